Source: an optimization exercise on an open RTL-to-GDS flow (aim: small area and a short achievable clock period). Production flows keep margins and buffers that such runs may drop.
At most, simulation tests tie the RTL to the original design; equivalence was not proved.
The runs stand in the order in which they began. Some may have run side by side, so a run need not build on the results above it, and the first need not be the original design.
Some runs may be left out. An edit can pass the tests and still lose a function that they never use.
No functional check of the RTL was part of runs 2 to 4.
No activity file was given, so power comes from the tool's default toggle rates.

===== flow/config.mk =====
export PLATFORM = sky130hd
export DESIGN_NAME = single_cycle_cpu_interrupt
export DESIGN_NICKNAME = single_cycle_cpu_interrupt
export VERILOG_FILES = /design/flow/design.v
export SDC_FILE = /design/flow/constraint.sdc
export NUM_CORES = 4
export LEC_CHECK = 0
export CAP_MARGIN = 20
export CORE_MARGIN = 2
export CORE_UTILIZATION = 35
export SETUP_SLACK_MARGIN = 0.3
export SLEW_MARGIN = 20

===== flow/run.sh =====
#!/bin/bash
# synth_recipe.tcl (not shown) runs the flow's synth.tcl, then flattens the netlist and writes it again
# the make line also repeats each setting of config.mk as NAME=value (left out here)
make -C /OpenROAD-flow-scripts/flow DESIGN_CONFIG=/design/flow/config.mk WORK_HOME=/design/flow/orfs CLKGATE_MAP_FILE= SYNTH_SCRIPT=/design/flow/synth_recipe.tcl finish

===== flow/constraint.sdc =====
create_clock -name core_clock -period 12.5 [get_ports {clock}]
set_input_delay 2.5000 -clock core_clock [delete_from_list [all_inputs] [get_ports {clock}]]
set_output_delay 2.5000 -clock core_clock [all_outputs]
set_load 0.01 [all_outputs]

===== flow/design.v =====
`timescale 1ns / 1ps
module single_cycle_cpu_interrupt (clock, resetn, inst, d_f_mem, pc, m_addr, d_t_mem, wmem, rmem,intr0, intr1);
    input  clock, resetn;   
    input  [31:0] inst;     
    input  [31:0] d_f_mem;  
    output [31:0] pc;       
    output [31:0] m_addr;   
    output [31:0] d_t_mem;  
    output wmem;
    output rmem;
    input  intr0;           
    input  intr1;           
    wire [05:00] opcode = inst[31:26];
    wire [04:00] rs     = inst[25:21];
    wire [04:00] rt     = inst[20:16];
    wire [04:00] rd     = inst[15:11];
    wire [04:00] sa     = inst[10:06];
    wire [05:00] func   = inst[05:00];
    wire [15:00] imm    = inst[15:00];
    wire [25:00] addr   = inst[25:00];
    wire         sign   = inst[15];
    wire i_add  = (opcode == 6'h00) & (func == 6'h20);
    wire i_sub  = (opcode == 6'h00) & (func == 6'h22);
    wire i_and  = (opcode == 6'h00) & (func == 6'h24);
    wire i_or   = (opcode == 6'h00) & (func == 6'h25);
    wire i_xor  = (opcode == 6'h00) & (func == 6'h26);
    wire i_slt  = (opcode == 6'h00) & (func == 6'h2a);
    wire i_sll  = (opcode == 6'h00) & (func == 6'h00);
    wire i_srl  = (opcode == 6'h00) & (func == 6'h02);
    wire i_sra  = (opcode == 6'h00) & (func == 6'h03);
    wire i_sllv = (opcode == 6'h00) & (func == 6'h04);
    wire i_srlv = (opcode == 6'h00) & (func == 6'h06);
    wire i_srav = (opcode == 6'h00) & (func == 6'h07);    
    wire i_jr   = (opcode == 6'h00) & (func == 6'h08);    
    wire i_addi = (opcode == 6'h08);
    wire i_andi = (opcode == 6'h0c);
    wire i_ori  = (opcode == 6'h0d);
    wire i_xori = (opcode == 6'h0e);
    wire i_slti = (opcode == 6'h0a);
    wire i_lw   = (opcode == 6'h23);
    wire i_sw   = (opcode == 6'h2b);
    wire i_beq  = (opcode == 6'h04);
    wire i_bne  = (opcode == 6'h05);
    wire i_lui  = (opcode == 6'h0f);
    wire i_j    = (opcode == 6'h02);
    wire i_jal  = (opcode == 6'h03);
    wire i_eret = (opcode == 6'h10) & inst[25] & (func == 6'h18);  
    reg wreg, wmem, rmem;
    reg [31:0] ALU_out;
    reg [4:0]  dest_rn;
    reg [31:0] next_pc;
    reg [31:0] pc, epc;
    reg ie;
    always @ (posedge clock or negedge resetn) begin
        if (!resetn) begin 
            pc  <= 32'h00;
            epc <= 32'h00;
            ie  <= 1'b1;                  
        end else if (i_eret) begin
            pc  <= epc;                   
            ie  <= 1'b1;                  
        end else if (intr0 && ie) begin
            epc <= next_pc;               
            pc  <= 32'h08;                
            ie  <= 1'b0;                  
        end else if (intr1 && ie) begin
            epc <= next_pc;               
            pc  <= 32'h10;                
            ie  <= 1'b0;                  
        end else pc  <= next_pc;
    end
    wire [31:0] data_2_rf = i_lw ? d_f_mem : ALU_out;
    reg  [31:0] regfile [1:31];
    wire [31:0] a = (rs==0) ? 0 : regfile[rs];
    wire [31:0] b = (rt==0) ? 0 : regfile[rt];
    always @ (posedge clock) begin
        if (wreg && (dest_rn != 0)) begin
            regfile[dest_rn] <= data_2_rf;
        end
    end
    wire [31:0] pc_plus_4 = pc + 4;
    assign d_t_mem =   b;
    assign m_addr  =   ALU_out;
    always @(*) begin
        ALU_out = 0;
        dest_rn = rd;
        wreg    = 0;
        wmem    = 0;
        rmem    = 0;
        next_pc = pc_plus_4;
        case (1'b1)
            i_add: begin  
                ALU_out = a + b;
                wreg    = 1; end
            i_sub: begin  
                ALU_out = a - b;
                wreg    = 1; end
            i_and: begin  
                ALU_out = a & b;
                wreg    = 1; end
            i_or: begin  
                ALU_out = a | b;
                wreg    = 1; end
            i_xor: begin  
                ALU_out = a ^ b;
                wreg    = 1; end
            i_slt: begin  
                ALU_out = a < b;
                wreg    = 1; end            
            i_sll: begin  
                ALU_out = b << sa;
                wreg    = 1; end
            i_srl: begin  
                ALU_out = b >> sa;
                wreg    = 1; end
            i_sra: begin  
                ALU_out = $signed(b) >>> sa;
                wreg    = 1; end
            i_sllv: begin  
                ALU_out = b << a;
                wreg    = 1; end
            i_srlv: begin  
                ALU_out = b >> a;
                wreg    = 1; end
            i_srav: begin  
                ALU_out = $signed(b) >>> a;
                wreg    = 1; end
            i_jr: begin  
                next_pc = a; end
            i_addi: begin  
                ALU_out = a + {{16{sign}},imm};
                dest_rn = rt;
                wreg    = 1; end         
            i_andi: begin  
                ALU_out = a & {16'h0,imm};
                dest_rn = rt;
                wreg    = 1; end
            i_ori: begin  
                ALU_out = a | {16'h0,imm};
                dest_rn = rt;
                wreg    = 1; end
            i_xori: begin  
                ALU_out = a ^ {16'h0,imm};
                dest_rn = rt;
                wreg    = 1; end
            i_slti: begin  
                ALU_out = a < {16'h0,imm};
                dest_rn = rt;
                wreg    = 1; end                
            i_lw: begin  
                ALU_out = a + {{16{sign}},imm};
                dest_rn = rt;
                rmem    = 1;
                wreg    = 1; end
            i_sw: begin  
                ALU_out = a + {{16{sign}},imm};
                wmem    = 1; end
            i_beq: begin  
                if (a == b) 
                  next_pc = pc_plus_4 + {{14{sign}},imm,2'b00}; end
            i_bne: begin  
                if (a != b) 
                  next_pc = pc_plus_4 + {{14{sign}},imm,2'b00}; end
            i_lui: begin  
                ALU_out = {imm,16'h0};
                dest_rn = rt;
                wreg    = 1; end
            i_j: begin  
                next_pc = {pc_plus_4[31:28],addr,2'b00}; end
            i_jal: begin  
                ALU_out = pc_plus_4;
                wreg    = 1;
                dest_rn = 5'd31;
                next_pc = {pc_plus_4[31:28],addr,2'b00}; end
            default: ;
        endcase
    end
endmodule

==> results of run 1 <==
## cell families (layout without fill, tap and decap cells)
| family | after synthesis | after routing | share of synthesized area |
|---|---|---|---|
| AO/OA/AOI/OAI | 1660 | 1660 | 0.162 |
| XOR/XNOR | 96 | 96 | 0.0121 |
| adder cells (fa/ha/maj) | 211 | 211 | 0.0384 |
| buffers and inverters | 618 | 1014 | 0.0430 |
| flip-flops | 1057 | 1057 | 0.451 |
| multiplexers | 950 | 950 | 0.203 |
| other | 0 | 12 | 0 |
| AND/OR/NAND/NOR | 1360 | 1360 | 0.0903 |
## flip-flops by register name (all words and copies together), names as in the netlist
name / cells
regfile: 992
pc: 32
epc: 32
ie: 1
## Yosys cell counts (23+ instances only)
cell      number  share of area
a211oi_1     119          0.013
a21o_1        50         0.0054
a21oi_1      349          0.025
a221o_1       42         0.0060
a221oi_1      43         0.0054
a22o_1        38         0.0048
a22oi_1      121          0.013
a31oi_1       73         0.0066
and2_1        32         0.0029
and3_1        23         0.0021
buf_1         41         0.0022
buf_2        101         0.0073
buf_4         44         0.0047
clkbuf_1     241          0.013
dfrtp_1       64          0.023
edfxtp_1     992           0.43
ha_1         207          0.037
inv_1        136         0.0073
mux2_2       114          0.018
mux2i_1      478          0.069
mux4_2       346           0.11
nand2_1      421          0.023
nand2b_1      34         0.0031
nand3_1      118         0.0085
nand4_1       25         0.0022
nor2_1       448          0.024
nor3_1        85         0.0061
nor4_1        29         0.0026
o211ai_1      61         0.0066
o21a_1        27         0.0029
o21ai_0      290          0.021
o221ai_1      40         0.0050
o22ai_1      121          0.011
o31ai_1       32         0.0035
or3_1         32         0.0029
xnor2_1       65         0.0082
xor2_1        31         0.0039
## cell type report
cell class              instances  area share
repair buffers                645      0.0672
multi-input cells            4277       0.445
clock inverters                81      0.0118
flip-flops and latches       1057       0.390
clock buffers                 135      0.0370
well taps                    2640      0.0410
diodes                         12    0.000373
inverters                     153     0.00714
## final timing paths
check,startpoint,end,cells after the start
worst max-delay path,inst[18],m_addr[31],27
worst max register to register,regfile[31][2],regfile[2][31],24
worst min register to register,epc[24],pc[24],2
min in group asynchronous,resetn,epc[19],2
max in group asynchronous,resetn,epc[27],2
worst min-delay path,epc[24],pc[24],2
## timing repair
action                                  CTS  global route
buffers inserted                          0             2
endpoints found under the setup margin    0            10
hold endpoints to repair                  0             0
resized for setup                         0            12
## per-layer routing
layer | vias to the layer above | track usage | routed length [um]
met4 | 14 | 0.220 | 27500
met2 | 4102 | 0.515 | 156000
met5 | - | 0 | 93
met1 | 30500 | 0.426 | 132000
li1 | 24200 | - | -
met3 | 889 | 0.0650 | 34000
## worst register-to-register path, delay by kind of cell (launching register included)
| family | cells | cell delay (ns) |
|---|---|---|
| adders and majority gates | 1 | 0.35 |
| muxes | 2 | 1.17 |
| and+or+nand+nor | 1 | 0.32 |
| buffers and inverters | 7 | 1.38 |
| DFF | 1 | 0.37 |
| AOI/OAI and AO/OA | 13 | 3.37 |
## where the power goes
group	internal, mW	leakage [nW]	switching (mW)
clock network	2.04	1.89	1.48
logic	1.18	17.3	2.32
registers	4.05	10.1	0.0598
total	7.28	29.3	3.86
## through the flow
step,power [mW],instance area [sq um],worst slack [ns],cells
final,11.1,80500,0.439,9000
after detailed placement,7.57,76400,0.415,8770
after CTS,11.1,80400,0.357,8986
after global placement,7.58,76400,0.311,8770
after floorplan,6.09,69600,1.72,5952
after global routing,11.5,80500,0.292,8989
==> metrics.yaml, run 1 <==
status: "finished clean"
synth_edf_count: 992
cp_data_arrival_time_ns: 9.56
drt_iter0_drc: 8670
synth_cells: 5952
power.density_nw_per_um2: 138
final_cell_mix: "edfxtp_1, mux2i_1, buf_4, nand2_1, nor2_1"
crit_fanout: 20
place_congestion: 1.06
dieHeight_um: 450
clk-insertion-delay-late_ns: 0.78
nNetsFinal: 6527
htreeDepth: 3
ir_worst_vdd_uv: 125
dr.pass1.iters: 9
rsz0062_at_grt: "no"
holdWs_ns: 0.474
critPathBufInv: 10
max_slew_margin: 0.167
cts.path.max_buffers: 3
syn_area_per_cell_sq_um: 11.7
fin_util: 0.408
clock-sinks: 1057
die_w_um: 450
gr-total-overflow: 0
core-area_sq_um: 197000
clk_pin_slew_ns: 0.06
synth.distinct_cells: 119
ys_ff_latch: 1057
grt_max_degree: 76
rrSetupSlack_ns: 5.16
wl_um: 349000
grt_pass1_vias: 56600
final_layout_size_suffix_gt1_frac: 0.207
tightest_slew_ns: 1.25
slowest_stage: "clkdlybuf4s50_1"
synthArstFlopShare: 0.0615
hpwl_um: 250000
hold_path.class: "reg2reg"
critPathTopFamily: "compound AO/OA/AOI/OAI gates"
final_common_cell: "edfxtp_1"
ys.flop_type: "edfxtp_1"
drv_slew: 0
numCtsBuffers: 114
yosysWarnings: 1
endpoint_kind: "primary output"
area_growth_pct: 15.6
nFillCells: 18900
p_leak_nw: 29.3
setup_viol: 0
netlist_area_sq_um: 69600
timing.final.crit_share: 0.965
avgViaCountPerCell: 6.63
rows: 163
antenna_found_initial: 26
multiInputGateArea_sq_um: 35800
drv_cap: 0
die_area_sq_um: 202000
clock_skew_ns: 0.0670
cts_hold_buf: 0
vias: 59700
cts_root_buffer: "clkbuf_16"
place.port_buffers: 165
min_period_ns: 12.06
ioPinCount: 166
routedWlPerCell_um: 38.8
ant_nets: 0
crit_type: "in2out"
cts_tree: "yes"
ff_latch_area_sq_um: 31400
synth-seq-area-share: 0.451
crit_top_cell: "buf_4"
grt_pass1_wl_um: 473000
grt_use_total: 0.333
fmax_ghz: 0.0829
hold_viol_final: 0
slowest_delay_ns: 0.62
worstPathRequired_ns: 10.00
tns_ns: 0
drc: 0
start_util: 0.353
critPathLaunchType: "primary input"
==> run 2, diff against run 1 <==
==> flow/design.v (replaced) <==
`timescale 1ns / 1ps
module single_cycle_cpu_interrupt (clock, resetn, inst, d_f_mem, pc, m_addr, d_t_mem, wmem, rmem, intr0, intr1);
    input  clock, resetn;
    input  [31:0] inst;
    input  [31:0] d_f_mem;
    output [31:0] pc;
    output [31:0] m_addr;
    output [31:0] d_t_mem;
    output wmem;
    output rmem;
    input  intr0;
    input  intr1;
    wire [5:0]  op  = inst[31:26];
    wire [4:0]  rs  = inst[25:21];
    wire [4:0]  rt  = inst[20:16];
    wire [4:0]  rd  = inst[15:11];
    wire [4:0]  sa  = inst[10:6];
    wire [5:0]  fn  = inst[5:0];
    wire [15:0] imm = inst[15:0];
    wire rtype  = (op == 6'h00);
    wire i_add  = rtype & (fn == 6'h20);
    wire i_sub  = rtype & (fn == 6'h22);
    wire i_and  = rtype & (fn == 6'h24);
    wire i_or   = rtype & (fn == 6'h25);
    wire i_xor  = rtype & (fn == 6'h26);
    wire i_slt  = rtype & (fn == 6'h2a);
    wire i_shf  = rtype & (fn[5:3] == 3'b000) & (fn[1:0] != 2'b01);   
    wire i_jr   = rtype & (fn == 6'h08);
    wire i_addi = (op == 6'h08);
    wire i_andi = (op == 6'h0c);
    wire i_ori  = (op == 6'h0d);
    wire i_xori = (op == 6'h0e);
    wire i_slti = (op == 6'h0a);
    wire i_lw   = (op == 6'h23);
    wire i_sw   = (op == 6'h2b);
    wire i_beq  = (op == 6'h04);
    wire i_bne  = (op == 6'h05);
    wire i_lui  = (op == 6'h0f);
    wire i_j    = (op == 6'h02);
    wire i_jal  = (op == 6'h03);
    wire i_eret = (op == 6'h10) & inst[25] & (fn == 6'h18);
    wire wreg = i_add | i_sub | i_and | i_or | i_xor | i_slt | i_shf |
                i_addi | i_andi | i_ori | i_xori | i_slti | i_lw | i_lui | i_jal;
    wire [4:0] dest = i_jal ? 5'd31 : (rtype ? rd : rt);
    wire [31:0] wd;
    wire [31:1] we;
    wire [31:0] q [1:31];
    genvar g, i;
    generate
        for (g = 1; g < 32; g = g + 1) begin : R
            assign we[g] = wreg & (dest == g);
            wire [31:0] d;
            reg  [31:0] r;
            always @(posedge clock) r <= d;
            assign q[g] = r;
            for (i = 0; i < 32; i = i + 1) begin : B
                rf_hold h (.we(we[g]), .wen(~we[g]), .d(wd[i]), .q(r[i]), .y(d[i]));
            end
        end
    endgenerate
    wire [32:0] sela, selb;
    generate
        for (g = 1; g < 32; g = g + 1) begin : S
            assign sela[g] = (rs == g);
            assign selb[g] = (rt == g);
        end
    endgenerate
    assign sela[0] = 1'b0; assign sela[32] = 1'b0;
    assign selb[0] = 1'b0; assign selb[32] = 1'b0;
    wire [31:0] a, b;
    generate
        for (i = 0; i < 32; i = i + 1) begin : P
            wire [10:0] na, nb;
            for (g = 0; g < 11; g = g + 1) begin : G
                rf_sel3 ua (.s0(sela[3*g]), .s1(sela[3*g+1]), .s2(sela[3*g+2]),
                            .d0(3*g   == 0 ? 1'b0 : q[3*g   == 0 ? 1 : 3*g  ][i]),
                            .d1(q[3*g+1][i]),
                            .d2(3*g+2 > 31 ? 1'b0 : q[3*g+2 > 31 ? 31 : 3*g+2][i]),
                            .y(na[g]));
                rf_sel3 ub (.s0(selb[3*g]), .s1(selb[3*g+1]), .s2(selb[3*g+2]),
                            .d0(3*g   == 0 ? 1'b0 : q[3*g   == 0 ? 1 : 3*g  ][i]),
                            .d1(q[3*g+1][i]),
                            .d2(3*g+2 > 31 ? 1'b0 : q[3*g+2 > 31 ? 31 : 3*g+2][i]),
                            .y(nb[g]));
            end
            assign a[i] = ~&na;
            assign b[i] = ~&nb;
        end
    endgenerate
    wire        sext   = i_addi | i_lw | i_sw;
    wire [31:0] immx   = {{16{sext & imm[15]}}, imm};
    wire        use_b  = rtype | i_beq | i_bne;
    wire [31:0] opb    = use_b ? b : immx;
    wire        subx   = rtype ? (fn[1] | fn[3]) : i_slti;   
    wire [32:0] sum    = {1'b0, a} + {1'b0, opb ^ {32{subx}}} + {32'h0, subx};
    wire        lt     = ~sum[32];                           
    wire [31:0] x_and = a & opb;
    wire [31:0] x_or  = a | opb;
    wire [31:0] x_xor = a ^ opb;
    wire        eq    = ~|x_xor;
    wire        left  = ~fn[1];
    wire        fill  = fn[0] & b[31];
    wire [4:0]  shamt = fn[2] ? a[4:0] : sa;
    wire        big   = fn[2] & (|a[31:5]);
    reg  [31:0] bx, sr, shres;
    integer k;
    always @(*) begin
        for (k = 0; k < 32; k = k + 1) bx[k] = left ? b[31-k] : b[k];
        sr = $signed({fill, bx}) >>> shamt;
        if (big) sr = {32{fill}};
        for (k = 0; k < 32; k = k + 1) shres[k] = left ? sr[31-k] : sr[k];
    end
    reg  [31:0] pc, epc;
    reg         ie;
    wire [31:0] pc4   = pc + 32'd4;
    wire [31:0] brt   = pc4 + {{14{imm[15]}}, imm, 2'b00};
    wire [31:0] jt    = {pc4[31:28], inst[25:0], 2'b00};
    wire        taken = (i_beq & eq) | (i_bne & ~eq);
    wire [31:0] next_pc = i_jr ? a : (i_j | i_jal) ? jt : taken ? brt : pc4;
    wire sel_add = i_add | i_sub | i_addi;
    wire sel_lt  = i_slt | i_slti;
    wire sel_and = i_and | i_andi;
    wire sel_or  = i_or  | i_ori;
    wire sel_xor = i_xor | i_xori;
    assign wd = ({32{sel_add}} & sum[31:0]) |
                ({32{sel_lt }} & {31'h0, lt}) |
                ({32{sel_and}} & x_and) |
                ({32{sel_or }} & x_or) |
                ({32{sel_xor}} & x_xor) |
                ({32{i_shf  }} & shres) |
                ({32{i_lui  }} & {imm, 16'h0}) |
                ({32{i_jal  }} & pc4) |
                ({32{i_lw   }} & d_f_mem);
    assign m_addr  = sum[31:0];
    assign d_t_mem = b;
    assign wmem    = i_sw;
    assign rmem    = i_lw;
    always @(posedge clock or negedge resetn) begin
        if (!resetn) begin
            pc  <= 32'h0;
            epc <= 32'h0;
            ie  <= 1'b1;
        end else if (i_eret) begin
            pc  <= epc;
            ie  <= 1'b1;
        end else if (ie && (intr0 || intr1)) begin
            epc <= next_pc;
            pc  <= intr0 ? 32'h08 : 32'h10;
            ie  <= 1'b0;
        end else begin
            pc  <= next_pc;
        end
    end
endmodule
module rf_hold (we, wen, d, q, y);
    input we, wen, d, q;
    output y;
    assign y = (we & d) | (wen & q);
endmodule
module rf_sel3 (s0, s1, s2, d0, d1, d2, y);
    input s0, s1, s2, d0, d1, d2;
    output y;
    assign y = ~((s0 & d0) | (s1 & d1) | (s2 & d2));
endmodule
--- a/flow/config.mk
+++ b/flow/config.mk
@@ -9,4 +9,6 @@
 export CORE_MARGIN = 2
-export CORE_UTILIZATION = 35
-export SETUP_SLACK_MARGIN = 0.3
+export CORE_UTILIZATION = 50
+export SETUP_SLACK_MARGIN = 4
 export SLEW_MARGIN = 20
+export SYNTH_HIERARCHICAL = 1
+export SYNTH_MINIMUM_KEEP_SIZE = 0
==> run 2 against run 1 <==
  * Area after synthesis decreased by 27%
  * Combinational power shrank 41%
  * Global-route usage increased by 19 points
  * Power is 18% lower
  * Final cell count is 19% lower
  * Highest routed layer unchanged
  * Critical path type unchanged
  * Synthesized cell count decreased by 18%
  * Setup slack improved by 2.0 ns
  * Cell area fell by 18%
  * Sequential power decreased by 13%
  * Wire length shrank 17%
  * Non-clock buffer count is 112 higher
  * Largest power group unchanged
  * Sequential share of layout area fell by 6.4 points
==> metrics.yaml, run 2 <==
status: "finished clean"  # unchanged
power.density_nw_per_um2: 138  # about the same
area_growth_pct: 29.6  # was 15.6%
rows: 116  # was 163
hpwl_um: 191000  # was 250000 um
tightest_slew_ns: 1.28  # was 1.25 ns
synth-seq-area-share: 0.423  # was 0.451
synth_cells: 4853  # was 5952
synthTopCellsByArea: "dfxtp_1, a22o_1, a222oi_1"  # was edfxtp_1, mux4_2, mux2i_1
htreeDepth: 3  # unchanged
vias: 58200  # was 59700
grt_max_degree: 66  # was 76
core-area_sq_um: 100000  # was 197000 sq um
crit_type: "in2out"  # unchanged
cts_tree: "yes"  # unchanged
antenna_found_initial: 29  # was 26
synth_top_area_cell: "dfxtp_1"  # was edfxtp_1
clk-insertion-delay-late_ns: 0.76  # was 0.78 ns
endpoint_kind: "primary output"  # unchanged
clock-sinks: 1057  # unchanged
cts_hold_buf: 0  # unchanged
hold_viol_final: 0  # unchanged
grt_use_total: 0.528  # was 0.333
min_period_ns: 10.05  # was 12.06 ns
yosysWarnings: 7  # was 1
fmax_ghz: 0.0995  # was 0.0829 GHz
cts.path.max_buffers: 3  # unchanged
nNetsFinal: 6057  # was 6527
holdWs_ns: 0.480  # was 0.474 ns
dieHeight_um: 323  # was 450 um
synth_edf_count: 0  # was 992
worstPathRequired_ns: 10.00  # about the same
cp_data_arrival_time_ns: 7.55  # was 9.56 ns
ys.flop_type: "dfxtp_1"  # was edfxtp_1
place_congestion: 1.10  # was 1.06
die_area_sq_um: 104000  # was 202000 sq um
synthDominantCellAreaShare: 0.391  # was 0.428
ir_worst_vdd_uv: 127  # was 125 uV
netlist_area_sq_um: 50900  # was 69600 sq um
crit_fanout: 19  # was 20
synth_most_common_cell: "a22o_1"  # was edfxtp_1
rsz0062_at_grt: "yes"  # was no
max_flop_register: "R.r"  # was regfile
synth.distinct_cells: 87  # was 119
tns_ns: 0  # unchanged
clk_pin_slew_ns: 0.06  # about the same
max_slew_margin: 0.146  # was 0.167
drv_cap: 0  # unchanged
wl_um: 289000  # was 349000 um
final_common_cell: "a22o_1"  # was edfxtp_1
drt_iter0_drc: 15000  # was 8670
setup_viol: 0  # unchanged
grt_pass1_vias: 52400  # was 56600
largest_registers: "R.r (992), epc (32), pc (32)"  # was regfile (992), epc (32), pc (32)
drc: 0  # unchanged
place.port_buffers: 165  # unchanged
nFillCells: 8083  # was 18900
start_util: 0.506  # was 0.353
syn_area_per_cell_sq_um: 10.5  # was 11.7 sq um
critPathLaunchType: "primary input"  # unchanged
gr-total-overflow: 0  # unchanged
routedWlPerCell_um: 39.5  # was 38.8 um
drv_slew: 0  # unchanged
synthArstFlopShare: 0.0615  # unchanged
ioPinCount: 166  # unchanged
avgViaCountPerCell: 7.94  # was 6.63
synth_common_cells: "a22o_1, dfxtp_1, a222oi_1"  # was edfxtp_1, mux2i_1, nor2_1
hold_path.class: "reg2reg"  # unchanged
die_w_um: 323  # was 450 um
grt_pass1_wl_um: 397000  # was 473000 um
ys_ff_latch: 1057  # unchanged
timing.final.crit_share: 0.804  # was 0.965
p_leak_nw: 26.2  # was 29.3 nW
ant_nets: 0  # unchanged
cts_root_buffer: "clkbuf_16"  # unchanged
final_cell_mix: "a22o_1, dfxtp_1, a222oi_1, buf_4, conb_1"  # was edfxtp_1, mux2i_1, buf_4, nand2_1, nor2_1
numCtsBuffers: 108  # was 114
largest_reg_flops: 992  # unchanged
dr.pass1.iters: 15  # was 9
clock_skew_ns: 0.0495  # was 0.0670 ns
final_layout_size_suffix_gt1_frac: 0.204  # was 0.207
## run 2: critical path, stage by stage
cell and delay (ns):
buf_6 0.18, nand3b_1 0.19, buf_12 0.17, nor2_4 0.13
buf_6 0.21, a222oi_1 0.38, nand4_1 0.52, nor2_4 0.54
nand4_1 0.26, buf_6 0.23, ha_2 0.21, a21o_1 0.22
a21o_1 0.18, a21oi_2 0.17, o211ai_1 0.22, or2_4 0.35
a31oi_4 0.25, buf_12 0.14, o21bai_4 0.06, a21oi_2 0.13
xnor2_1 0.12, buf_2 0.15
## run 2: through the flow
stage / power [mW] / worst slack (ns) / utilization / instance area [sq um] / std cells
after floorplan: 4.62 / 3.17 / - / 52500 / 5108
after global placement: 5.38 / 0.233 / 0.577 / 58000 / 6806
after detailed placement: 5.39 / 0.400 / 0.577 / 58000 / 6808
after CTS: 8.87 / 2.83 / 0.647 / 64900 / 7242
after global routing: 9.26 / 2.45 / 0.656 / 65900 / 7314
final: 9.09 / 2.45 / 0.656 / 65900 / 7328
## run 2: final timing paths
kind / slack [ns] / cells past startpoint / start / end
max: 2.45 / 22 / inst[25] / m_addr[27]
min: 0.48 / 2 / epc[6] / pc[6]
max reg2reg: 6.04 / 18 / R[24].r[3] / epc[26]
max in group asynchronous: 9.91 / 2 / resetn / pc[17]
min in group asynchronous: 1.96 / 2 / resetn / pc[3]
min reg2reg: 0.48 / 2 / epc[6] / pc[6]
## run 2: cells by family (layout without fill, tap and decap cells)
group,Yosys count,count (layout),share of synthesized area
simple gates,877,885,0.0858
other cells,1,276,0.0000737
buf+inv,275,1110,0.0211
fa+ha+maj,127,127,0.0315
xor+xnor,116,116,0.0200
compound gates,2302,2302,0.391
flops,1057,1057,0.423
mux,98,98,0.0282
## run 2: final cells by class
class | count | area [sq um] | area share
multi-input combinational | 3784 | 31500 | 0.478
sequential | 1057 | 21500 | 0.326
timing repair buffer | 757 | 6850 | 0.104
clock buffer | 151 | 3140 | 0.0476
tap | 1357 | 1700 | 0.0258
clock inverter | 48 | 591 | 0.00896
inverter | 154 | 578 | 0.00877
antenna | 20 | 50.0 | 0.000759
## run 2: power breakdown
group	switching (mW)	total (mW)	internal, mW
registers	0.113	3.58	3.47
clock network	1.49	3.43	1.94
logic	1.27	2.07	0.807
## run 2: modules after synthesis (local to each module, per instance)
module | times used | cells | flops+latches | area (sq um)
single_cycle_cpu_interrupt | 1 | 3157 | 1057 | 35100
rf_sel3 | 704 | 1 | 0 | 10.0
rf_hold | 992 | 1 | 0 | 8.76
## run 2: timing repair
item / in CTS / in global routing
gates resized for setup: 442 / 85
cloned: 8 / 5
pin swaps: 220 / 129
buffers inserted: 227 / 60
endpoints found under the setup margin: 1107 / 262
## run 2: layer usage
metal	share of wire	routed length [um]	GRT usage	up-vias
li1	-	-	-	23000
met5	0.0014	413	0.0227	-
met1	0.34	98400	0.638	27800
met4	0.099	28600	0.386	32
met3	0.18	51100	0.251	1535
met2	0.38	111000	0.725	5778
==> run 3, diff against run 2 <==
--- a/flow/config.mk
+++ b/flow/config.mk
@@ -10,3 +10,3 @@
 export CORE_UTILIZATION = 50
-export SETUP_SLACK_MARGIN = 4
+export SETUP_SLACK_MARGIN = 5
 export SLEW_MARGIN = 20
==> run 3 against run 2 <==
  * The run now fails in global routing
  * Synthesized cell count is the same
  * Area after synthesis unchanged
==> metrics.yaml, run 3 <==
synth_top_family_by_area: "compound AO/OA/AOI/OAI gates"  # unchanged
grt_use_total: 0.562
dieHeight_um: 323  # unchanged
synth_fa_ha_area_frac: 0.0315  # unchanged
synthArstFlopShare: 0.0615  # unchanged
synth_cells: 4853  # unchanged
stop_stage: "global routing"
place.port_buffers: 165  # unchanged
ys_ff_latch: 1057  # unchanged
synth.distinct_cells: 87  # unchanged
clock-sinks: 1057  # unchanged
synth_top_area_cell: "dfxtp_1"  # unchanged
rows: 116  # unchanged
pre_cts_ws_ns: 0.349  # was 0.400 ns
start_util: 0.506  # unchanged
synthDominantCellAreaShare: 0.391  # unchanged
synthTopCellsByArea: "dfxtp_1, a22o_1, a222oi_1"  # unchanged
synthMuxAreaShare: 0.0282  # unchanged
synth_most_common_cell: "a22o_1"  # unchanged
place_congestion: 1.09  # was 1.10
numCtsBuffers: 108  # unchanged
ys.flop_type: "dfxtp_1"  # unchanged
yosys.area_share.simple: 0.0858  # unchanged
cts_root_buffer: "clkbuf_16"  # unchanged
synth_edf_count: 0  # unchanged
synth_xor_xnor_area_share: 0.0200  # unchanged
synth-seq-area-share: 0.423  # unchanged
grt_max_degree: 66
syn_area_per_cell_sq_um: 10.5  # unchanged
ioPinCount: 166  # unchanged
hpwl_um: 190000  # was 191000 um
synth_compound_area_frac: 0.391  # unchanged
yosysWarnings: 7  # unchanged
status: "did not finish"  # was finished clean
synth_common_cells: "a22o_1, dfxtp_1, a222oi_1"  # unchanged
gr-total-overflow: 1
netlist_area_sq_um: 50900  # unchanged
error_line: "[ERROR GRT-0232] Routing congestion too high. Check the congestion heatmap in the GUI."
htreeDepth: 3  # unchanged
die_w_um: 323  # unchanged
cts.path.max_buffers: 3  # unchanged
run 3: cell counts after synthesis:
No cell type changed its count.
run 3: logic make-up after synthesis:
family | after synthesis
compound gates | 2302
xor+xnor | 116
mux | 98
simple gates | 877
flops | 1057
other cells | 1
fa+ha+maj | 127
buf+inv | 275
run 3: Yosys stat by module, one instance, submodules excluded:
module                      cell area [sq um]  cells
rf_hold                                  8.76      1
single_cycle_cpu_interrupt              35100   3157
rf_sel3                                  10.0      1
run 3: timing repair:
item                                    4_1_cts
setup buffers                               299
hold buffers                                  0
pin swaps                                   288
cloned                                       20
gates resized for setup                     672
endpoints found under the setup margin     1116
run 3: per-stage QoR:
step / area (sq um) / instances / util / hold WS [ns] / power, mW
detailed placement: 58200 / 6825 / 0.580 / 0.460 / 5.41
floorplan: 52700 / 5108 / - / 0.443 / 4.63
CTS: 66600 / 7347 / 0.663 / 0.474 / 9.09
global placement: 58200 / 6824 / 0.580 / 0.457 / 5.40
run 3: worst min-delay path by stage:
stage                  from     end  slack [ns]  cells after the start
CTS                 epc[18]  pc[18]        0.47                      2
detailed placement  epc[18]  pc[18]        0.46                      2
global placement    epc[15]  pc[15]        0.46                      2
floorplan           epc[30]  pc[30]        0.44                      2
run 3: metal layers:
layer  global-route usage  overflow
met5               0.0366         0
met4                0.461         0
met3                0.320         0
met2                0.742         0
met1                0.649         1
run 3: power by group through the flow:
| stage | Combinational [mW] | Sequential [mW] | Clock, mW |
|---|---|---|---|
| after detailed placement | 1.77 | 3.64 | 0 |
| after floorplan | 0.998 | 3.63 | 0 |
| after CTS | 1.96 | 3.57 | 3.55 |
| after global placement | 1.76 | 3.64 | 0 |
==> run 4, diff against run 3 <==
--- a/flow/design.v
+++ b/flow/design.v
@@ -60,3 +60,3 @@
     endgenerate
-    wire [32:0] sela, selb;
+    wire [31:1] sela, selb;
     generate
@@ -67,4 +67,2 @@
     endgenerate
-    assign sela[0] = 1'b0; assign sela[32] = 1'b0;
-    assign selb[0] = 1'b0; assign selb[32] = 1'b0;
     wire [31:0] a, b;
@@ -72,20 +70,16 @@
         for (i = 0; i < 32; i = i + 1) begin : P
-            wire [10:0] na, nb;
-            for (g = 0; g < 11; g = g + 1) begin : G
-                rf_sel3 ua (.s0(sela[3*g]), .s1(sela[3*g+1]), .s2(sela[3*g+2]),
-                            .d0(3*g   == 0 ? 1'b0 : q[3*g   == 0 ? 1 : 3*g  ][i]),
-                            .d1(q[3*g+1][i]),
-                            .d2(3*g+2 > 31 ? 1'b0 : q[3*g+2 > 31 ? 31 : 3*g+2][i]),
+            wire [9:0] na, nb;
+            for (g = 0; g < 10; g = g + 1) begin : G
+                rf_sel3 ua (.s0(sela[3*g+1]), .s1(sela[3*g+2]), .s2(sela[3*g+3]),
+                            .d0(q[3*g+1][i]), .d1(q[3*g+2][i]), .d2(q[3*g+3][i]),
                             .y(na[g]));
-                rf_sel3 ub (.s0(selb[3*g]), .s1(selb[3*g+1]), .s2(selb[3*g+2]),
-                            .d0(3*g   == 0 ? 1'b0 : q[3*g   == 0 ? 1 : 3*g  ][i]),
-                            .d1(q[3*g+1][i]),
-                            .d2(3*g+2 > 31 ? 1'b0 : q[3*g+2 > 31 ? 31 : 3*g+2][i]),
+                rf_sel3 ub (.s0(selb[3*g+1]), .s1(selb[3*g+2]), .s2(selb[3*g+3]),
+                            .d0(q[3*g+1][i]), .d1(q[3*g+2][i]), .d2(q[3*g+3][i]),
                             .y(nb[g]));
             end
-            assign a[i] = ~&na;
-            assign b[i] = ~&nb;
-        end
-    endgenerate
-    wire        sext   = i_addi | i_lw | i_sw;
+            assign a[i] = ~&{na, ~(sela[31] & q[31][i])};
+            assign b[i] = ~&{nb, ~(selb[31] & q[31][i])};
+        end
+    endgenerate
+    wire        sext   = i_addi;
     wire [31:0] immx   = {{16{sext & imm[15]}}, imm};
@@ -93,9 +87,30 @@
     wire [31:0] opb    = use_b ? b : immx;
-    wire        subx   = rtype ? (fn[1] | fn[3]) : i_slti;   
-    wire [32:0] sum    = {1'b0, a} + {1'b0, opb ^ {32{subx}}} + {32'h0, subx};
-    wire        lt     = ~sum[32];                           
-    wire [31:0] x_and = a & opb;
-    wire [31:0] x_or  = a | opb;
-    wire [31:0] x_xor = a ^ opb;
-    wire        eq    = ~|x_xor;
+    wire        subx   = rtype ? (fn[1] & ~fn[2]) : i_slti;   
+    wire [31:0] bb     = opb ^ {32{subx}};
+    wire [31:0] p      = a ^ bb;
+    wire [31:0] gg     = a & bb;
+    wire [31:0] gk [0:5];
+    wire [31:0] pk [0:5];
+    assign gk[0] = {gg[31:1], gg[0] | (p[0] & subx)};
+    assign pk[0] = p;
+    genvar l;
+    generate
+        for (l = 0; l < 5; l = l + 1) begin : KS
+            for (i = 0; i < 32; i = i + 1) begin : N
+                if (i >= (1 << l)) begin : C
+                    assign gk[l+1][i] = gk[l][i] | (pk[l][i] & gk[l][i - (1 << l)]);
+                    assign pk[l+1][i] = pk[l][i] & pk[l][i - (1 << l)];
+                end else begin : W
+                    assign gk[l+1][i] = gk[l][i];
+                    assign pk[l+1][i] = pk[l][i];
+                end
+            end
+        end
+    endgenerate
+    wire [31:0] sum = p ^ {gk[5][30:0], subx};
+    wire        lt  = ~gk[5][31];                        
+    wire [31:0] x_and = gg;
+    wire [31:0] x_or  = gg | p;
+    wire [31:0] x_xor = p;
+    wire        eq    = ~|p;
     wire        left  = ~fn[1];
@@ -114,4 +129,49 @@
     reg         ie;
-    wire [31:0] pc4   = pc + 32'd4;
-    wire [31:0] brt   = pc4 + {{14{imm[15]}}, imm, 2'b00};
+    wire [29:0] pu = pc[31:2];
+    wire [7:0]  gall;                                    
+    wire [7:0]  gin;                                     
+    wire [29:0] pinc;
+    generate
+        for (i = 0; i < 8; i = i + 1) begin : IG
+            if (i < 7) begin : F
+                assign gall[i] = &pu[4*i+3:4*i];
+            end else begin : L
+                assign gall[i] = &pu[29:28];
+            end
+            if (i == 0) begin : Z
+                assign gin[i] = 1'b1;
+            end else begin : NZ
+                assign gin[i] = &gall[i-1:0];
+            end
+        end
+        for (i = 0; i < 30; i = i + 1) begin : IB
+            if (i % 4 == 0) begin : Z
+                assign pinc[i] = pu[i] ^ gin[i/4];
+            end else begin : NZ
+                assign pinc[i] = pu[i] ^ (gin[i/4] & (&pu[i-1:4*(i/4)]));
+            end
+        end
+    endgenerate
+    wire [31:0] pc4 = {pinc, pc[1:0]};
+    wire [29:0] bo  = {{14{imm[15]}}, imm};
+    wire [29:0] bp  = pu ^ bo;                           
+    wire [29:0] bg  = pu & bo;
+    wire [29:0] bg0 = {bg[29:1], bg[0] | bp[0]};
+    reg  [29:0] cg, cp, bc;
+    integer m, n, st;
+    always @(*) begin
+        cg = bg0; cp = bp;
+        for (st = 1; st < 32; st = st * 2)
+            for (n = 2 * st - 1; n < 30; n = n + 2 * st) begin
+                cg[n] = cg[n] | (cp[n] & cg[n - st]);
+                cp[n] = cp[n] & cp[n - st];
+            end
+        for (st = 8; st >= 1; st = st / 2)
+            for (n = 3 * st - 1; n < 30; n = n + 2 * st) begin
+                cg[n] = cg[n] | (cp[n] & cg[n - st]);
+                cp[n] = cp[n] & cp[n - st];
+            end
+        bc = {cg[28:0], 1'b1};                           
+    end
+    wire [31:0] brt   = {bp ^ bc, pc[1:0]};
     wire [31:0] jt    = {pc4[31:28], inst[25:0], 2'b00};
@@ -133,3 +193,22 @@
                 ({32{i_lw   }} & d_f_mem);
-    assign m_addr  = sum[31:0];
+    wire [31:0] mim = {{16{imm[15]}}, imm};
+    wire [31:0] mp  = a ^ mim;
+    wire [31:0] mgk [0:5];
+    wire [31:0] mpk [0:5];
+    assign mgk[0] = a & mim;
+    assign mpk[0] = mp;
+    generate
+        for (l = 0; l < 5; l = l + 1) begin : MKS
+            for (i = 0; i < 32; i = i + 1) begin : N
+                if (i >= (1 << l)) begin : C
+                    assign mgk[l+1][i] = mgk[l][i] | (mpk[l][i] & mgk[l][i - (1 << l)]);
+                    assign mpk[l+1][i] = mpk[l][i] & mpk[l][i - (1 << l)];
+                end else begin : W
+                    assign mgk[l+1][i] = mgk[l][i];
+                    assign mpk[l+1][i] = mpk[l][i];
+                end
+            end
+        end
+    endgenerate
+    assign m_addr  = mp ^ {mgk[5][30:0], 1'b0};
     assign d_t_mem = b;
--- a/flow/config.mk
+++ b/flow/config.mk
@@ -9,4 +9,5 @@
 export CORE_MARGIN = 2
-export CORE_UTILIZATION = 50
-export SETUP_SLACK_MARGIN = 5
+export CORE_UTILIZATION = 45
+export CTS_BUF_LIST = sky130_fd_sc_hd__clkbuf_8
+export SETUP_SLACK_MARGIN = 4
 export SLEW_MARGIN = 20
==> run 4 against run 3 <==
  * The run now finishes clean
  * Synthesized cell count is 1.1% higher
  * Area after synthesis is 1.0% higher
==> metrics.yaml, run 4 <==
status: "finished clean"  # was did not finish
drt_iter0_drc: 13700
gr-total-overflow: 0
synthArstFlopShare: 0.0615  # unchanged
critPathLaunchType: "primary input"
finalInstanceArea_sq_um: 63400
drc: 0
die_area_sq_um: 117000
power.density_nw_per_um2: 128
endpoint_kind: "primary output"
clock-sinks: 1057  # unchanged
fmax_ghz: 0.101
drv_cap: 0
grt_pass1_vias: 50600
grt_max_degree: 66
avgViaCountPerCell: 7.85
cp_data_arrival_time_ns: 7.44
setup_ws_ns: 2.56
min_period_ns: 9.94
vias: 56300
final_layout_size_suffix_gt1_frac: 0.190
antenna_found_initial: 28
tightest_slew_ns: 1.25
worstPathRequired_ns: 10.00
synth_common_cells: "a22o_1, dfxtp_1, a222oi_1"  # unchanged
dr.pass1.iters: 17
synth_cells: 4906  # was 4853
setup_viol: 0
ant_nets: 0
final_cell_mix: "a22o_1, dfxtp_1, a222oi_1, buf_4, nand2_1"
timing.final.crit_share: 0.796
drv_slew: 0
clk-insertion-delay-late_ns: 0.91
place_congestion: 1.05  # was 1.09
tns_ns: 0
p_total_mw: 8.09
largest_reg_flops: 992
wl_um: 279000
ir_worst_vdd_uv: 111
rows: 123  # was 116
cts_hold_buf: 0  # unchanged
area_growth_pct: 23.4
htreeDepth: 4  # was 3
synth.distinct_cells: 100  # was 87
synth_top_area_cell: "dfxtp_1"  # unchanged
rsz0062_at_grt: "yes"
cts_tree: "yes"
synth-seq-area-share: 0.418  # was 0.423
crit_type: "in2out"
routedWlPerCell_um: 38.8
dieHeight_um: 342  # was 323 um
start_util: 0.455  # was 0.506
crit_fanout: 7
grt_use_total: 0.453
cts_root_buffer: "clkbuf_8"  # was clkbuf_16
pre_cts_ws_ns: 0.674  # was 0.349 ns
hold_viol_final: 0
nNetsFinal: 5754
numCtsBuffers: 176  # was 108
hpwl_um: 184000  # was 190000 um
cts.path.max_buffers: 3  # unchanged
synth_most_common_cell: "a22o_1"  # unchanged
syn_area_per_cell_sq_um: 10.5  # about the same
ys.flop_type: "dfxtp_1"  # unchanged
hold_path.class: "reg2reg"
p_leak_nw: 25.0
netlist_area_sq_um: 51400  # was 50900 sq um
largest_registers: "R.r (992), epc (32), pc (32)"
max_flop_register: "R.r"
grt_pass1_wl_um: 386000
final_common_cell: "a22o_1"
place.port_buffers: 165  # unchanged
clk_pin_slew_ns: 0.06
yosysWarnings: 7  # unchanged
placed_area_sq_um: 56600  # was 58200 sq um
synth_edf_count: 0  # unchanged
core-area_sq_um: 113000
synthDominantCellAreaShare: 0.387  # was 0.391
max_slew_margin: 0.165
ioPinCount: 166  # unchanged
die_w_um: 342  # was 323 um
clock_skew_ns: 0.0601
ys_ff_latch: 1057  # unchanged
synthTopCellsByArea: "dfxtp_1, a22o_1, a222oi_1"  # unchanged
[run 4: cell count changes after synthesis, sizes merged, moves of 13 or more]
cell / delta
nand2: +71
nand4: -13
nor3: -49
a21o: +13
nand3: -38
clkbuf: +13
a22oi: +13
o21ai: +28
a2111o: +30
fa: +15
a222oi: -81
[run 4: logic make-up after synthesis]
logic type / synth area share
XOR/XNOR: 0.0184
flip-flops: 0.418
adder cells (fa/ha/maj): 0.0385
buffers and inverters: 0.0226
multiplexers: 0.0296
AND/OR/NAND/NOR: 0.0838
AO/OA/AOI/OAI: 0.389
[run 4: layout make-up]
type	instances	area, sq um
clock inverters	99	692
inverters	156	594
fillers	9841	49400
repair buffers	582	5270
well taps	1500	1880
multi-input cells	3565	30500
diodes	6	15.0
clock buffers	210	2890
flip-flops and latches	1057	21500
[run 4: modules after synthesis (local to each module, per instance)]
module	cell area (sq um)	cells	flops+latches	copies in the design
rf_sel3	10.0	1	0	640
rf_hold	8.76	1	0	992
single_cycle_cpu_interrupt	36300	3274	1057	1
[run 4: critical path, cell delays in order]
cell       delay [ns]
buf_12           0.13
or2b_4           0.28
buf_6            0.16
nor2_4           0.08
buf_16           0.15
a222oi_1         0.62
nand4_1          0.74
nor2_4           0.39
nand3_4          0.16
ha_4             0.36
o211ai_1         0.11
a21oi_2          0.20
a41oi_2          0.22
a311oi_4         0.44
o2111ai_2        0.18
a31oi_2          0.19
a21o_1           0.15
a21oi_2          0.07
xnor2_2          0.15
buf_2            0.15
[run 4: metal layers]
| layer | up-vias | routed length (um) | global-route usage | share of wire |
|---|---|---|---|---|
| li1 | 22500 | - | - | - |
| met1 | 27400 | 104000 | 0.590 | 0.37 |
| met2 | 5167 | 106000 | 0.603 | 0.38 |
| met3 | 1192 | 48300 | 0.227 | 0.17 |
| met4 | 38 | 19700 | 0.238 | 0.071 |
| met5 | - | 492 | 0.0167 | 0.0018 |
[run 4: power by group]
| group | total (mW) | internal, mW | switching [mW] |
|---|---|---|---|
| Combinational | 1.30 | 0.484 | 0.815 |
| Sequential | 3.61 | 3.46 | 0.148 |
| Clock | 3.18 | 1.67 | 1.51 |
[run 4: worst paths after layout]
path	start	endpoint	slack [ns]	cells after the start
setup reg to reg	R[25].r[22]	R[5].r[25]	5.84	18
max in group asynchronous	resetn	epc[30]	10.12	2
hold / removal	epc[22]	pc[22]	0.48	2
hold reg to reg	epc[22]	pc[22]	0.48	2
setup / recovery	inst[25]	m_addr[30]	2.56	20
min in group asynchronous	resetn	pc[5]	1.80	2
[run 4: stage by stage]
stage	hold slack, ns	cells	util
3_5_place_dp	0.462	6635	0.501
6_report	0.478	7175	0.562
3_3_place_gp	0.455	6635	0.501
5_1_grt	0.503	7171	0.562
4_1_cts	0.481	7099	0.552
2_1_floorplan	0.448	4906	-
[run 4: repair_timing]
| item | CTS | global route |
|---|---|---|
| gates cloned | 10 | 4 |
| pin swaps | 163 | 109 |
| setup buffers | 145 | 62 |
| resized for setup | 339 | 137 |
| endpoints found under the setup margin | 1005 | 490 |
==> run 5, diff against run 4 <==
--- a/flow/design.v
+++ b/flow/design.v
@@ -67,3 +67,3 @@
     endgenerate
-    wire [31:0] a, b;
+    wire [31:0] a, b, am;
     generate
@@ -71,2 +71,4 @@
             wire [9:0] na, nb;
+            wire [2:0] xa, xb;
+            wire       an, bn, amn;
             for (g = 0; g < 10; g = g + 1) begin : G
@@ -79,4 +81,14 @@
             end
-            assign a[i] = ~&{na, ~(sela[31] & q[31][i])};
-            assign b[i] = ~&{nb, ~(selb[31] & q[31][i])};
+            rf_nand4 a0 (.a(na[0]), .b(na[1]), .c(na[2]), .d(na[3]), .y(xa[0]));
+            rf_nand4 a1 (.a(na[4]), .b(na[5]), .c(na[6]), .d(na[7]), .y(xa[1]));
+            rf_nand3 a2 (.a(na[8]), .b(na[9]), .c(~(sela[31] & q[31][i])), .y(xa[2]));
+            rf_nor3  a3 (.a(xa[0]), .b(xa[1]), .c(xa[2]), .y(an));
+            rf_nor3  a4 (.a(xa[0]), .b(xa[1]), .c(xa[2]), .y(amn));
+            rf_nand4 b0 (.a(nb[0]), .b(nb[1]), .c(nb[2]), .d(nb[3]), .y(xb[0]));
+            rf_nand4 b1 (.a(nb[4]), .b(nb[5]), .c(nb[6]), .d(nb[7]), .y(xb[1]));
+            rf_nand3 b2 (.a(nb[8]), .b(nb[9]), .c(~(selb[31] & q[31][i])), .y(xb[2]));
+            rf_nor3  b3 (.a(xb[0]), .b(xb[1]), .c(xb[2]), .y(bn));
+            assign a[i]  = ~an;
+            assign am[i] = ~amn;
+            assign b[i]  = ~bn;
         end
@@ -100,4 +112,4 @@
                 if (i >= (1 << l)) begin : C
-                    assign gk[l+1][i] = gk[l][i] | (pk[l][i] & gk[l][i - (1 << l)]);
-                    assign pk[l+1][i] = pk[l][i] & pk[l][i - (1 << l)];
+                    ks_node n (.gi(gk[l][i]), .pi(pk[l][i]), .gj(gk[l][i - (1 << l)]),
+                               .pj(pk[l][i - (1 << l)]), .go(gk[l+1][i]), .po(pk[l+1][i]));
                 end else begin : W
@@ -194,6 +206,6 @@
     wire [31:0] mim = {{16{imm[15]}}, imm};
-    wire [31:0] mp  = a ^ mim;
+    wire [31:0] mp  = am ^ mim;
     wire [31:0] mgk [0:5];
     wire [31:0] mpk [0:5];
-    assign mgk[0] = a & mim;
+    assign mgk[0] = am & mim;
     assign mpk[0] = mp;
@@ -203,4 +215,4 @@
                 if (i >= (1 << l)) begin : C
-                    assign mgk[l+1][i] = mgk[l][i] | (mpk[l][i] & mgk[l][i - (1 << l)]);
-                    assign mpk[l+1][i] = mpk[l][i] & mpk[l][i - (1 << l)];
+                    ks_node n (.gi(mgk[l][i]), .pi(mpk[l][i]), .gj(mgk[l][i - (1 << l)]),
+                               .pj(mpk[l][i - (1 << l)]), .go(mgk[l+1][i]), .po(mpk[l+1][i]));
                 end else begin : W
@@ -243 +255,22 @@
 endmodule
+module rf_nand4 (a, b, c, d, y);
+    input a, b, c, d;
+    output y;
+    assign y = ~(a & b & c & d);
+endmodule
+module rf_nand3 (a, b, c, y);
+    input a, b, c;
+    output y;
+    assign y = ~(a & b & c);
+endmodule
+module rf_nor3 (a, b, c, y);
+    input a, b, c;
+    output y;
+    assign y = ~(a | b | c);
+endmodule
+module ks_node (gi, pi, gj, pj, go, po);
+    input gi, pi, gj, pj;
+    output go, po;
+    assign go = gi | (pi & gj);
+    assign po = pi & pj;
+endmodule
==> run 5 against run 4 <==
  * Power fell by 0.60%
  * Global-route usage up 2.1 points
  * Clock skew is 0.013 ns higher
  * Setup slack better by 0.96 ns
  * Wire length up 8.8%
  * Core utilization up 0.46 points
  * Die area up 3.4%
  * First-iteration DRC count down 1.7%
==> metrics.yaml, run 5 <==
ioPinCount: 166  # unchanged
tightest_slew_ns: 1.20  # was 1.25 ns
vias: 58800  # was 56300
htreeDepth: 4  # unchanged
p_total_mw: 8.04  # was 8.09 mW
hold_viol_final: 0  # unchanged
yosysWarnings: 7  # unchanged
die_area_sq_um: 121000  # was 117000 sq um
placed_area_sq_um: 58600  # was 56600 sq um
cts_tree: "yes"  # unchanged
dieHeight_um: 348  # was 342 um
dp_cells: 6949  # was 6635
rows: 126  # was 123
endpoint_kind: "primary output"  # unchanged
area_growth_pct: 25.3  # was 23.4%
cp_cell_sequence: "buf_12 -> or2_4 -> buf_12 -> nor2_4 -> buf_6 -> a222oi_1 -> nand4_1 -> buf_6 -> nor3_4 -> inv_2 -> ha_4 -> and2_4 -> and2_4 -> and2_1 -> a21o_1 -> a21o_1 -> xnor2_2 -> xnor2_2 -> buf_2"  # was buf_12 -> or2b_4 -> buf_6 -> nor2_4 -> buf_16 -> a222oi_1 -> nand4_1 -> nor2_4 -> nand3_4 -> ha_4 -> o211ai_1 -> a21oi_2 -> a41oi_2 -> a311oi_4 -> o2111ai_2 -> a31oi_2 -> a21o_1 -> a21oi_2 -> xnor2_2 -> buf_2
core-area_sq_um: 118000  # was 113000 sq um
nNetsFinal: 6139  # was 5754
finalInstanceArea_sq_um: 66600  # was 63400 sq um
numCtsBuffers: 178  # was 176
ant_nets: 0  # unchanged
drv_slew: 0  # unchanged
max_slew_margin: 0.201  # was 0.165
dr.pass1.iters: 14  # was 17
clock_skew_ns: 0.0730  # was 0.0601 ns
cts_hold_buf: 0  # unchanged
cp_data_arrival_time_ns: 6.49  # was 7.44 ns
cts.path.max_buffers: 3  # unchanged
worstPathRequired_ns: 10.00  # about the same
netlist_area_sq_um: 53100  # was 51400 sq um
routedWlPerCell_um: 39.8  # was 38.8 um
antenna_found_initial: 6  # was 28
hold_path.class: "reg2reg"  # unchanged
status: "finished clean"  # unchanged
fin_util: 0.566  # was 0.562
cts_root_buffer: "clkbuf_8"  # unchanged
fin_cells: 7613  # was 7175
critPathBufInv: 6  # was 4
final_cell_mix: "a22o_1, dfxtp_1, a222oi_1, buf_4, a21o_1"  # was a22o_1, dfxtp_1, a222oi_1, buf_4, nand2_1
place_congestion: 1.07  # was 1.05
grt_use_total: 0.474  # was 0.453
max_flop_register: "R.r"  # unchanged
min_period_ns: 8.99  # was 9.94 ns
drv_cap: 0  # unchanged
final_common_cell: "a22o_1"  # unchanged
grt_max_degree: 66  # unchanged
multiInputGateArea_sq_um: 32500  # was 30500 sq um
rsz0062_at_grt: "yes"  # unchanged
critPathTopFamily: "simple AND/OR/NAND/NOR gates"  # was compound AO/OA/AOI/OAI gates
gr-total-overflow: 0  # unchanged
die_w_um: 348  # was 342 um
drt_iter0_drc: 13400  # was 13700
clock-sinks: 1057  # unchanged
largest_reg_flops: 992  # unchanged
final_layout_size_suffix_gt1_frac: 0.204  # was 0.190
drc: 0  # unchanged
clk_pin_slew_ns: 0.06  # about the same
hpwl_um: 194000  # was 184000 um
ff_latch_area_sq_um: 21500  # unchanged
slowest_stage: "a222oi_1"  # was nand4_1
tns_ns: 0  # unchanged
grt_pass1_wl_um: 415000  # was 386000 um
synth_cells: 5151  # was 4906
clk-insertion-delay-late_ns: 0.98  # was 0.91 ns
syn_area_per_cell_sq_um: 10.3  # was 10.5 sq um
power.density_nw_per_um2: 121  # was 128 nW/um^2
fmax_ghz: 0.111  # was 0.101 GHz
start_util: 0.452  # was 0.455
slowest_delay_ns: 0.70  # was 0.74 ns
p_leak_nw: 28.8  # was 25.0 nW
critPathLaunchType: "primary input"  # unchanged
timing.final.crit_share: 0.719  # was 0.796
setup_viol: 0  # unchanged
largest_registers: "R.r (992), epc (32), pc (32)"  # unchanged
ir_worst_vdd_uv: 114  # was 111 uV
grt_pass1_vias: 53600  # was 50600
avgViaCountPerCell: 7.72  # was 7.85
nFillCells: 10400  # was 9841
wl_um: 303000  # was 279000 um
place.port_buffers: 165  # unchanged
crit_type: "in2out"  # unchanged
crit_fanout: 8  # was 7
-- run 5: timing repair --
| item | CTS | global route |
|---|---|---|
| setup buffers | 231 | 62 |
| gates resized for setup | 306 | 108 |
| hold endpoints to repair | 0 | 0 |
| endpoints found under the setup margin | 1116 | 773 |
| pin swaps | 225 | 88 |
| gates cloned | 29 | 8 |
-- run 5: final timing paths --
path                       startpoint          to  slack [ns]  cells after the start
min reg2reg                   epc[31]     epc[31]        0.48                      2
min                           epc[31]     epc[31]        0.48                      2
max                          inst[24]  m_addr[31]        3.51                     19
max reg2reg                R[1].r[11]  R[30].r[7]        5.70                     15
max in group asynchronous      resetn      pc[25]       10.11                      2
min in group asynchronous      resetn       pc[4]        1.77                      2
-- run 5: per-stage QoR --
step | setup WS [ns] | hold slack (ns)
global route | 3.62 | 0.497
detailed placement | 1.73 | 0.470
global placement | 1.76 | 0.464
finish | 3.51 | 0.482
floorplan | 4.00 | 0.450
CTS | 3.84 | 0.486
-- run 5: area by class of cell --
type,count,area share
inverter,173,0.00975
timing repair buffer,681,0.0934
antenna,6,0.000225
clock inverter,100,0.0106
multi-input combinational,3834,0.488
sequential,1057,0.323
clock buffer,226,0.0467
tap,1536,0.0289
-- run 5: report_power, final --
group	leakage (nW)	total (mW)	switching [mW]	internal (mW)
logic	17.8	1.13	0.692	0.442
clock network	2.17	3.35	1.58	1.77
registers	8.84	3.56	0.110	3.45
-- run 5: per-layer routing --
| layer | track usage | part of all wire | vias to the layer above |
|---|---|---|---|
| li1 | - | - | 23500 |
| met1 | 0.613 | 0.37 | 28500 |
| met2 | 0.638 | 0.38 | 5383 |
| met3 | 0.195 | 0.16 | 1350 |
| met4 | 0.318 | 0.087 | 8 |
| met5 | 0.00640 | 0.00048 | - |
-- run 5: worst register-to-register path: stages (launching register included) --
cell and delay [ns]:
dfxtp_1 0.32, a222oi_1 0.68, nand4_1 0.21, buf_6 0.21
buf_4 0.14, nor3_2 0.87, nand4_1 0.20, nor4_1 0.95
a41o_1 0.62, nand2_1 0.27, nand2_1 0.19, o21ai_0 0.37
a221oi_1 0.93, o21ai_2 0.10, buf_4 0.33, a22o_1 0.29
==> run 6, diff against run 5 <==
--- a/flow/design.v
+++ b/flow/design.v
@@ -196,11 +196,16 @@
     wire sel_xor = i_xor | i_xori;
-    assign wd = ({32{sel_add}} & sum[31:0]) |
-                ({32{sel_lt }} & {31'h0, lt}) |
-                ({32{sel_and}} & x_and) |
-                ({32{sel_or }} & x_or) |
-                ({32{sel_xor}} & x_xor) |
-                ({32{i_shf  }} & shres) |
-                ({32{i_lui  }} & {imm, 16'h0}) |
-                ({32{i_jal  }} & pc4) |
-                ({32{i_lw   }} & d_f_mem);
+    wire [31:0] wd_early = ({32{sel_and}} & x_and) |
+                           ({32{sel_or }} & x_or) |
+                           ({32{sel_xor}} & x_xor) |
+                           ({32{i_shf  }} & shres) |
+                           ({32{i_lui  }} & {imm, 16'h0}) |
+                           ({32{i_jal  }} & pc4) |
+                           ({32{i_lw   }} & d_f_mem) |
+                           {31'h0, sel_add & sum[0]};
+    rf_ao21 w0 (.a(sel_lt), .b(lt), .c(wd_early[0]), .y(wd[0]));
+    generate
+        for (i = 1; i < 32; i = i + 1) begin : WD
+            rf_ao21 w (.a(sel_add), .b(sum[i]), .c(wd_early[i]), .y(wd[i]));
+        end
+    endgenerate
     wire [31:0] mim = {{16{imm[15]}}, imm};
@@ -276 +281,6 @@
 endmodule
+module rf_ao21 (a, b, c, y);
+    input a, b, c;
+    output y;
+    assign y = (a & b) | c;
+endmodule
==> run 6 against run 5 <==
  * Setup slack better by 0.084 ns
  * Count of clock-buffer cells in the layout down 15
  * Critical path depth down 1
  * Largest cell class unchanged
==> metrics.yaml, run 6 <==
worstPathRequired_ns: 10.00  # about the same
ir_worst_vdd_uv: 97.9  # was 114 uV
slowest_stage: "a222oi_1"  # unchanged
hold_viol_final: 0  # unchanged
tns_ns: 0  # unchanged
drt_iter0_drc: 13300  # was 13400
yosysWarnings: 7  # unchanged
final_cell_mix: "a22o_1, dfxtp_1, a222oi_1, buf_4, a21o_1"  # unchanged
grt_pass1_wl_um: 417000  # was 415000 um
place_congestion: 1.05  # was 1.07
dp_cells: 6914  # was 6949
avgViaCountPerCell: 7.69  # was 7.72
status: "finished clean"  # unchanged
cts_tree: "yes"  # unchanged
clk_pin_slew_ns: 0.06  # about the same
ant_nets: 0  # unchanged
crit_type: "in2out"  # unchanged
setup_ws_ns: 3.60  # was 3.51 ns
pre_cts_ws_ns: 1.55  # was 1.73 ns
synth_cells: 5115  # was 5151
cts_root_buffer: "clkbuf_8"  # unchanged
setup_viol: 0  # unchanged
drc: 0  # unchanged
hpwl_um: 194000  # about the same
fin_cells: 7535  # was 7613
dieHeight_um: 348  # about the same
p_leak_nw: 28.8  # about the same
start_util: 0.452  # about the same
fmax_ghz: 0.112  # was 0.111 GHz
numCtsBuffers: 175  # was 178
critPathLaunchType: "primary input"  # unchanged
syn_area_per_cell_sq_um: 10.4  # was 10.3 sq um
cp_data_arrival_time_ns: 6.40  # was 6.49 ns
clock-sinks: 1057  # unchanged
clock_skew_ns: 0.0695  # was 0.0730 ns
drv_cap: 0  # unchanged
hold_path.class: "reg2reg"  # unchanged
cp_cell_sequence: "buf_12 -> nand2b_4 -> nor2_4 -> buf_4 -> a222oi_1 -> nand4_1 -> buf_6 -> nor3_4 -> inv_2 -> ha_4 -> and2_4 -> a21o_1 -> a21o_1 -> a21o_1 -> a21o_1 -> xnor2_2 -> xnor2_2 -> buf_2"  # was buf_12 -> or2_4 -> buf_12 -> nor2_4 -> buf_6 -> a222oi_1 -> nand4_1 -> buf_6 -> nor3_4 -> inv_2 -> ha_4 -> and2_4 -> and2_4 -> and2_1 -> a21o_1 -> a21o_1 -> xnor2_2 -> xnor2_2 -> buf_2
area_growth_pct: 24.7  # was 25.3%
endpoint_kind: "primary output"  # unchanged
grt_pass1_vias: 53500  # was 53600
cts_hold_buf: 0  # unchanged
fin_util: 0.564  # was 0.566
slowest_delay_ns: 0.47  # was 0.70 ns
final_common_cell: "a22o_1"  # unchanged
min_from: "epc[3]"  # was epc[31]
min_to: "epc[3]"  # was epc[31]
htreeDepth: 4  # unchanged
rsz0062_at_grt: "yes"  # unchanged
nFillCells: 10300  # was 10400
vias: 57900  # was 58800
max_slew_margin: 0.152  # was 0.201
worstRegToRegCells: 14  # was 15
core-area_sq_um: 118000  # unchanged
timing.final.crit_share: 0.712  # was 0.719
cts.path.max_buffers: 3  # unchanged
largest_registers: "R.r (992), epc (32), pc (32)"  # unchanged
antenna_found_initial: 18  # was 6
rrSetupSlack_ns: 6.21  # was 5.70 ns
place.port_buffers: 165  # unchanged
die_area_sq_um: 121000  # about the same
crit_top_cell: "a21o_1"
rows: 126  # unchanged
worst_r2r_endpoint: "R[10].r[7]"  # was R[30].r[7]
largest_reg_flops: 992  # unchanged
die_w_um: 348  # about the same
grt_use_total: 0.477  # was 0.474
tightest_slew_ns: 1.26  # was 1.20 ns
wl_um: 302000  # was 303000 um
final_layout_size_suffix_gt1_frac: 0.204  # about the same
nNetsFinal: 6080  # was 6139
grt_max_degree: 66  # unchanged
dr.pass1.iters: 25  # was 14
drv_slew: 0  # unchanged
worstSetupStartpoint: "inst[24]"  # unchanged
routedWlPerCell_um: 40.1  # was 39.8 um
max_flop_register: "R.r"  # unchanged
whs_path_depth: 1  # was 2
min_period_ns: 8.90  # was 8.99 ns
power.density_nw_per_um2: 119  # was 121 nW/um^2
clk-insertion-delay-late_ns: 0.94  # was 0.98 ns
r2r_start: "R[22].r[31]"  # was R[1].r[11]
ioPinCount: 166  # unchanged
netlist_area_sq_um: 53200  # was 53100 sq um
gr-total-overflow: 0  # unchanged
crit_fanout: 16  # was 8
==> run 6: through the flow <==
stage / instance area [sq um] / power (mW) / hold slack, ns
6_report: 66400 / 7.90 / 0.474
5_1_grt: 66400 / 8.07 / 0.494
4_1_cts: 65700 / 7.81 / 0.476
3_5_place_dp: 58600 / 4.70 / 0.464
3_3_place_gp: 58500 / 4.69 / 0.454
2_1_floorplan: 53300 / 4.16 / 0.444
==> run 6: worst max-delay path, delay by kind of cell <==
| kind | cells | cell delay [ns] |
|---|---|---|
| AO/OA/AOI/OAI | 5 | 1.37 |
| XOR/XNOR | 2 | 0.35 |
| adder cells (fa/ha/maj) | 1 | 0.24 |
| buffers and inverters | 5 | 0.82 |
| AND/OR/NAND/NOR | 5 | 1.08 |
==> run 6: where the power goes <==
| group | leakage, nW | switching (mW) | internal (mW) |
|---|---|---|---|
| Sequential | 8.84 | 0.113 | 3.45 |
| Clock | 2.02 | 1.53 | 1.60 |
| Combinational | 18.0 | 0.749 | 0.446 |
==> run 6: what timing repair did <==
item,in CTS,in global routing
pin swaps,204,103
endpoints found under the setup margin,1116,159
setup buffers,246,37
gates resized for setup,354,89
cloned,27,1
endpoints found under the hold margin,0,0
==> run 6: routing by layer <==
layer,up-vias,part of all wire,track usage
li1,23300,-,-
met1,27900,0.35,0.593
met2,5371,0.39,0.670
met3,1383,0.15,0.180
met4,30,0.096,0.353
met5,-,0.0011,0.00240
==> run 6: worst max path at each step <==
stage | end | slack, ns | depth (start not counted)
3_5_place_dp | m_addr[25] | 1.55 | 15
3_3_place_gp | m_addr[31] | 1.58 | 16
6_report | m_addr[31] | 3.60 | 18
5_1_grt | m_addr[31] | 3.64 | 20
4_1_cts | m_addr[31] | 3.79 | 19
2_1_floorplan | m_addr[31] | 4.00 | 15
==> run 6: cell type report <==
type / instances / area (sq um) / area share
multi-input cells: 3799 / 32600 / 0.492
clock inverters: 95 / 597 / 0.00899
clock buffers: 211 / 2900 / 0.0438
well taps: 1536 / 1920 / 0.0290
diodes: 4 / 10.0 / 0.000151
inverters: 174 / 653 / 0.00984
repair buffers: 659 / 6170 / 0.0930
flip-flops and latches: 1057 / 21500 / 0.324
==> run 7, diff against run 6 <==
--- a/flow/design.v
+++ b/flow/design.v
@@ -112,7 +112,12 @@
                 if (i >= (1 << l)) begin : C
-                    ks_node n (.gi(gk[l][i]), .pi(pk[l][i]), .gj(gk[l][i - (1 << l)]),
-                               .pj(pk[l][i - (1 << l)]), .go(gk[l+1][i]), .po(pk[l+1][i]));
+                    if (l % 2 == 0) begin : E
+                        ks_an n (.gi(gk[l][i]), .pi(pk[l][i]), .gj(gk[l][i - (1 << l)]),
+                                 .pj(pk[l][i - (1 << l)]), .go(gk[l+1][i]), .po(pk[l+1][i]));
+                    end else begin : O
+                        ks_oa n (.gi(gk[l][i]), .pi(pk[l][i]), .gj(gk[l][i - (1 << l)]),
+                                 .pj(pk[l][i - (1 << l)]), .go(gk[l+1][i]), .po(pk[l+1][i]));
+                    end
                 end else begin : W
-                    assign gk[l+1][i] = gk[l][i];
-                    assign pk[l+1][i] = pk[l][i];
+                    assign gk[l+1][i] = ~gk[l][i];
+                    assign pk[l+1][i] = ~pk[l][i];
                 end
@@ -121,4 +126,4 @@
     endgenerate
-    wire [31:0] sum = p ^ {gk[5][30:0], subx};
-    wire        lt  = ~gk[5][31];                        
+    wire [31:0] sum = p ^ {~gk[5][30:0], subx};
+    wire        lt  = gk[5][31];                         
     wire [31:0] x_and = gg;
@@ -131,3 +136,3 @@
     wire        big   = fn[2] & (|a[31:5]);
-    reg  [31:0] bx, sr, shres;
+    reg  [31:0] bx, sr, srr;
     integer k;
@@ -136,5 +141,7 @@
         sr = $signed({fill, bx}) >>> shamt;
-        if (big) sr = {32{fill}};
-        for (k = 0; k < 32; k = k + 1) shres[k] = left ? sr[31-k] : sr[k];
+        for (k = 0; k < 32; k = k + 1) srr[k] = sr[31-k];
     end
+    wire sel_shr  = i_shf & ~left & ~big;
+    wire sel_shl  = i_shf & left & ~big;
+    wire sel_fill = i_shf & big & fill;
     reg  [31:0] pc, epc;
@@ -199,3 +206,5 @@
                            ({32{sel_xor}} & x_xor) |
-                           ({32{i_shf  }} & shres) |
+                           ({32{sel_shr}} & sr) |
+                           ({32{sel_shl}} & srr) |
+                           {32{sel_fill}} |
                            ({32{i_lui  }} & {imm, 16'h0}) |
@@ -220,7 +229,12 @@
                 if (i >= (1 << l)) begin : C
-                    ks_node n (.gi(mgk[l][i]), .pi(mpk[l][i]), .gj(mgk[l][i - (1 << l)]),
-                               .pj(mpk[l][i - (1 << l)]), .go(mgk[l+1][i]), .po(mpk[l+1][i]));
+                    if (l % 2 == 0) begin : E
+                        ks_an n (.gi(mgk[l][i]), .pi(mpk[l][i]), .gj(mgk[l][i - (1 << l)]),
+                                 .pj(mpk[l][i - (1 << l)]), .go(mgk[l+1][i]), .po(mpk[l+1][i]));
+                    end else begin : O
+                        ks_oa n (.gi(mgk[l][i]), .pi(mpk[l][i]), .gj(mgk[l][i - (1 << l)]),
+                                 .pj(mpk[l][i - (1 << l)]), .go(mgk[l+1][i]), .po(mpk[l+1][i]));
+                    end
                 end else begin : W
-                    assign mgk[l+1][i] = mgk[l][i];
-                    assign mpk[l+1][i] = mpk[l][i];
+                    assign mgk[l+1][i] = ~mgk[l][i];
+                    assign mpk[l+1][i] = ~mpk[l][i];
                 end
@@ -229,3 +243,3 @@
     endgenerate
-    assign m_addr  = mp ^ {mgk[5][30:0], 1'b0};
+    assign m_addr  = mp ^ {~mgk[5][30:0], 1'b0};
     assign d_t_mem = b;
@@ -275,7 +289,13 @@
 endmodule
-module ks_node (gi, pi, gj, pj, go, po);
+module ks_an (gi, pi, gj, pj, go, po);
     input gi, pi, gj, pj;
     output go, po;
-    assign go = gi | (pi & gj);
-    assign po = pi & pj;
+    assign go = ~(gi | (pi & gj));
+    assign po = ~(pi & pj);
+endmodule
+module ks_oa (gi, pi, gj, pj, go, po);
+    input gi, pi, gj, pj;
+    output go, po;
+    assign go = ~(gi & (pi | gj));
+    assign po = ~(pi | pj);
 endmodule
==> run 7 against run 6 <==
  * Area after synthesis fell by 0.34%
  * Clock skew is 0.00054 ns higher
  * Global-route usage fell by 0.98 points
  * Register-to-register slack lost 0.26 ns
  * Power rose by 0.74%
  * Clock power up 4%
  * Highest routed layer unchanged
==> metrics.yaml, run 7 <==
synth_cells: 5101  # was 5115
hold_viol_final: 0  # unchanged
min_period_ns: 8.89  # was 8.90 ns
setup_viol: 0  # unchanged
r2r_start: "R[13].r[31]"  # was R[22].r[31]
cts_hold_buf: 0  # unchanged
drt_iter0_drc: 13400  # was 13300
clock-sinks: 1057  # unchanged
max_flop_register: "R.r"  # unchanged
die_area_sq_um: 121000  # about the same
timing.final.crit_share: 0.711  # was 0.712
critPathTopFamily: "compound AO/OA/AOI/OAI gates"  # unchanged
final_common_cell: "a22o_1"  # unchanged
numCtsBuffers: 175  # unchanged
whs_path_depth: 2  # was 1
hpwl_um: 190000  # was 194000 um
largest_registers: "R.r (992), epc (32), pc (32)"  # unchanged
critPathBufInv: 7  # was 5
slowest_delay_ns: 0.92  # was 0.47 ns
start_util: 0.455  # was 0.452
place.port_buffers: 165  # unchanged
htreeDepth: 4  # unchanged
grt_use_total: 0.467  # was 0.477
fin_util: 0.571  # was 0.564
die_w_um: 347  # was 348 um
area_growth_pct: 25.4  # was 24.7%
clk-insertion-delay-late_ns: 0.96  # was 0.94 ns
clock_skew_ns: 0.0700  # was 0.0695 ns
min_from: "epc[31]"  # was epc[3]
dr.pass1.iters: 15  # was 25
wl_um: 300000  # was 302000 um
crit_type: "in2reg"  # was in2out
yosysWarnings: 7  # unchanged
rsz0062_at_grt: "yes"  # unchanged
critPathLaunchType: "primary input"  # unchanged
cp_data_arrival_time_ns: 9.70  # was 6.40 ns
tightest_slew_ns: 1.23  # was 1.26 ns
cp_cell_sequence: "clkdlybuf4s50_1 -> buf_12 -> nor2b_2 -> nand2_4 -> nor2_4 -> buf_4 -> a222oi_1 -> nand4_1 -> nor3_2 -> buf_6 -> buf_4 -> nand2b_1 -> nor4b_4 -> buf_4 -> a221oi_1 -> o211ai_1 -> a221oi_1 -> o211ai_1 -> a21o_1 -> buf_4 -> a22o_1"  # was buf_12 -> nand2b_4 -> nor2_4 -> buf_4 -> a222oi_1 -> nand4_1 -> buf_6 -> nor3_4 -> inv_2 -> ha_4 -> and2_4 -> a21o_1 -> a21o_1 -> a21o_1 -> a21o_1 -> xnor2_2 -> xnor2_2 -> buf_2
dieHeight_um: 347  # was 348 um
dp_cells: 6891  # was 6914
clk_pin_slew_ns: 0.06  # about the same
power_frac_seq: 0.447  # was 0.451
drv_cap: 0  # unchanged
p_leak_nw: 26.1  # was 28.8 nW
final_cell_mix: "a22o_1, dfxtp_1, a222oi_1, buf_4, nand2_1"  # was a22o_1, dfxtp_1, a222oi_1, buf_4, a21o_1
ir_worst_vdd_uv: 114  # was 97.9 uV
holdWs_ns: 0.485  # was 0.474 ns
avgViaCountPerCell: 7.75  # was 7.69
max_slew_margin: 0.176  # was 0.152
ioPinCount: 166  # unchanged
cts_root_buffer: "clkbuf_8"  # unchanged
core-area_sq_um: 117000  # was 118000 sq um
gr-total-overflow: 0  # unchanged
slowest_stage: "a221oi_1"  # was a222oi_1
status: "finished clean"  # unchanged
cts_tree: "yes"  # unchanged
syn_area_per_cell_sq_um: 10.4  # about the same
drv_slew: 0  # unchanged
cts.path.max_buffers: 3  # unchanged
grt_pass1_wl_um: 409000  # was 417000 um
power.density_nw_per_um2: 120  # was 119 nW/um^2
crit_fanout: 31  # was 16
nNetsFinal: 6069  # was 6080
routedWlPerCell_um: 39.8  # was 40.1 um
grt_max_degree: 66  # unchanged
p_int_mw: 5.59  # was 5.50 mW
fmax_ghz: 0.113  # was 0.112 GHz
antenna_found_initial: 17  # was 18
p_switching_mw: 2.36  # was 2.40 mW
worstPathRequired_ns: 13.31  # was 10.00 ns
grt_pass1_vias: 53000  # was 53500
rrSetupSlack_ns: 5.95  # was 6.21 ns
largest_reg_flops: 992  # unchanged
fin_cells: 7532  # was 7535
rows: 125  # was 126
p_total_mw: 7.95  # was 7.90 mW
final_layout_size_suffix_gt1_frac: 0.246  # was 0.204
comb_power_share: 0.142  # was 0.151
netlist_area_sq_um: 53000  # was 53200 sq um
worstRegToRegCells: 15  # was 14
p_sw_frac: 0.297  # was 0.304
power_frac_clock: 0.410  # was 0.398
endpoint_kind: "flip-flop"  # was primary output
ant_nets: 0  # unchanged
worst_r2r_endpoint: "R[11].r[21]"  # was R[10].r[7]
vias: 58400  # was 57900
hold_path.class: "reg2reg"  # unchanged
place_congestion: 1.05  # about the same
crit_top_cell: "buf_4"  # was a21o_1
tns_ns: 0  # unchanged
min_to: "epc[31]"  # was epc[3]
drc: 0  # unchanged
## run 7: per-layer routing
layer | routed length [um] | vias up | track usage
li1 | - | 23300 | -
met1 | 110000 | 28500 | 0.600
met2 | 119000 | 5349 | 0.654
met3 | 48900 | 1220 | 0.191
met4 | 22500 | 24 | 0.273
met5 | 263 | - | 0.00400
## run 7: per-stage QoR
step | setup WS (ns) | instance area, sq um
after detailed placement | 1.53 | 58300
final | 3.61 | 66500
after floorplan | 4.06 | 53000
after global routing | 3.86 | 66400
after global placement | 1.39 | 58300
after CTS | 3.80 | 65300
## run 7: area by class of cell
class / instances / area (sq um)
multi-input combinational: 3763 / 32400
clock buffer: 222 / 3060
clock inverter: 93 / 639
antenna: 15 / 37.5
tap: 1524 / 1910
fill: 10200 / 50000
timing repair buffer: 673 / 6240
inverter: 185 / 694
sequential: 1057 / 21500
## run 7: worst max-delay path by stage
stage,from,endpoint,slack [ns],cells after the start
global route,inst[23],m_addr[31],3.86,19
finish,inst[16],R[11].r[21],3.61,21
floorplan,inst[23],m_addr[31],4.06,15
global placement,inst[23],m_addr[31],1.39,16
CTS,inst[23],m_addr[31],3.80,19
detailed placement,inst[23],m_addr[31],1.53,16
## run 7: repair_timing
item	CTS	global route
endpoints found under the hold margin	0	0
gates resized for setup	311	185
gates cloned	19	8
buffers inserted	239	43
setup endpoints to repair	1116	111
pin swaps	167	117
## run 7: power by group through the flow
stage,Sequential [mW],Clock (mW),Combinational (mW)
after floorplan,3.61,0,0.555
after global placement,3.63,0,0.991
after detailed placement,3.63,0,0.997
after CTS,3.56,3.25,1.06
after global routing,3.57,3.40,1.18
final,3.56,3.27,1.13
## run 7: tightest hold or removal path: stages (launching register included)
cell	delay, ns
dfrtp_1	0.34
nand2_1	0.04
o21ai_0	0.06
==> run 8, diff against run 7 <==
--- a/flow/config.mk
+++ b/flow/config.mk
@@ -10,3 +10,5 @@
 export CORE_UTILIZATION = 45
-export CTS_BUF_LIST = sky130_fd_sc_hd__clkbuf_8
+export CTS_BUF_LIST = sky130_fd_sc_hd__clkbuf_16
+export CTS_CLUSTER_DIAMETER = 70
+export CTS_CLUSTER_SIZE = 24
 export SETUP_SLACK_MARGIN = 4
==> run 8 against run 7 <==
  * Sequential power about the same
  * Critical path depth decreased by 9
  * Sequential share of layout area increased by 0.67 points
  * First-iteration DRC count decreased by 1.8%
  * Non-clock buffer count decreased by 6
  * Cell area decreased by 2.0%
  * Largest cell class unchanged
  * Highest routed layer unchanged
==> metrics.yaml, run 8 <==
fmax_ghz: 0.115  # was 0.113 GHz
cts_tree: "yes"  # unchanged
hold_path.class: "reg2reg"  # unchanged
slowest_delay_ns: 0.63  # was 0.92 ns
ir_worst_vdd_uv: 119  # was 114 uV
holdWs_ns: 0.490  # was 0.485 ns
grt_max_degree: 66  # unchanged
finalInstanceArea_sq_um: 65100  # was 66500 sq um
syn_area_per_cell_sq_um: 10.4  # unchanged
area_growth_pct: 22.8  # was 25.4%
clk_pin_slew_ns: 0.08  # was 0.06 ns
worstPathRequired_ns: 10.00  # was 13.31 ns
dp_cells: 6891  # unchanged
pre_cts_ws_ns: 1.53  # unchanged
nNetsFinal: 5963  # was 6069
crit_type: "in2out"  # was in2reg
endpoint_kind: "primary output"  # was flip-flop
grt_pass1_vias: 51900  # was 53000
critPathLaunchType: "primary input"  # unchanged
ioPinCount: 166  # unchanged
start_util: 0.455  # unchanged
p_leak_nw: 25.1  # was 26.1 nW
crit_fanout: 32  # was 31
die_area_sq_um: 121000  # unchanged
core-area_sq_um: 117000  # unchanged
p_total_mw: 7.30  # was 7.95 mW
grt_use_total: 0.464  # was 0.467
final_common_cell: "a22o_1"  # unchanged
final_cell_mix: "a22o_1, dfxtp_1, a222oi_1, buf_4, nand2_1"  # unchanged
ant_nets: 0  # unchanged
place_congestion: 1.05  # unchanged
max_flop_register: "R.r"  # unchanged
cts.path.max_buffers: 3  # unchanged
fin_util: 0.559  # was 0.571
max_slew_margin: 0.204  # was 0.176
cp_cell_sequence: "clkdlybuf4s50_1 -> buf_8 -> nand3b_1 -> buf_4 -> nor2_4 -> buf_4 -> a222oi_1 -> nand4_1 -> nor3_2 -> buf_6 -> inv_1 -> clkdlybuf4s50_1"  # was clkdlybuf4s50_1 -> buf_12 -> nor2b_2 -> nand2_4 -> nor2_4 -> buf_4 -> a222oi_1 -> nand4_1 -> nor3_2 -> buf_6 -> buf_4 -> nand2b_1 -> nor4b_4 -> buf_4 -> a221oi_1 -> o211ai_1 -> a221oi_1 -> o211ai_1 -> a21o_1 -> buf_4 -> a22o_1
cp_data_arrival_time_ns: 6.19  # was 9.70 ns
synth_cells: 5101  # unchanged
gr-total-overflow: 0  # unchanged
clk-insertion-delay-late_ns: 0.70  # was 0.96 ns
cts_root_buffer: "clkbuf_16"  # was clkbuf_8
numCtsBuffers: 72  # was 175
clock-sinks: 1057  # unchanged
drt_iter0_drc: 13200  # was 13400
netlist_area_sq_um: 53000  # unchanged
die_w_um: 347  # unchanged
drv_slew: 0  # unchanged
clock_skew_ns: 0.0415  # was 0.0700 ns
dieHeight_um: 347  # unchanged
final_layout_size_suffix_gt1_frac: 0.232  # was 0.246
rows: 125  # unchanged
setup_ws_ns: 3.81  # was 3.61 ns
hpwl_um: 190000  # unchanged
placed_area_sq_um: 58300  # unchanged
place.port_buffers: 165  # unchanged
hold_viol_final: 0  # unchanged
min_period_ns: 8.69  # was 8.89 ns
slowest_stage: "nand4_1"  # was a221oi_1
status: "finished clean"  # unchanged
routedWlPerCell_um: 40.4  # was 39.8 um
nFillCells: 10200  # about the same
dr.pass1.iters: 15  # unchanged
yosysWarnings: 7  # unchanged
avgViaCountPerCell: 7.85  # was 7.75
grt_pass1_wl_um: 405000  # was 409000 um
timing.final.crit_share: 0.695  # was 0.711
largest_reg_flops: 992  # unchanged
largest_registers: "R.r (992), epc (32), pc (32)"  # unchanged
fin_cells: 7328  # was 7532
tightest_slew_ns: 1.19  # was 1.23 ns
setup_viol: 0  # unchanged
tns_ns: 0  # unchanged
drv_cap: 0  # unchanged
antenna_found_initial: 14  # was 17
rsz0062_at_grt: "yes"  # unchanged
htreeDepth: 3  # was 4
vias: 57500  # was 58400
power.density_nw_per_um2: 112  # was 120 nW/um^2
drc: 0  # unchanged
wl_um: 296000  # was 300000 um
[run 8: cell types whose count changed in the layout (fill, tap and decap cells not counted), sizes merged]
cell	change
dlygate4sd2	-1
clkdlybuf4s15	-2
diode	-12
clkbuf	-149
buf	-3
clkdlybuf4s50	-1
dlymetal6s2s	+2
inv	-35
bufinv	-3
clkinv	-3
nor2	+3
[run 8: routing by layer]
metal / vias up / wire (um) / track usage
met5: - / 223 / 0.00360
met4: 26 / 23000 / 0.261
met1: 28100 / 108000 / 0.604
met2: 5176 / 117000 / 0.652
li1: 23100 / - / -
met3: 1167 / 47500 / 0.177
[run 8: path summary, 6_finish.rpt]
path	start	depth (start not counted)	slack [ns]	end
min reg2reg	epc[2]	2	0.49	pc[2]
min	epc[2]	2	0.49	pc[2]
min in group asynchronous	resetn	2	2.02	pc[19]
max	inst[16]	12	3.81	d_t_mem[17]
max in group asynchronous	resetn	2	9.91	epc[2]
max reg2reg	R[4].r[5]	17	6.25	R[13].r[21]
[run 8: report_power, final]
part	leakage, nW	internal [mW]	switching, mW
clock	1.21	1.18	1.43
combinational	15.1	0.443	0.686
sequential	8.84	3.44	0.112
total	25.1	5.07	2.23
[run 8: critical path: cells and delay by family]
kind | cells | cell delay, ns
AOI/OAI and AO/OA | 1 | 0.62
buffers and inverters | 7 | 1.90
and+or+nand+nor | 4 | 1.13
[run 8: area by class of cell]
cell class | count | area (sq um) | area share
multi-input cells | 3766 | 32400 | 0.497
flip-flops and latches | 1057 | 21500 | 0.330
repair buffers | 667 | 6210 | 0.0953
well taps | 1524 | 1910 | 0.0293
clock buffers | 74 | 1850 | 0.0284
inverters | 185 | 701 | 0.0108
clock inverters | 52 | 601 | 0.00922
diodes | 3 | 7.51 | 0.000115
[run 8: what timing repair did]
action,CTS,global route
pin swaps,170,129
setup buffers,218,64
setup endpoints to repair,1116,526
cloned,20,3
resized for setup,303,195
hold buffers,0,0
endpoints found under the hold margin,0,0
==> run 9, diff against run 8 <==
==> flow/design.v: back to that of run 6 <==
==> run 9 against run 8 <==
  * Via count increased by 0.52%
  * Sequential cell count is the same
  * First-iteration DRC count is 0.71% higher
  * Combinational power grew 6%
  * Core utilization is 0.13 points higher
  * Non-clock buffer count increased by 11
  * Cell area rose by 1.2%
  * Sequential share of layout area is 0.38 points lower
  * Die area increased by 0.34%
  * Setup slack got worse by 0.19 ns
  * Area after synthesis grew 0.34%
  * Critical path type unchanged
  * Largest cell class unchanged
==> metrics.yaml, run 9 <==
final_cell_mix: "a22o_1, dfxtp_1, a222oi_1, buf_4, a21o_1"  # was a22o_1, dfxtp_1, a222oi_1, buf_4, nand2_1
dr.pass1.iters: 20  # was 15
hpwl_um: 194000  # was 190000 um
comb_power_share: 0.161  # was 0.155
drv_cap: 0  # unchanged
worstSetupPathDepth: 15  # was 12
power.density_nw_per_um2: 113  # was 112 nW/um^2
status: "finished clean"  # unchanged
syn_area_per_cell_sq_um: 10.4  # about the same
drt_iter0_drc: 13200  # about the same
max_slew_margin: 0.149  # was 0.204
final_common_cell: "a22o_1"  # unchanged
p_int_mw: 5.12  # was 5.07 mW
synth_cells: 5115  # was 5101
gr-total-overflow: 0  # unchanged
clock-sinks: 1057  # unchanged
die_w_um: 348  # was 347 um
cts_hold_buf: 0  # unchanged
p_switching_mw: 2.35  # was 2.23 mW
final_layout_size_suffix_gt1_frac: 0.193  # was 0.232
antenna_found_initial: 11  # was 14
setup_viol: 0  # unchanged
power_frac_clock: 0.362  # was 0.359
finalInstanceArea_sq_um: 65900  # was 65100 sq um
fmax_ghz: 0.113  # was 0.115 GHz
cts_tree: "yes"  # unchanged
place_congestion: 1.05  # about the same
numCtsBuffers: 73  # was 72
rows: 126  # was 125
netlist_area_sq_um: 53200  # was 53000 sq um
vias: 57800  # was 57500
place.port_buffers: 165  # unchanged
dieHeight_um: 348  # was 347 um
cts_root_buffer: "clkbuf_16"  # unchanged
nFillCells: 10300  # was 10200
grt_pass1_vias: 52400  # was 51900
largest_reg_flops: 992  # unchanged
hold_viol_final: 0  # unchanged
rsz0062_at_grt: "yes"  # unchanged
holdWs_ns: 0.477  # was 0.490 ns
worstPathRequired_ns: 10.00  # about the same
tns_ns: 0  # unchanged
p_total_mw: 7.46  # was 7.30 mW
cts.path.max_buffers: 3  # unchanged
placed_area_sq_um: 58600  # was 58300 sq um
cp_cell_sequence: "buf_16 -> or3b_4 -> buf_12 -> nor2_4 -> buf_12 -> a222oi_1 -> nand4_1 -> buf_6 -> nor3_4 -> inv_2 -> ha_4 -> and2_4 -> a21o_1 -> xor2_1 -> clkdlybuf4s50_1"  # was clkdlybuf4s50_1 -> buf_8 -> nand3b_1 -> buf_4 -> nor2_4 -> buf_4 -> a222oi_1 -> nand4_1 -> nor3_2 -> buf_6 -> inv_1 -> clkdlybuf4s50_1
ir_worst_vdd_uv: 110  # was 119 uV
area_growth_pct: 23.8  # was 22.8%
yosysWarnings: 7  # unchanged
routedWlPerCell_um: 40.8  # was 40.4 um
p_leak_nw: 28.3  # was 25.1 nW
drv_slew: 0  # unchanged
slowest_stage: "clkdlybuf4s50_1"  # was nand4_1
clk_pin_slew_ns: 0.06  # was 0.08 ns
multiInputGateArea_sq_um: 32800  # was 32400 sq um
max_flop_register: "R.r"  # unchanged
grt_use_total: 0.472  # was 0.464
p_sw_frac: 0.314  # was 0.306
fin_util: 0.560  # was 0.559
cp_data_arrival_time_ns: 6.38  # was 6.19 ns
ioPinCount: 166  # unchanged
power_frac_seq: 0.477  # was 0.487
critPathLaunchType: "primary input"  # unchanged
largest_registers: "R.r (992), epc (32), pc (32)"  # unchanged
min_period_ns: 8.88  # was 8.69 ns
critPathBufInv: 6  # was 7
grt_max_degree: 66  # unchanged
start_util: 0.452  # was 0.455
htreeDepth: 3  # unchanged
hold_path.class: "reg2reg"  # unchanged
slowest_delay_ns: 0.66  # was 0.63 ns
nNetsFinal: 6002  # was 5963
clock_skew_ns: 0.0597  # was 0.0415 ns
die_area_sq_um: 121000  # about the same
worstRegToRegCells: 14  # was 17
ff_latch_area_sq_um: 21500  # unchanged
grt_pass1_wl_um: 412000  # was 405000 um
whs_path_depth: 1  # was 2
critPathTopFamily: "buffers and inverters"  # unchanged
crit_top_cell: "buf_12"
clk-insertion-delay-late_ns: 0.74  # was 0.70 ns
drc: 0  # unchanged
core-area_sq_um: 118000  # was 117000 sq um
crit_type: "in2out"  # unchanged
timing.final.crit_share: 0.711  # was 0.695
avgViaCountPerCell: 7.82  # was 7.85
endpoint_kind: "primary output"  # unchanged
wl_um: 301000  # was 296000 um
ant_nets: 0  # unchanged
tightest_slew_ns: 1.27  # was 1.19 ns
crit_fanout: 7  # was 32
==> run 9: area by class of cell <==
| type | instances | share of cell area |
|---|---|---|
| timing repair buffer | 678 | 0.0977 |
| clock buffer | 74 | 0.0281 |
| antenna | 12 | 0.000456 |
| inverter | 174 | 0.00991 |
| clock inverter | 55 | 0.0115 |
| sequential | 1057 | 0.326 |
| multi-input combinational | 3804 | 0.497 |
| tap | 1536 | 0.0292 |
==> run 9: through the flow <==
step / instances / setup WS [ns]
2_1_floorplan: 5115 / 4.00
5_1_grt: 7380 / 3.67
3_3_place_gp: 6908 / 1.58
4_1_cts: 7308 / 3.84
3_5_place_dp: 6914 / 1.55
6_report: 7390 / 3.62
==> run 9: worst paths after layout <==
check,start,endpoint,slack [ns]
hold reg to reg,epc[3],epc[3],0.48
setup reg to reg,R[22].r[31],R[8].r[7],6.21
hold / removal,epc[3],epc[3],0.48
setup / recovery,inst[23],m_addr[3],3.62
min in group asynchronous,resetn,pc[14],2.00
max in group asynchronous,resetn,pc[23],9.93
==> run 9: repair_timing <==
action / CTS / global route
setup endpoints to repair: 1116 / 665
cloned: 29 / 5
pin swaps: 195 / 134
gates resized for setup: 355 / 121
buffers inserted: 236 / 64
==> run 9: power groups by stage <==
stage / registers [mW] / clock network (mW) / logic [mW]
finish: 3.56 / 2.70 / 1.20
global placement: 3.63 / 0 / 1.06
floorplan: 3.61 / 0 / 0.552
CTS: 3.55 / 2.69 / 1.14
detailed placement: 3.63 / 0 / 1.07
global route: 3.56 / 2.82 / 1.25
==> run 9: per-layer routing <==
metal	part of all wire	GRT usage	wire, um
met1	0.35	0.589	107000
met2	0.39	0.659	119000
met3	0.16	0.173	46800
met4	0.096	0.354	28900
met5	0.00031	0.00640	92
==> run 9: worst register-to-register path, cell delays in order, from the launching register on <==
cell and delay (ns):
dfxtp_1 0.34, a222oi_1 0.40, nand4_1 0.74, nor3_2 0.87, nand4_1 0.19, nor4_2 0.67, a31oi_1 0.17, buf_4 0.25
nor2_1 0.57, nor2_1 0.28, a21oi_1 0.46, a21oi_1 0.13, o21ai_1 0.10, a21o_2 0.74, a22o_1 0.33
==> run 10, diff against run 9 <==
--- a/flow/design.v
+++ b/flow/design.v
@@ -103,22 +103,8 @@
     wire [31:0] gg     = a & bb;
-    wire [31:0] gk [0:5];
-    wire [31:0] pk [0:5];
-    assign gk[0] = {gg[31:1], gg[0] | (p[0] & subx)};
-    assign pk[0] = p;
+    wire [31:0] g0 = {gg[31:1], gg[0] | (p[0] & subx)};
+    wire [31:0] gn5;                                     
     genvar l;
-    generate
-        for (l = 0; l < 5; l = l + 1) begin : KS
-            for (i = 0; i < 32; i = i + 1) begin : N
-                if (i >= (1 << l)) begin : C
-                    ks_node n (.gi(gk[l][i]), .pi(pk[l][i]), .gj(gk[l][i - (1 << l)]),
-                               .pj(pk[l][i - (1 << l)]), .go(gk[l+1][i]), .po(pk[l+1][i]));
-                end else begin : W
-                    assign gk[l+1][i] = gk[l][i];
-                    assign pk[l+1][i] = pk[l][i];
-                end
-            end
-        end
-    endgenerate
-    wire [31:0] sum = p ^ {gk[5][30:0], subx};
-    wire        lt  = ~gk[5][31];                        
+    ks32 aks (.g(g0), .p(p), .gn(gn5));
+    wire [31:0] sum = p ^ {~gn5[30:0], subx};
+    wire        lt  = gn5[31];                         
     wire [31:0] x_and = gg;
@@ -131,3 +117,3 @@
     wire        big   = fn[2] & (|a[31:5]);
-    reg  [31:0] bx, sr, shres;
+    reg  [31:0] bx, sr, srr;
     integer k;
@@ -136,5 +122,7 @@
         sr = $signed({fill, bx}) >>> shamt;
-        if (big) sr = {32{fill}};
-        for (k = 0; k < 32; k = k + 1) shres[k] = left ? sr[31-k] : sr[k];
+        for (k = 0; k < 32; k = k + 1) srr[k] = sr[31-k];
     end
+    wire sel_shr  = i_shf & ~left & ~big;
+    wire sel_shl  = i_shf & left & ~big;
+    wire sel_fill = i_shf & big & fill;
     reg  [31:0] pc, epc;
@@ -199,3 +187,5 @@
                            ({32{sel_xor}} & x_xor) |
-                           ({32{i_shf  }} & shres) |
+                           ({32{sel_shr}} & sr) |
+                           ({32{sel_shl}} & srr) |
+                           {32{sel_fill}} |
                            ({32{i_lui  }} & {imm, 16'h0}) |
@@ -212,20 +202,5 @@
     wire [31:0] mp  = am ^ mim;
-    wire [31:0] mgk [0:5];
-    wire [31:0] mpk [0:5];
-    assign mgk[0] = am & mim;
-    assign mpk[0] = mp;
-    generate
-        for (l = 0; l < 5; l = l + 1) begin : MKS
-            for (i = 0; i < 32; i = i + 1) begin : N
-                if (i >= (1 << l)) begin : C
-                    ks_node n (.gi(mgk[l][i]), .pi(mpk[l][i]), .gj(mgk[l][i - (1 << l)]),
-                               .pj(mpk[l][i - (1 << l)]), .go(mgk[l+1][i]), .po(mpk[l+1][i]));
-                end else begin : W
-                    assign mgk[l+1][i] = mgk[l][i];
-                    assign mpk[l+1][i] = mpk[l][i];
-                end
-            end
-        end
-    endgenerate
-    assign m_addr  = mp ^ {mgk[5][30:0], 1'b0};
+    wire [31:0] mgn5;
+    ks32 mks (.g(am & mim), .p(mp), .gn(mgn5));
+    assign m_addr  = mp ^ {~mgn5[30:0], 1'b0};
     assign d_t_mem = b;
@@ -275,7 +250,13 @@
 endmodule
-module ks_node (gi, pi, gj, pj, go, po);
+module ks_an (gi, pi, gj, pj, go, po);
     input gi, pi, gj, pj;
     output go, po;
-    assign go = gi | (pi & gj);
-    assign po = pi & pj;
+    assign go = ~(gi | (pi & gj));
+    assign po = ~(pi & pj);
+endmodule
+module ks_oa (gi, pi, gj, pj, go, po);
+    input gi, pi, gj, pj;
+    output go, po;
+    assign go = ~(gi & (pi | gj));
+    assign po = ~(pi | pj);
 endmodule
@@ -286 +267,29 @@
 endmodule
+module ks32 (g, p, gn);
+    input  [31:0] g, p;
+    output [31:0] gn;
+    wire [31:0] gk [0:5];
+    wire [31:0] pk [0:5];
+    assign gk[0] = g;
+    assign pk[0] = p;
+    genvar l, i;
+    generate
+        for (l = 0; l < 5; l = l + 1) begin : L
+            for (i = 0; i < 32; i = i + 1) begin : N
+                if (i >= (1 << l)) begin : C
+                    if (l % 2 == 0) begin : E
+                        assign gk[l+1][i] = ~(gk[l][i] | (pk[l][i] & gk[l][i - (1 << l)]));
+                        assign pk[l+1][i] = ~(pk[l][i] & pk[l][i - (1 << l)]);
+                    end else begin : O
+                        assign gk[l+1][i] = ~(gk[l][i] & (pk[l][i] | gk[l][i - (1 << l)]));
+                        assign pk[l+1][i] = ~(pk[l][i] | pk[l][i - (1 << l)]);
+                    end
+                end else begin : W
+                    assign gk[l+1][i] = ~gk[l][i];
+                    assign pk[l+1][i] = ~pk[l][i];
+                end
+            end
+        end
+    endgenerate
+    assign gn = gk[5];
+endmodule
==> run 10 against run 9 <==
  * Global-route usage is 0.94 points lower
  * Via count fell by 3.4%
  * Setup slack worse by 0.22 ns
  * First-iteration DRC count down 5.2%
  * Wire length down 5.7%
  * Count of clock-buffer cells in the layout is 4 lower
  * Sequential share of layout area increased by 1.1 points
  * Combinational power decreased by 11%
  * Hold slack better by 0.0041 ns
  * Die area shrank 2.4%
  * Final cell count down 2.9%
==> metrics.yaml, run 10 <==
cp_data_arrival_time_ns: 6.60  # was 6.38 ns
status: "finished clean"  # unchanged
nNetsFinal: 5828  # was 6002
cts_root_buffer: "clkbuf_16"  # unchanged
die_w_um: 344  # was 348 um
fin_cells: 7176  # was 7390
fmax_ghz: 0.110  # was 0.113 GHz
slowest_delay_ns: 0.52  # was 0.66 ns
ioPinCount: 166  # unchanged
place_congestion: 1.07  # was 1.05
dieHeight_um: 344  # was 348 um
cts_hold_buf: 0  # unchanged
critPathTopFamily: "buffers and inverters"  # unchanged
p_leak_nw: 25.2  # was 28.3 nW
slowest_stage: "a222oi_1"  # was clkdlybuf4s50_1
routedWlPerCell_um: 39.6  # was 40.8 um
wl_met1_um: 99100  # was 107000 um
critPathBufInv: 9  # was 6
cp_cell_sequence: "buf_16 -> or2_4 -> buf_4 -> buf_12 -> buf_4 -> nor2_4 -> buf_12 -> a222oi_1 -> nand4_1 -> buf_6 -> nor3_2 -> inv_1 -> ha_4 -> and4_1 -> nand2_1 -> a211o_4 -> nand2_4 -> inv_6 -> o211ai_1 -> a31oi_1 -> xnor2_2 -> buf_2"  # was buf_16 -> or3b_4 -> buf_12 -> nor2_4 -> buf_12 -> a222oi_1 -> nand4_1 -> buf_6 -> nor3_4 -> inv_2 -> ha_4 -> and2_4 -> a21o_1 -> xor2_1 -> clkdlybuf4s50_1
rsz0062_at_grt: "yes"  # unchanged
drv_slew: 0  # unchanged
setup_viol: 0  # unchanged
gr-total-overflow: 0  # unchanged
final_cell_mix: "a22o_1, dfxtp_1, a222oi_1, buf_4, nand2_1"  # was a22o_1, dfxtp_1, a222oi_1, buf_4, a21o_1
wl_met2_um: 113000  # was 119000 um
numCtsBuffers: 69  # was 73
worstSetupPathDepth: 22  # was 15
timing.final.crit_share: 0.728  # was 0.711
avgViaCountPerCell: 7.78  # was 7.82
highest_layer: "met5"  # unchanged
hold_viol_final: 0  # unchanged
crit_type: "in2out"  # unchanged
start_util: 0.454  # was 0.452
worstRegToRegCells: 15  # was 14
largest_registers: "R.r (992), epc (32), pc (32)"  # unchanged
drc: 0  # unchanged
grt_use_total: 0.462  # was 0.472
cts.path.max_buffers: 3  # unchanged
setup_ws_ns: 3.40  # was 3.62 ns
ant_nets: 0  # unchanged
grt_max_degree: 66  # unchanged
htreeDepth: 3  # unchanged
clock_skew_ns: 0.0458  # was 0.0597 ns
worstPathRequired_ns: 10.00  # about the same
max_flop_register: "R.r"  # unchanged
wl_um: 284000  # was 301000 um
met3_length_um: 45700  # was 46800 um
synth_cells: 4979  # was 5115
largest_reg_flops: 992  # unchanged
clk_pin_slew_ns: 0.09  # was 0.06 ns
whs_path_depth: 1  # unchanged
dr.pass1.iters: 17  # was 20
final_common_cell: "a22o_1"  # unchanged
grt_pass1_vias: 51400  # was 52400
tightest_slew_ns: 1.25  # was 1.27 ns
antenna_found_initial: 8  # was 11
power.density_nw_per_um2: 112  # was 113 nW/um^2
nFillCells: 10000  # was 10300
place.port_buffers: 165  # unchanged
final_layout_size_suffix_gt1_frac: 0.193  # about the same
drv_cap: 0  # unchanged
crit_fanout: 15  # was 7
rows: 124  # was 126
hpwl_um: 180000  # was 194000 um
ir_worst_vdd_uv: 110  # about the same
cts_tree: "yes"  # unchanged
min_period_ns: 9.10  # was 8.88 ns
yosysWarnings: 8  # was 7
drt_iter0_drc: 12600  # was 13200
p_total_mw: 7.17  # was 7.46 mW
tns_ns: 0  # unchanged
syn_area_per_cell_sq_um: 10.4  # about the same
clk-insertion-delay-late_ns: 0.71  # was 0.74 ns
dp_cells: 6764  # was 6914
hold_path.class: "reg2reg"  # unchanged
endpoint_kind: "primary output"  # unchanged
fin_util: 0.558  # was 0.560
pre_cts_ws_ns: 1.13  # was 1.55 ns
max_slew_margin: 0.163  # was 0.149
area_growth_pct: 22.9  # was 23.8%
core-area_sq_um: 114000  # was 118000 sq um
critPathLaunchType: "primary input"  # unchanged
die_area_sq_um: 118000  # was 121000 sq um
grt_pass1_wl_um: 394000  # was 412000 um
vias: 55800  # was 57800
netlist_area_sq_um: 51900  # was 53200 sq um
clock-sinks: 1057  # unchanged
-- run 10: cell types whose count changed in the layout (fill, tap and decap cells not counted), sizes merged, moves of 13 or more --
cell	previous run	this run
o21ai	103	136
xnor2	53	114
xor2	78	17
and2	203	21
buf	537	522
a21o	316	63
nand2	235	267
inv	199	232
nand3	91	110
o211ai	13	26
a21oi	81	175
-- run 10: report_power, final --
group,internal (mW),total [mW],switching (mW)
Combinational,0.427,1.07,0.646
Sequential,3.44,3.54,0.101
Clock,1.14,2.56,1.41
Total,5.01,7.17,2.16
-- run 10: area by class of cell --
class,instances,area (sq um),share of cell area
well taps,1512,1890,0.0296
flip-flops and latches,1057,21500,0.337
repair buffers,654,5970,0.0936
diodes,4,10.0,0.000157
inverters,206,781,0.0122
multi-input cells,3625,31300,0.491
clock buffers,70,1750,0.0274
clock inverters,48,592,0.00927
-- run 10: worst paths after layout --
path | from | to | slack (ns)
min | epc[19] | pc[19] | 0.48
min reg2reg | epc[19] | pc[19] | 0.48
max | inst[25] | m_addr[16] | 3.40
max in group asynchronous | resetn | pc[25] | 9.89
max reg2reg | R[19].r[27] | R[21].r[1] | 6.32
min in group asynchronous | resetn | pc[0] | 1.99
-- run 10: through the flow --
step | area [sq um] | hold WS (ns)
floorplan | 52000 | 0.445
global placement | 57200 | 0.458
detailed placement | 57300 | 0.468
CTS | 63300 | 0.469
global route | 63800 | 0.483
finish | 63800 | 0.481
-- run 10: what timing repair did --
action	in CTS	in global routing
hold endpoints to repair	0	0
pin swaps	202	84
gates resized for setup	390	101
setup buffers	239	30
setup endpoints to repair	1116	355
gates cloned	21	0
-- run 10: routing by layer --
layer,vias up,GRT usage
met5,-,0.0228
met4,10,0.330
met3,1246,0.186
met2,5040,0.649
met1,26900,0.570
li1,22600,-
-- run 10: worst register-to-register path, cell delays in order, from the launching register on --
cell and delay [ns]:
dfxtp_1 0.36, a222oi_1 0.51, nand4_1 0.43, nor3_2 0.65
nand4_1 0.17, nor4_1 0.69, nand2_1 0.39, nor4b_4 0.24
buf_4 0.27, a221oi_1 0.74, o21ai_0 0.25, a221o_1 0.36
a221o_1 0.27, a21o_1 0.15, buf_4 0.26, a22o_1 0.33
==> run 11, diff against run 10 <==
==> flow/design.v: back to that of run 7 <==
--- a/flow/config.mk
+++ b/flow/config.mk
@@ -13,3 +13,3 @@
 export CTS_CLUSTER_SIZE = 24
-export SETUP_SLACK_MARGIN = 4
+export SETUP_SLACK_MARGIN = 4.5
 export SLEW_MARGIN = 20
==> run 11 against run 10 <==
  * Core utilization grew 2.1 points
  * Area after synthesis grew 2.1%
  * Global-route usage grew 2.1 points
  * Maximum frequency grew 4.8%
  * Via count grew 5.6%
  * Sequential cell count is the same
  * Wire length grew 8.1%
  * Count of clock-buffer cells in the layout grew 3
  * Combinational power grew about 10%
  * Critical path type unchanged
  * Largest power group unchanged
==> metrics.yaml, run 11 <==
clk-insertion-delay-late_ns: 0.74  # was 0.71 ns
min_from: "epc[31]"  # was epc[19]
p_total_mw: 7.44  # was 7.17 mW
grt_max_degree: 66  # unchanged
slowest_delay_ns: 0.41  # was 0.52 ns
drv_slew: 0  # unchanged
start_util: 0.455  # was 0.454
tightest_slew_ns: 1.28  # was 1.25 ns
critPathTopFamily: "simple AND/OR/NAND/NOR gates"  # was buffers and inverters
ioPinCount: 166  # unchanged
antenna_found_initial: 19  # was 8
wl_met1_um: 111000  # was 99100 um
routedWlPerCell_um: 41.1  # was 39.6 um
max_flop_register: "R.r"  # unchanged
area_growth_pct: 27.2  # was 22.9%
max_slew_margin: 0.140  # was 0.163
nFillCells: 10100  # was 10000
die_w_um: 347  # was 344 um
grt_pass1_wl_um: 420000  # was 394000 um
crit_type: "in2out"  # unchanged
wl_met2_um: 121000  # was 113000 um
netlist_area_sq_um: 53000  # was 51900 sq um
grt_pass1_vias: 53400  # was 51400
dieHeight_um: 347  # was 344 um
place.port_buffers: 165  # unchanged
htreeDepth: 3  # unchanged
clock-sinks: 1057  # unchanged
cts.path.max_buffers: 3  # unchanged
hold_viol_final: 0  # unchanged
p_leak_nw: 26.4  # was 25.2 nW
grt_use_total: 0.483  # was 0.462
nNetsFinal: 6104  # was 5828
drv_cap: 0  # unchanged
tns_ns: 0  # unchanged
power.density_nw_per_um2: 110  # was 112 nW/um^2
hold_path.class: "reg2reg"  # unchanged
min_period_ns: 8.69  # was 9.10 ns
highest_layer: "met5"  # unchanged
rsz0062_at_grt: "yes"  # unchanged
die_area_sq_um: 121000  # was 118000 sq um
fmax_ghz: 0.115  # was 0.110 GHz
slowest_stage: "a222oi_1"  # unchanged
worst_r2r_endpoint: "R[17].r[24]"  # was R[21].r[1]
drt_iter0_drc: 13100  # was 12600
whs_path_depth: 2  # was 1
status: "finished clean"  # unchanged
worstPathRequired_ns: 10.00  # about the same
largest_reg_flops: 992  # unchanged
crit_fanout: 32  # was 15
min_to: "epc[31]"  # was pc[19]
critPathLaunchType: "primary input"  # unchanged
dr.pass1.iters: 17  # unchanged
clock_skew_ns: 0.0660  # was 0.0458 ns
met3_length_um: 49900  # was 45700 um
syn_area_per_cell_sq_um: 10.4  # about the same
wl_um: 307000  # was 284000 um
place_congestion: 1.04  # was 1.07
cts_hold_buf: 0  # unchanged
cp_data_arrival_time_ns: 6.19  # was 6.60 ns
drc: 0  # unchanged
timing.final.crit_share: 0.695  # was 0.728
hpwl_um: 192000  # was 180000 um
finalInstanceArea_sq_um: 67500  # was 63800 sq um
placed_area_sq_um: 58400  # was 57300 sq um
largest_registers: "R.r (992), epc (32), pc (32)"  # unchanged
yosysWarnings: 7  # was 8
cts_tree: "yes"  # unchanged
vias: 58900  # was 55800
worstRegToRegCells: 16  # was 15
clk_pin_slew_ns: 0.09  # about the same
ant_nets: 0  # unchanged
cp_cell_sequence: "buf_12 -> buf_12 -> buf_16 -> nand3b_1 -> buf_6 -> buf_4 -> nor2_4 -> buf_8 -> a222oi_1 -> nand3_1 -> nor3_4 -> inv_2 -> ha_4 -> nand2_2 -> nor2_4 -> buf_4 -> nand2_1 -> nor2_2 -> a21oi_4 -> xnor2_2 -> buf_2"  # was buf_16 -> or2_4 -> buf_4 -> buf_12 -> buf_4 -> nor2_4 -> buf_12 -> a222oi_1 -> nand4_1 -> buf_6 -> nor3_2 -> inv_1 -> ha_4 -> and4_1 -> nand2_1 -> a211o_4 -> nand2_4 -> inv_6 -> o211ai_1 -> a31oi_1 -> xnor2_2 -> buf_2
avgViaCountPerCell: 7.88  # was 7.78
rows: 125  # was 124
gr-total-overflow: 0  # unchanged
setup_viol: 0  # unchanged
final_layout_size_suffix_gt1_frac: 0.263  # was 0.193
critPathBufInv: 9  # unchanged
core-area_sq_um: 117000  # was 114000 sq um
endpoint_kind: "primary output"  # unchanged
cts_root_buffer: "clkbuf_16"  # unchanged
r2r_start: "R[1].r[17]"  # was R[19].r[27]
synth_cells: 5101  # was 4979
ir_worst_vdd_uv: 143  # was 110 uV
numCtsBuffers: 73  # was 69
final_common_cell: "a22o_1"  # unchanged
final_cell_mix: "a22o_1, dfxtp_1, a222oi_1, buf_4, nand2_1"  # unchanged
rrSetupSlack_ns: 6.60  # was 6.32 ns
run 11: metrics by stage:
| step | util | hold slack (ns) | setup slack, ns | instances |
|---|---|---|---|---|
| 2_1_floorplan | - | 0.450 | 4.50 | 5101 |
| 5_1_grt | 0.579 | 0.509 | 3.77 | 7472 |
| 3_5_place_dp | 0.501 | 0.475 | 1.69 | 6897 |
| 6_report | 0.579 | 0.490 | 3.81 | 7480 |
| 4_1_cts | 0.567 | 0.492 | 4.03 | 7397 |
| 3_3_place_gp | 0.501 | 0.461 | 1.78 | 6895 |
run 11: power breakdown:
group / internal [mW] / leakage (nW) / switching, mW
Clock: 1.20 / 1.26 / 1.50
Sequential: 3.44 / 8.84 / 0.115
Combinational: 0.474 / 16.3 / 0.707
Total: 5.11 / 26.4 / 2.32
run 11: layer usage:
metal | vias up | global-route usage
li1 | 23400 | -
met1 | 28800 | 0.613
met2 | 5378 | 0.676
met3 | 1353 | 0.201
met4 | 26 | 0.293
met5 | - | 0.00320
run 11: timing repair:
| action | CTS | global route |
|---|---|---|
| gates resized for setup | 587 | 165 |
| endpoints found under the setup margin | 1116 | 1068 |
| gates cloned | 27 | 3 |
| setup buffers | 340 | 68 |
| pin swaps | 314 | 173 |
run 11: final cells by class:
type	instances	area, sq um	area share
multi-input combinational	3768	33100	0.491
clock buffer	73	1830	0.0271
sequential	1057	21500	0.318
clock inverter	60	778	0.0115
inverter	185	694	0.0103
antenna	8	20.0	0.000297
tap	1524	1910	0.0283
timing repair buffer	805	7660	0.114
run 11: worst max-delay path by stage:
stage,start,end,depth (start not counted)
after detailed placement,inst[23],m_addr[31],16
after global routing,inst[22],m_addr[31],21
final,inst[22],m_addr[24],21
after global placement,inst[24],m_addr[31],17
after CTS,inst[22],m_addr[31],20
after floorplan,inst[22],m_addr[31],15
run 11: worst register-to-register path, stage by stage (launching register included):
cell and delay (ns):
dfxtp_1 0.34, a222oi_1 0.71, nand4_1 0.16, buf_4 0.20, nor3_2 0.79, nand4_1 0.19, nor4_1 0.34, nand2_1 0.26
nor4b_4 0.20, buf_4 0.24, a221oi_1 0.41, o211ai_1 0.16, a221oi_1 0.68, o221ai_1 0.25, a21o_1 0.21, buf_4 0.28
a22o_1 0.37

## port drivers added, routing unchanged
How much do the figures lean on ideal ports? The routed layouts below were timed once more, with nothing changed but the port constraints.
Step 1 sets driving cells, clkbuf_16 on the clock port and buf_2 on the other inputs (assumed; they add their load-dependent delay and slew).
Step 2, shift: input delay + t, output delay - t, t = (earliest + latest rising clock arrival at the registers) / 2. This alone moves slack from input paths to output paths.
a / b / c = ideal ports / drivers / drivers and shift; a / b = the first two.
run	t (ns)	setup slack, ns	slew at the worst register clock pin (ns)
run 1	0.837	0.439 / 0.408 / 0.408	0.07 / 0.07
run 2	0.812	2.446 / 2.285 / 2.285	0.08 / 0.08
run 4	0.951	2.555 / 2.468 / 2.468	0.07 / 0.07
run 5	1.030	3.515 / 3.386 / 2.641	0.08 / 0.08
run 6	0.976	3.599 / 3.409 / 2.954	0.07 / 0.07
run 7	0.994	3.612 / 3.577 / 2.663	0.08 / 0.08
run 8	0.768	3.810 / 3.728 / 2.995	0.10 / 0.10
run 9	0.783	3.617 / 3.376 / 3.022	0.10 / 0.10
run 10	0.770	3.397 / 3.260 / 3.151	0.10 / 0.10
run 11	0.789	3.810 / 3.745 / 3.624	0.10 / 0.10
After both steps every run listed still meets setup and hold. The setup slack of run 7, which loses most, moves by -0.035 ns with the drivers and by -0.949 ns with both steps.
